From an optimization exercise on the open Yosys and OpenROAD flow, aimed at small area, a short achievable clock period and few clock cycles per item; shortcuts taken in it are not production practice.
Function was checked by simulation only, so behaviour that the tests miss may differ from the original.
Runs are listed by start time; runs that overlapped did not see each other's results, and the first one shown may already differ from the original design.
Not every run is shown, and edits may drop behaviour that the tests do not exercise.
No driver is modelled on the clock port, so clocking that relies on it looks cheaper here than on a real chip.
No activity file was given, so power comes from the tool's default toggle rates.

==> flow/run.sh <==
#!/bin/bash
# synth_recipe.tcl (not shown) runs the flow's synth.tcl, then flattens the netlist and writes it again
# the make line also repeats each setting of config.mk as NAME=value (left out here)
make -C /OpenROAD-flow-scripts/flow DESIGN_CONFIG=/design/flow/config.mk WORK_HOME=/design/flow/orfs CLKGATE_MAP_FILE= SYNTH_SCRIPT=/design/flow/synth_recipe.tcl finish
==> flow/config.mk <==
export PLATFORM = sky130hd
export DESIGN_NAME = Xsr
export DESIGN_NICKNAME = Xsr
export VERILOG_FILES = /design/flow/design.v
export SDC_FILE = /design/flow/constraint.sdc
export NUM_CORES = 4
export LEC_CHECK = 0
export CAP_MARGIN = 20
export CORE_MARGIN = 2
export CORE_UTILIZATION = 40
export SLEW_MARGIN = 20
==> flow/constraint.sdc <==
create_clock -name core_clock -period 50.0 [get_ports {clk}]
set_input_delay 10.0000 -clock core_clock [delete_from_list [all_inputs] [get_ports {clk}]]
set_output_delay 10.0000 -clock core_clock [all_outputs]
set_load 0.01 [all_outputs]
==> flow/design.v <==
module Splitmix (
  input  wire [63 : 0] seed,
  output wire [63 : 0] next_state,
  output wire [63 : 0] value
);
parameter val1 = 64'h9e3779b97f4a7c15; 
parameter val2 = 64'hbf58476d1ce4e5b9;
parameter val3 = 64'h94d049bb133111eb; 
wire [63 : 0] a;
wire [63 : 0] b;
wire [63 : 0] c;
assign a   = seed + val1;
assign b   = (a ^ (a >> 30)) * val2;
assign c   = (b ^ (b >> 27)) * val3;
assign value = (c ^ (c >> 31));
assign next_state = a;
endmodule
module Xsr (
  input  wire        clk,
  input  wire        rst,
  input  wire [63:0] seed,
  input  wire        gen,
  output wire        ready,
  output wire        valid,
  output wire [63:0] out
);
reg [63:0] s0, s1, s2, s3, o;
reg        busy, valid_reg;
reg [5:0]  cnt;
reg [1:0]  wi;    
reg [1:0] wsel, gsh;
reg       ld_z, ld_w, nz, neg;
always @* begin
  wsel = 2'd0; gsh = 2'd0; ld_z = 1'b0; ld_w = 1'b0; nz = 1'b0; neg = 1'b0;
  case (cnt)
      6'd0: begin wsel = 2'd0; ld_z = 1'b1; end
      6'd1: begin gsh = 2'd3; nz = 1'b1; neg = 1'b1; end
      6'd2: begin gsh = 2'd2; nz = 1'b0; neg = 1'b0; end
      6'd3: begin gsh = 2'd1; nz = 1'b1; neg = 1'b1; end
      6'd4: begin gsh = 2'd0; nz = 1'b1; neg = 1'b1; end
      6'd5: begin gsh = 2'd0; nz = 1'b1; neg = 1'b1; end
      6'd6: begin gsh = 2'd1; nz = 1'b0; neg = 1'b0; end
      6'd7: begin gsh = 2'd0; nz = 1'b1; neg = 1'b0; end
      6'd8: begin gsh = 2'd1; nz = 1'b1; neg = 1'b0; end
      6'd9: begin gsh = 2'd2; nz = 1'b1; neg = 1'b1; end
      6'd10: begin gsh = 2'd1; nz = 1'b1; neg = 1'b1; end
      6'd11: begin gsh = 2'd0; nz = 1'b1; neg = 1'b1; end
      6'd12: begin gsh = 2'd0; nz = 1'b1; neg = 1'b0; end
      6'd13: begin gsh = 2'd1; nz = 1'b1; neg = 1'b0; end
      6'd14: begin gsh = 2'd1; nz = 1'b1; neg = 1'b1; end
      6'd15: begin gsh = 2'd0; nz = 1'b1; neg = 1'b0; end
      6'd16: begin gsh = 2'd1; nz = 1'b1; neg = 1'b1; end
      6'd17: begin gsh = 2'd1; nz = 1'b1; neg = 1'b0; end
      6'd18: begin gsh = 2'd0; nz = 1'b1; neg = 1'b0; end
      6'd19: begin gsh = 2'd1; nz = 1'b1; neg = 1'b1; end
      6'd20: begin gsh = 2'd0; nz = 1'b1; neg = 1'b0; end
      6'd21: begin gsh = 2'd0; nz = 1'b1; neg = 1'b1; end
      6'd22: begin gsh = 2'd1; nz = 1'b1; neg = 1'b1; end
      6'd23: begin gsh = 2'd1; nz = 1'b1; neg = 1'b1; end
      6'd24: begin gsh = 2'd1; nz = 1'b1; neg = 1'b0; end
      6'd25: begin wsel = 2'd1; ld_z = 1'b1; end
      6'd26: begin gsh = 2'd3; nz = 1'b1; neg = 1'b1; end
      6'd27: begin gsh = 2'd1; nz = 1'b1; neg = 1'b0; end
      6'd28: begin gsh = 2'd0; nz = 1'b1; neg = 1'b0; end
      6'd29: begin gsh = 2'd0; nz = 1'b1; neg = 1'b0; end
      6'd30: begin gsh = 2'd0; nz = 1'b1; neg = 1'b1; end
      6'd31: begin gsh = 2'd0; nz = 1'b1; neg = 1'b0; end
      6'd32: begin gsh = 2'd2; nz = 1'b0; neg = 1'b0; end
      6'd33: begin gsh = 2'd0; nz = 1'b1; neg = 1'b0; end
      6'd34: begin gsh = 2'd1; nz = 1'b1; neg = 1'b0; end
      6'd35: begin gsh = 2'd0; nz = 1'b1; neg = 1'b0; end
      6'd36: begin gsh = 2'd1; nz = 1'b1; neg = 1'b1; end
      6'd37: begin gsh = 2'd2; nz = 1'b1; neg = 1'b1; end
      6'd38: begin gsh = 2'd0; nz = 1'b1; neg = 1'b1; end
      6'd39: begin gsh = 2'd2; nz = 1'b1; neg = 1'b0; end
      6'd40: begin gsh = 2'd0; nz = 1'b1; neg = 1'b0; end
      6'd41: begin gsh = 2'd0; nz = 1'b1; neg = 1'b1; end
      6'd42: begin gsh = 2'd0; nz = 1'b1; neg = 1'b0; end
      6'd43: begin gsh = 2'd0; nz = 1'b1; neg = 1'b1; end
      6'd44: begin gsh = 2'd2; nz = 1'b1; neg = 1'b0; end
      6'd45: begin gsh = 2'd2; nz = 1'b1; neg = 1'b0; end
      6'd46: begin gsh = 2'd1; nz = 1'b1; neg = 1'b0; end
      6'd47: begin gsh = 2'd1; nz = 1'b0; neg = 1'b0; end
      6'd48: begin gsh = 2'd0; nz = 1'b1; neg = 1'b1; end
      6'd49: begin gsh = 2'd0; nz = 1'b1; neg = 1'b1; end
      6'd50: begin gsh = 2'd0; nz = 1'b1; neg = 1'b1; end
      6'd51: begin wsel = 2'd2; ld_w = 1'b1; end
    default: ;
  endcase
end
reg [63:0] kg;
always @* begin
  case (wi)
    2'd0: kg = 64'h9e3779b97f4a7c15;
    2'd1: kg = 64'hdaa66d2c7ddf743f;
    2'd2: kg = 64'h78dde6e5fd29f054;
    2'd3: kg = 64'h3c6ef372fe94f82a;
  endcase
end
wire [63:0] b1 = busy ? kg : {s1[61:0], 2'b0};
wire [63:0] x5 = s1 + b1;
wire [63:0] r  = {x5[56:0], x5[63:57]};
reg  [63:0] a2;
always @* begin
  if (!busy) a2 = r;
  else case (gsh)
    2'd0: a2 = {o[61:0], 1'b0, neg};
    2'd1: a2 = {o[60:0], 2'b0, neg};
    2'd2: a2 = {o[59:0], 3'b0, neg};
    default: a2 = {63'b0, neg};
  endcase
end
wire [63:0] b2 = busy ? ((s1 ^ {64{neg}}) & {64{nz}}) : {r[60:0], 3'b0};
wire [63:0] y  = a2 + b2;
reg [63:0] w;
always @* begin
  case (wsel)
    2'd0: w = x5 ^ (x5 >> 30);
    2'd1: w = o ^ (o >> 27);
    default: w = o ^ (o >> 31);
  endcase
end
wire en   = gen & ~busy;
wire last = (cnt == 6'd51);
wire ld0 = busy & ld_w & (wi == 2'd0);
wire ld2 = busy & ld_w & (wi == 2'd1);
wire ld3 = busy & ld_w & (wi == 2'd2);
wire ld1 = busy & ((ld_w & (wi == 2'd3)) | ld_z);
wire ldseed = rst | (busy & ld_w & (wi != 2'd3));
wire [63:0] t  = s1 << 17;
wire [63:0] n2 = s2 ^ s0;
wire [63:0] n3 = s3 ^ s1;
assign ready = ~busy;
assign valid = valid_reg;
assign out   = o;
always @(posedge clk) begin
  o <= y;
  if (rst) begin
    busy <= 1'b1;
    cnt <= 6'd0;
    wi <= 2'd0;
    valid_reg <= 1'b0;
  end else begin
    valid_reg <= en;
    if (busy) begin
      if (last) begin
        cnt <= 6'd0;
        wi <= wi + 2'd1;
        if (wi == 2'd3) busy <= 1'b0;
      end else begin
        cnt <= cnt + 6'd1;
      end
    end
  end
  if (ld0) s0 <= w; else if (en) s0 <= s0 ^ n3;
  if (ld2) s2 <= w; else if (en) s2 <= n2 ^ t;
  if (ld3) s3 <= w; else if (en) s3 <= {n3[18:0], n3[63:19]};
  if (ldseed) s1 <= seed; else if (ld1) s1 <= w; else if (en) s1 <= s1 ^ n2;
end
endmodule
==> results of run 1 <==
[worst max-delay path: cells and delay by family]
family	cells	cell delay [ps]
and+or+nand+nor	2	1320
buffers and inverters	2	960
AOI/OAI and AO/OA	1	280
[metrics by stage]
step | power (mW) | instance area (µm²) | setup WS, ps | hold WS (ps)
floorplan | 1.07 | 29400 | 37090 | 507
global placement | 1.52 | 31200 | 36490 | 539
detailed placement | 1.52 | 31200 | 36470 | 553
CTS | 1.82 | 32500 | 37070 | 566
global route | 1.92 | 32500 | 37330 | 624
finish | 1.86 | 32500 | 37450 | 562
[worst min path at each step]
| stage | endpoint | slack, ps | cells after the start |
|---|---|---|---|
| after floorplan | cnt[1]$_SDFFE_PP0P_ | 510 | 2 |
| after global placement | cnt[1]$_SDFFE_PP0P_ | 540 | 2 |
| after detailed placement | cnt[1]$_SDFFE_PP0P_ | 550 | 2 |
| after CTS | cnt[1]$_SDFFE_PP0P_ | 570 | 2 |
| after global routing | cnt[1]$_SDFFE_PP0P_ | 620 | 2 |
| final | cnt[1]$_SDFFE_PP0P_ | 560 | 2 |
[logic make-up after synthesis]
kind of cell | after synthesis
AO/OA/AOI/OAI | 1198
AND/OR/NAND/NOR | 908
XOR/XNOR | 535
buffers and inverters | 365
flip-flops | 337
adder cells (fa/ha/maj) | 141
multiplexers | 53
[per-layer routing]
layer  vias up  share of wire  track usage
li1      12600              -            -
met1     13400           0.40        0.448
met2      1581           0.43        0.508
met3       321           0.11       0.0769
met4         4          0.059        0.155
met5         -        0.00021            0
[power by group through the flow]
| stage | sequential [mW] | combinational [mW] | clock (mW) |
|---|---|---|---|
| 2_1_floorplan | 0.416 | 0.655 | 0 |
| 6_report | 0.538 | 1.02 | 0.301 |
| 5_1_grt | 0.530 | 1.08 | 0.313 |
| 3_5_place_dp | 0.532 | 0.988 | 0 |
| 3_3_place_gp | 0.533 | 0.988 | 0 |
| 4_1_cts | 0.527 | 0.994 | 0.304 |
[layout make-up]
cell class	instances	share of cell area
Multi-Input combinational cell	2835	0.576
Timing Repair Buffer	173	0.0501
Clock inverter	13	0.00431
Sequential cell	337	0.287
Inverter	85	0.00981
Tap cell	959	0.0369
Antenna cell	4	0.000308
Clock buffer	59	0.0358
[layout by cell type (no fill, tap or decap), types with 76 or more instances in the layout]
master           netlist  routed
a21o_1                89      89
a21oi_1              365     364
clkdlybuf4s50_1        0     132
dfxtp_1               81      76
edfxtp_1             256     256
ha_1                 140     140
inv_1                 84      83
nand2_1              330     325
nor2_1               273     271
o21ai_0              305     302
o22ai_1               82      82
xnor2_1              354     353
xor2_1               174     173
==> metrics.cfg, run 1 <==
[die]
die_x_um=275
placementRows=99
die_height_um=275
start_util=0.404
pin_count=133
die_area_um2=75700
core-area_um2=72800

[worst_setup_path]
arrival_ps=12650
cp_max_fo=64
cp_slowest_cell=nand2_4
reg2reg_depth=29
start_kind=primary input
reg2reg_setup_slack_ps=40130
cp-endpoint=s1[40]$_DFFE_PP_
critPathCaptureType=register
path_cells=clkdlybuf4s50_1 -> o21bai_4 -> buf_4 -> nor2_4 -> nand2_4
crit_path_start=rst
crit_required_ps=50110
r2r-end=o[42]$_DFF_P_
slowest_delay_ps=700
critPathKind=primary input to register
r2r_start=wi[0]$_SDFFE_PP0P_

[yosys]
netlist_area_um2=29400
ys_ff_latch=337
netlist.area_leader.share=0.262
yosysMostFrequentCell=a21oi_1
postSynthCellCount=3537
avgSynthCellArea_um2=8.31
synth_compound_gate_area_share=0.252
ys_seq_area_frac=0.317
ys_top_cells_by_count=365 x a21oi_1, 354 x xnor2_1, 330 x nand2_1, 305 x o21ai_0, 273 x nor2_1
ys_warn_count=1
synth_nets=3745
async_reset_ff_frac=0
synth.distinct_cells=87
synth_top_family_by_area=compound AO/OA/AOI/OAI gates
synth_area_leaders=edfxtp_1 26%, xnor2_1 11%, a21oi_1 6.2%
synthFlopType=edfxtp_1
synth_xor_area_frac=0.163
synthAdderAreaFrac=0.0603
synthSimpleGateAreaFrac=0.141
yosysTopAreaCell=edfxtp_1
synth_edf_count=256
synthMuxAreaShare=0.0184

[min_path]
hold_start=cnt[1]$_SDFFE_PP0P_
min_path_type=register to register

[drt]
ant_nets=0
wirelength_mm=130
drt_first_iter_violations=3584
avgViaCountPerCell=6.25
wl_per_cell_um=29.0
drt_first_pass_iters=6
drc=0
vias=27900

[clocking]
cts_root_buffer=clkbuf_16
clockBufferDepth=3
cts.reportedPaths.clkPinSlew_ps=60
cts_resized=0
ctsHoldBuffers=0
htree_num_levels=2
insertion_delay_ps=590
postCtsSetupBuffers=0
clock_sinks=337
numCtsBuffers=43
cts_tree=yes

[pwr]
pwr-share-comb=0.549
max-vdd-ir-drop_v=0.0000310
intPower_mw=0.915
powerDensity_nw_per_um2=57.2
clock_power_share=0.162
p_sw_mw=0.945
swShare=0.508
seqPwrFrac=0.289
cellLeakagePower_nw=12.1

[job]
maxCapViolations=0

[final_layout]
seq_area_um2=9320
syn2layout_area_growth_pct=10.7
multiInputGateArea_um2=18700
final_core_util=0.447
fin_nets=3683
layout-drive-gt1-share=0.0511
stdcell_count=4465
fill_cells=7300

[sta]
finalCriticalPeriod_ps=12550
rsz0062_at_grt=false
hold_viol_final=0
slew_violations=0
max_freq_mhz=79.7
finalCritPeriodShare=0.251
slew_headroom=0.112
setup_tns_ps=0
clock_skew_ps=21.6
setup_violations=0
worst_slew_pin_slew_ps=1320

[grt]
antenna_found_initial=9
grt_pass1_vias=25200
grt_overflow=0
grt_pass1_wl_mm=182
grt_max_degree=100
gr-usage-all-layers=0.334

[placed_design]
dp_cells=4389
port_buffers=132
post-dp-hpwl_mm=98.5
place_congestion=1.04

[outcome]
outcome=no timing/DRC/antenna violations

Testbench counts, summed over its fixed seeds: cycles 9,864, items 8,192.
==> run 2, diff against run 1 <==
==> flow/design.v (replaced) <==
module Splitmix (
  input  wire [63 : 0] seed,
  output wire [63 : 0] next_state,
  output wire [63 : 0] value
);
parameter val1 = 64'h9e3779b97f4a7c15; 
parameter val2 = 64'hbf58476d1ce4e5b9;
parameter val3 = 64'h94d049bb133111eb; 
wire [63 : 0] a;
wire [63 : 0] b;
wire [63 : 0] c;
assign a   = seed + val1;
assign b   = (a ^ (a >> 30)) * val2;
assign c   = (b ^ (b >> 27)) * val3;
assign value = (c ^ (c >> 31));
assign next_state = a;
endmodule
module Xsr (
  input  wire        clk,
  input  wire        rst,
  input  wire [63:0] seed,
  input  wire        gen,
  output wire        ready,
  output wire        valid,
  output wire [63:0] out
);
reg [63:0] s0, s1, s2, s3, o;
reg        busy, v;
reg [5:0]  cnt;
reg [1:0]  wi;    
wire [1:0] wsel, gsh;
wire       ldw, nz, neg, addk;
assign wsel[0] = (cnt == 6'd26);
assign wsel[1] = (cnt == 6'd52);
assign gsh[0] = (cnt == 6'd0) | (cnt == 6'd2) | (cnt == 6'd4) | (cnt == 6'd7) | (cnt == 6'd9) | (cnt == 6'd11) | (cnt == 6'd14) | (cnt == 6'd15) | (cnt == 6'd17) | (cnt == 6'd18) | (cnt == 6'd20) | (cnt == 6'd23) | (cnt == 6'd24) | (cnt == 6'd25) | (cnt == 6'd27) | (cnt == 6'd28) | (cnt == 6'd35) | (cnt == 6'd37) | (cnt == 6'd47) | (cnt == 6'd48);
assign gsh[1] = (cnt == 6'd0) | (cnt == 6'd2) | (cnt == 6'd3) | (cnt == 6'd10) | (cnt == 6'd27) | (cnt == 6'd33) | (cnt == 6'd38) | (cnt == 6'd40) | (cnt == 6'd45) | (cnt == 6'd46);
assign ldw = (cnt == 6'd1) | (cnt == 6'd26) | (cnt == 6'd52);
assign nz = (cnt == 6'd0) | (cnt == 6'd2) | (cnt == 6'd4) | (cnt == 6'd5) | (cnt == 6'd6) | (cnt == 6'd8) | (cnt == 6'd9) | (cnt == 6'd10) | (cnt == 6'd11) | (cnt == 6'd12) | (cnt == 6'd13) | (cnt == 6'd14) | (cnt == 6'd15) | (cnt == 6'd16) | (cnt == 6'd17) | (cnt == 6'd18) | (cnt == 6'd19) | (cnt == 6'd20) | (cnt == 6'd21) | (cnt == 6'd22) | (cnt == 6'd23) | (cnt == 6'd24) | (cnt == 6'd25) | (cnt == 6'd27) | (cnt == 6'd28) | (cnt == 6'd29) | (cnt == 6'd30) | (cnt == 6'd31) | (cnt == 6'd32) | (cnt == 6'd34) | (cnt == 6'd35) | (cnt == 6'd36) | (cnt == 6'd37) | (cnt == 6'd38) | (cnt == 6'd39) | (cnt == 6'd40) | (cnt == 6'd41) | (cnt == 6'd42) | (cnt == 6'd43) | (cnt == 6'd44) | (cnt == 6'd45) | (cnt == 6'd46) | (cnt == 6'd47) | (cnt == 6'd49) | (cnt == 6'd50) | (cnt == 6'd51);
assign neg = (cnt == 6'd2) | (cnt == 6'd4) | (cnt == 6'd5) | (cnt == 6'd6) | (cnt == 6'd10) | (cnt == 6'd11) | (cnt == 6'd12) | (cnt == 6'd15) | (cnt == 6'd17) | (cnt == 6'd20) | (cnt == 6'd22) | (cnt == 6'd23) | (cnt == 6'd24) | (cnt == 6'd27) | (cnt == 6'd31) | (cnt == 6'd37) | (cnt == 6'd38) | (cnt == 6'd39) | (cnt == 6'd42) | (cnt == 6'd44) | (cnt == 6'd49) | (cnt == 6'd50) | (cnt == 6'd51);
assign addk = (cnt == 6'd0);
reg [63:0] kg;
always @* begin
  case (wi)
    2'd0: kg = 64'h9e3779b97f4a7c15;
    2'd1: kg = 64'hdaa66d2c7ddf743f;
    2'd2: kg = 64'h78dde6e5fd29f054;
    2'd3: kg = 64'h3c6ef372fe94f82a;
  endcase
end
wire [63:0] n2  = s2 ^ s0;
wire [63:0] n3  = s3 ^ s1;
wire [63:0] s0n = s0 ^ ({64{v}} & n3);
wire [63:0] s1n = s1 ^ ({64{v}} & n2);
wire [63:0] s2n = s2 ^ ({64{v}} & (s0 ^ {s1[46:0], 17'b0}));
wire [63:0] s3n = v ? {n3[18:0], n3[63:19]} : s3;
wire [63:0] x5;
add_bk a1 (.a(s1n), .b({s1n[61:0], 2'b0}), .s(x5));
wire [63:0] r = {x5[56:0], x5[63:57]};
reg  [63:0] a2;
always @* begin
  if (!busy) a2 = r;
  else case (gsh)
    2'd0: a2 = {o[61:0], 1'b0, neg};
    2'd1: a2 = {o[60:0], 2'b0, neg};
    2'd2: a2 = {o[59:0], 3'b0, neg};
    default: a2 = addk ? kg : {63'b0, neg};
  endcase
end
wire [63:0] b2 = busy ? ((s1 ^ {64{neg}}) & {64{nz}}) : {r[60:0], 3'b0};
wire [63:0] y;
add_bk a2a (.a(a2), .b(b2), .s(y));
reg [63:0] w;
always @* begin
  case (wsel)
    2'd0: w = o ^ (o >> 30);
    2'd1: w = o ^ (o >> 27);
    default: w = o ^ (o >> 31);
  endcase
end
wire last   = (cnt == 6'd52);
wire ldp    = busy & ldw & (wsel == 2'd2);
wire ld0    = ldp & (wi == 2'd0);
wire ld2    = ldp & (wi == 2'd1);
wire ld3    = ldp & (wi == 2'd2);
wire ld1    = busy & ldw & ((wsel != 2'd2) | (wi == 2'd3));
wire ldseed = busy & ((cnt == 6'd63) | (ldp & (wi != 2'd3)));
assign ready = ~busy;
assign valid = v;
assign out   = o;
always @(posedge clk) begin
  o <= y;
  if (rst) begin
    busy <= 1'b1;
    cnt <= 6'd63;
    wi <= 2'd0;
    v <= 1'b0;
  end else begin
    v <= gen & ~busy;
    if (busy) begin
      if (last) begin
        cnt <= 6'd0;
        wi <= wi + 2'd1;
        if (wi == 2'd3) busy <= 1'b0;
      end else begin
        cnt <= cnt + 6'd1;
      end
    end
  end
  s0 <= ld0 ? w : s0n;
  s2 <= ld2 ? w : s2n;
  s3 <= ld3 ? w : s3n;
  s1 <= ldseed ? seed : ld1 ? w : s1n;
end
endmodule
module add_bk #(parameter N = 64) (input [N-1:0] a, input [N-1:0] b, output [N-1:0] s);
  wire [N-1:0] p0 = a ^ b;
  wire [N-1:0] g0 = a & b;
  reg  [N-1:0] G, P;
  integer i, d;
  always @* begin
    G = g0; P = p0;
    for (d = 1; d < N; d = d * 2)
      for (i = 2*d-1; i < N; i = i + 2*d) begin
        G[i] = G[i] | (P[i] & G[i-d]);
        P[i] = P[i] & P[i-d];
      end
    for (d = N/4; d >= 1; d = d / 2)
      for (i = 3*d-1; i < N; i = i + 2*d) begin
        G[i] = G[i] | (P[i] & G[i-d]);
        P[i] = P[i] & P[i-d];
      end
  end
  assign s = p0 ^ {G[N-2:0], 1'b0};
endmodule
==> run 2 against run 1 <==
Effect of this change: maximum frequency up 4.2%; clock skew hardly changed; setup slack improved by 510 ps; synthesized area is 15% lower; sequential cell count decreased by 7; count of clock-buffer cells in the layout is 6 higher; sequential share of layout area down 2.9 points; register-to-register slack got worse by 1100 ps; worst hold slack gained 3.7 ps.
==> metrics.cfg, run 2 <==
[outcome]
outcome=no timing/DRC/antenna violations  ; unchanged

[clocking]
numCtsBuffers=42  ; was 43
htree_num_levels=2  ; unchanged
clock_sinks=330  ; was 337
cts.reportedPaths.clkPinSlew_ps=60  ; about the same
cts_resized=0  ; unchanged
cts_root_buffer=clkbuf_16  ; unchanged
insertion_delay_ps=590  ; about the same
clockBufferDepth=3  ; unchanged
cts_tree=yes  ; unchanged
postCtsSetupBuffers=0  ; unchanged
ctsHoldBuffers=0  ; unchanged

[sta]
hold_ws_ps=566  ; was 562 ps
max_freq_mhz=83.1  ; was 79.7 MHz
slew_violations=0  ; unchanged
finalCriticalPeriod_ps=12040  ; was 12550 ps
slew_headroom=0.159  ; was 0.112
finalCritPeriodShare=0.241  ; was 0.251
hold_viol_final=0  ; unchanged
setup_violations=0  ; unchanged
rsz0062_at_grt=false  ; unchanged
clock_skew_ps=21.5  ; was 21.6 ps
setup_tns_ps=0  ; unchanged
worst_slew_pin_slew_ps=1250  ; was 1320 ps

[drt]
wirelength_mm=109  ; was 130 mm
drc=0  ; unchanged
vias=22500  ; was 27.9k
avgViaCountPerCell=5.80  ; was 6.25
wl_per_cell_um=28.1  ; was 29.0 µm
drt_first_pass_iters=5  ; was 6
ant_nets=0  ; unchanged
drt_first_iter_violations=2538  ; was 3584

[grt]
grt_pass1_vias=21600  ; was 25.2k
grt_overflow=0  ; unchanged
antenna_found_initial=3  ; was 9
grt_max_degree=83  ; was 100
grt_pass1_wl_mm=154  ; was 182 mm
gr-usage-all-layers=0.335  ; was 0.334

[final_layout]
layout.cells.most_common_list=359 x nor2_1, 357 x a21oi_1, 285 x xor2_1  ; was 364 x a21oi_1, 353 x xnor2_1, 325 x nand2_1
stdcell_count=3877  ; was 4465
diodes=0  ; was 4
layout_commonest_cell=nor2_1  ; was a21oi_1
final_core_util=0.457  ; was 0.447
fill_cells=6056  ; was 7300
fin_nets=3267  ; was 3683
syn2layout_area_growth_pct=13.0  ; was 10.7%
layout-drive-gt1-share=0.0533  ; was 0.0511

[yosys]
netlist.area_leader.share=0.214  ; was 0.262
postSynthCellCount=2981  ; was 3537
ys_warn_count=2  ; was 1
synth_edf_count=64  ; was 256
ys_top_cells_by_count=359 x nor2_1, 358 x a21oi_1, 285 x nand2_1, 285 x xor2_1, 266 x dfxtp_1  ; was 365 x a21oi_1, 354 x xnor2_1, 330 x nand2_1, 305 x o21ai_0, 273 x nor2_1
yosysTopAreaCell=dfxtp_1  ; was edfxtp_1
async_reset_ff_frac=0  ; unchanged
ys_ff_latch=330  ; was 337
synthFlopType=dfxtp_1  ; was edfxtp_1
ys_seq_area_frac=0.291  ; was 0.317
synth_area_leaders=dfxtp_1 21%, xor2_1 10%, xnor2_1 8.7%  ; was edfxtp_1 26%, xnor2_1 11%, a21oi_1 6.2%
yosysMostFrequentCell=nor2_1  ; was a21oi_1
netlist_area_um2=24900  ; was 29400 µm²
synth.distinct_cells=73  ; was 87
synth_nets=3242  ; was 3745
avgSynthCellArea_um2=8.35  ; was 8.31 µm²

[worst_setup_path]
critPathKind=register to primary output  ; was primary input to register
reg2reg_depth=32  ; was 29
path_cells=clkdlybuf4s50_1  ; was clkdlybuf4s50_1 -> o21bai_4 -> buf_4 -> nor2_4 -> nand2_4
cp_slowest_cell=dfxtp_1  ; was nand2_4
start_kind=register  ; was primary input
critPathCaptureType=primary output  ; was register
reg2reg_setup_slack_ps=39060  ; was 40130 ps
r2r_start=v$_SDFF_PP0_  ; was wi[0]$_SDFFE_PP0P_
slowest_delay_ps=770  ; was 700 ps
timing.critical_path.buf_inv=1  ; was 2
crit_family=flip-flops  ; was simple AND/OR/NAND/NOR gates
r2r-end=o[63]$_DFF_P_  ; was o[42]$_DFF_P_
crit_required_ps=40000  ; was 50110 ps
arrival_ps=2040  ; was 12650 ps
cp_max_fo=11  ; was 64

[placed_design]
place_congestion=0.987  ; was 1.04
dp_cells=3799  ; was 4389
post-dp-hpwl_mm=83.5  ; was 98.5 mm
port_buffers=132  ; unchanged

[min_path]
whs_endpoint=wi[1]$_SDFFE_PP0P_  ; was cnt[1]$_SDFFE_PP0P_
hold_depth=2  ; unchanged
hold_start=wi[1]$_SDFFE_PP0P_  ; was cnt[1]$_SDFFE_PP0P_
min_path_type=register to register  ; unchanged

[die]
die_x_um=253  ; was 275 µm
die_height_um=253  ; was 275 µm
start_util=0.404  ; about the same
die_area_um2=64200  ; was 75700 µm²
core-area_um2=61600  ; was 72800 µm²
pin_count=133  ; unchanged
placementRows=91  ; was 99

[job]
maxCapViolations=0  ; unchanged

run 2: changes by cell type after synthesis, moves of 55 or more:
cell,delta
clkbuf_1,-95
dfxtp_1,+185
edfxtp_1,-192
fa_1,+62
mux2i_1,+55
nor2_1,+86
o21ai_0,-181
xnor2_1,-106
xor2_1,+111
run 2: stage by stage:
stage / setup WS [ps] / area [µm²]
floorplan: 39110 / 24900
global placement: 38610 / 26800
detailed placement: 38570 / 26800
CTS: 37950 / 28100
global route: 37950 / 28100
finish: 37960 / 28100
run 2: worst max-delay path by stage:
stage,from,to,cells past startpoint
after floorplan,busy$_SDFF_PP1_,ready,3
after global placement,o[47]$_DFF_P_,out[47],1
after detailed placement,o[47]$_DFF_P_,out[47],1
after CTS,o[47]$_DFF_P_,out[47],1
after global routing,o[47]$_DFF_P_,out[47],1
final,o[47]$_DFF_P_,out[47],1
run 2: area by class of cell:
cell class                      count  area, µm²  area share
Sequential cell                   330       7250       0.258
Timing Repair Buffer              167       1580      0.0563
Clock buffer                       65       1210      0.0430
Multi-Input combinational cell   2391      16700       0.593
Inverter                           74        278     0.00987
Tap cell                          837       1050      0.0372
Clock inverter                     13       82.6     0.00294
run 2: layer usage:
| metal | track usage | vias up | wire length [µm] |
|---|---|---|---|
| met5 | 0 | - | 23 |
| met4 | 0.186 | 4 | 6810 |
| met3 | 0.0581 | 249 | 9340 |
| met2 | 0.530 | 1067 | 49000 |
| met1 | 0.433 | 11000 | 43700 |
| li1 | - | 10200 | - |
run 2: cell families (layout without fill, tap and decap cells):
kind of cell,count (synthesis),in the layout,synth area share
flip-flops,330,330,0.291
XOR/XNOR,533,533,0.188
buffers and inverters,260,319,0.0422
AND/OR/NAND/NOR,822,822,0.141
multiplexers,136,136,0.0566
AO/OA/AOI/OAI,706,706,0.165
adder cells (fa/ha/maj),194,194,0.117
run 2: tightest hold or removal path, delay by kind of cell, from the launching register on:
family | cells | cell delay, ps
AO/OA/AOI/OAI | 1 | 60
flip-flops | 1 | 370
AND/OR/NAND/NOR | 1 | 80
Testbench counts for the RTL of run 2, summed over its fixed seeds: cycles 9,904, items 8,192.
Power of run 2 is not shown: the default activity estimate is doubtful for this run.
==> run 3, diff against run 2 <==
==> flow/design.v (replaced) <==
module Splitmix (
  input  wire [63 : 0] seed,
  output wire [63 : 0] next_state,
  output wire [63 : 0] value
);
parameter val1 = 64'h9e3779b97f4a7c15; 
parameter val2 = 64'hbf58476d1ce4e5b9;
parameter val3 = 64'h94d049bb133111eb; 
wire [63 : 0] a;
wire [63 : 0] b;
wire [63 : 0] c;
assign a   = seed + val1;
assign b   = (a ^ (a >> 30)) * val2;
assign c   = (b ^ (b >> 27)) * val3;
assign value = (c ^ (c >> 31));
assign next_state = a;
endmodule
module Xsr (
  input  wire        clk,
  input  wire        rst,
  input  wire [63:0] seed,
  input  wire        gen,
  output wire        ready,
  output wire        valid,
  output wire [63:0] out
);
reg [63:0] s0, s1, s2, s3, o;
reg        busy, rdy, v;
reg [5:0]  cnt;   
reg [1:0]  wi;    
wire h_gsh0 = (cnt == 6'd0) | (cnt == 6'd1) | (cnt == 6'd2) | (cnt == 6'd4) | (cnt == 6'd7) | (cnt == 6'd9) | (cnt == 6'd11) | (cnt == 6'd14) | (cnt == 6'd15) | (cnt == 6'd17) | (cnt == 6'd18) | (cnt == 6'd20) | (cnt == 6'd23) | (cnt == 6'd24) | (cnt == 6'd25) | (cnt == 6'd26) | (cnt == 6'd27) | (cnt == 6'd28) | (cnt == 6'd35) | (cnt == 6'd37) | (cnt == 6'd47) | (cnt == 6'd48);
wire h_gsh1 = (cnt == 6'd0) | (cnt == 6'd1) | (cnt == 6'd2) | (cnt == 6'd3) | (cnt == 6'd10) | (cnt == 6'd26) | (cnt == 6'd27) | (cnt == 6'd33) | (cnt == 6'd38) | (cnt == 6'd40) | (cnt == 6'd45) | (cnt == 6'd46);
wire h_nz = (cnt == 6'd2) | (cnt == 6'd4) | (cnt == 6'd5) | (cnt == 6'd6) | (cnt == 6'd8) | (cnt == 6'd9) | (cnt == 6'd10) | (cnt == 6'd11) | (cnt == 6'd12) | (cnt == 6'd13) | (cnt == 6'd14) | (cnt == 6'd15) | (cnt == 6'd16) | (cnt == 6'd17) | (cnt == 6'd18) | (cnt == 6'd19) | (cnt == 6'd20) | (cnt == 6'd21) | (cnt == 6'd22) | (cnt == 6'd23) | (cnt == 6'd24) | (cnt == 6'd25) | (cnt == 6'd27) | (cnt == 6'd28) | (cnt == 6'd29) | (cnt == 6'd30) | (cnt == 6'd31) | (cnt == 6'd32) | (cnt == 6'd34) | (cnt == 6'd35) | (cnt == 6'd36) | (cnt == 6'd37) | (cnt == 6'd38) | (cnt == 6'd39) | (cnt == 6'd40) | (cnt == 6'd41) | (cnt == 6'd42) | (cnt == 6'd43) | (cnt == 6'd44) | (cnt == 6'd45) | (cnt == 6'd46) | (cnt == 6'd47) | (cnt == 6'd49) | (cnt == 6'd50) | (cnt == 6'd51);
wire h_neg = (cnt == 6'd2) | (cnt == 6'd4) | (cnt == 6'd5) | (cnt == 6'd6) | (cnt == 6'd10) | (cnt == 6'd11) | (cnt == 6'd12) | (cnt == 6'd15) | (cnt == 6'd17) | (cnt == 6'd20) | (cnt == 6'd22) | (cnt == 6'd23) | (cnt == 6'd24) | (cnt == 6'd27) | (cnt == 6'd31) | (cnt == 6'd37) | (cnt == 6'd38) | (cnt == 6'd39) | (cnt == 6'd42) | (cnt == 6'd44) | (cnt == 6'd49) | (cnt == 6'd50) | (cnt == 6'd51);
reg [63:0] kg;
always @* begin
  case (wi)
    2'd0: kg = 64'hdaa66d2c7ddf743f;
    2'd1: kg = 64'h9e3779b97f4a7c15;
    2'd2: kg = 64'h78dde6e5fd29f054;
    2'd3: kg = 64'h3c6ef372fe94f82a;
  endcase
end
wire c_init  = busy & (cnt == 6'd63);           
wire c_add   = busy & (cnt == 6'd0);            
wire c_xs30  = busy & (cnt == 6'd1);            
wire c_mid   = busy & (cnt == 6'd26);           
wire c_end   = busy & (cnt == 6'd52);           
wire c_x1    = busy & (cnt == 6'd53);           
wire c_x2    = busy & (cnt == 6'd54);           
wire c_zero  = c_init | c_end | c_x1 | c_x2;    
wire horner  = busy & ~c_add & ~c_zero;
wire [1:0] gsh = (c_zero | c_add) ? 2'd3 : {h_gsh1, h_gsh0};
wire nz  = horner & h_nz | c_add;
wire neg = horner & h_neg;
wire last = (c_end & wi[1]) | (c_x1 & (wi == 2'd1)) | (c_x2 & (wi == 2'd0));
wire e0 = v | c_x1;
wire e2 = v | c_x2;
wire c0 = c_init | c_x2;
wire c2 = c_init;
wire [63:0] n2  = s2 ^ s0;
wire [63:0] n3  = s3 ^ s1;
wire [63:0] s0n = (s0 & {64{~c0}}) ^ ({64{e0}} & n3);
wire [63:0] s1n = s1 ^ ({64{v}} & n2);
wire [63:0] s2n = (s2 & {64{~c2}}) ^ ({64{e2}} & (s0 ^ {s1[46:0], 17'b0}));
wire [63:0] s3n = v ? {n3[18:0], n3[63:19]} : s3;
wire [63:0] x5;
add_bk a1 (.a(s1n), .b({s1n[61:0], 2'b0}), .s(x5));
wire [63:0] r = {x5[56:0], x5[63:57]};
reg  [63:0] a2;
always @* begin
  if (!busy) a2 = r;
  else case (gsh)
    2'd0: a2 = {o[61:0], 1'b0, neg};
    2'd1: a2 = {o[60:0], 2'b0, neg};
    2'd2: a2 = {o[59:0], 3'b0, neg};
    default: a2 = c_add ? kg : {63'b0, neg};
  endcase
end
wire [63:0] b2 = busy ? ((s1 ^ {64{neg}}) & {64{nz}}) : {r[60:0], 3'b0};
wire [63:0] y;
add_bk a2a (.a(a2), .b(b2), .s(y));
wire [63:0] w = o ^ (c_xs30 ? (o >> 30) : c_mid ? (o >> 27) : (o >> 31));
wire ld3    = (c_add & (wi == 2'd0)) | (c_end & (wi == 2'd2));
wire ld1    = c_xs30 | c_mid | c_x1 | (c_end & (wi != 2'd2));
wire ldseed = c_init | c_x2 | (c_end & (wi == 2'd2)) | (c_x1 & (wi == 2'd1));
assign ready = rdy;
assign valid = v;
assign out   = o;
always @(posedge clk) begin
  o <= y;
  if (rst) begin
    busy <= 1'b1;
    rdy <= 1'b0;
    cnt <= 6'd63;
    wi <= 2'd0;
    v <= 1'b0;
  end else begin
    v <= gen & rdy;
    if (busy) begin
      if (last) begin
        cnt <= 6'd0;
        wi <= wi + 2'd1;
        if (wi == 2'd3) begin
          busy <= 1'b0;
          rdy <= 1'b1;
        end
      end else begin
        cnt <= cnt + 6'd1;
      end
    end
  end
  s0 <= s0n;
  s2 <= s2n;
  s3 <= ld3 ? w : s3n;
  s1 <= ldseed ? seed : ld1 ? w : s1n;
end
endmodule
module add_bk #(parameter N = 64) (input [N-1:0] a, input [N-1:0] b, output [N-1:0] s);
  wire [N-1:0] p0 = a ^ b;
  wire [N-1:0] g0 = a & b;
  reg  [N-1:0] G, P;
  integer i, d;
  always @* begin
    G = g0; P = p0;
    for (d = 1; d < N; d = d * 2)
      for (i = 2*d-1; i < N; i = i + 2*d) begin
        G[i] = G[i] | (P[i] & G[i-d]);
        P[i] = P[i] & P[i-d];
      end
    for (d = N/4; d >= 1; d = d / 2)
      for (i = 3*d-1; i < N; i = i + 2*d) begin
        G[i] = G[i] | (P[i] & G[i-d]);
        P[i] = P[i] & P[i-d];
      end
  end
  assign s = p0 ^ {G[N-2:0], 1'b0};
endmodule
==> flow/flow/run.sh (new file) <==
#!/bin/bash
# Standard synthesis and layout; the only change is the port buffer cell
# (buf_2 instead of the default clkdlybuf4s50_1). Each step's output goes to
# its own log here.
set -euo pipefail
bash standard.sh synth > synth.log 2>&1
bash standard.sh "BUFFER_PORTS_ARGS=-buffer_cell sky130_fd_sc_hd__buf_2" finish > layout.log 2>&1
==> flow/standard.sh (new file) <==
#!/bin/bash
# synth_recipe.tcl (not shown) runs the flow's synth.tcl, then flattens the netlist and writes it again
# the make line also repeats each setting of config.mk as NAME=value (left out here)
make -C /OpenROAD-flow-scripts/flow DESIGN_CONFIG=/design/flow/config.mk WORK_HOME=/design/flow/orfs CLKGATE_MAP_FILE= SYNTH_SCRIPT=/design/flow/synth_recipe.tcl "${@:-finish}"
removed: flow/run.sh
==> run 3 against run 2 <==
Effect of this change: count of clock-buffer cells in the layout is 2 lower; synthesized area fell by 2.1%; cell count fell by 4.3%; clock skew decreased by 5.8 ps; non-clock buffer count is 2 lower; synthesized cell count fell by 2.9%; register-to-register slack better by 1300 ps; largest cell class unchanged; worst hold slack worse by 110 ps; global-route usage decreased by 2.8 points; cell area down 4.3%; first-iteration DRC count shrank 2.0%; maximum frequency rose by 5.1%.
==> metrics.cfg, run 3 <==
[worst_setup_path]
critPathCaptureType=primary output  ; unchanged
cp_slowest_cell=dfxtp_1  ; unchanged
start_kind=register  ; unchanged
timing.critical_path.buf_inv=1  ; unchanged
critPathKind=register to primary output  ; unchanged
cp_max_fo=6  ; was 11
crit_required_ps=40000  ; about the same
path_cells=buf_2  ; was clkdlybuf4s50_1
slowest_delay_ps=650  ; was 770 ps
crit_family=flip-flops  ; unchanged
arrival_ps=1450  ; was 2040 ps

[sta]
finalCriticalPeriod_ps=11450  ; was 12040 ps
hold_viol_final=0  ; unchanged
slew_headroom=0.288  ; was 0.159
clock_skew_ps=15.6  ; was 21.5 ps
max_freq_mhz=87.3  ; was 83.1 MHz
setup_tns_ps=0  ; unchanged
setup_violations=0  ; unchanged
hold_ws_ps=451  ; was 566 ps
worst_slew_pin_slew_ps=1070  ; was 1250 ps
finalCritPeriodShare=0.229  ; was 0.241
rsz0062_at_grt=false  ; unchanged
slew_violations=0  ; unchanged

[grt]
grt_pass1_wl_mm=142  ; was 154 mm
grt_pass1_vias=20800  ; was 21.6k
antenna_found_initial=2  ; was 3
grt_max_degree=99  ; was 83
grt_overflow=0  ; unchanged
gr-usage-all-layers=0.307  ; was 0.335

[clocking]
cts.reportedPaths.clkPinSlew_ps=60  ; about the same
numCtsBuffers=41  ; was 42
htree_num_levels=2  ; unchanged
cts_tree=yes  ; unchanged
postCtsSetupBuffers=0  ; unchanged
clockBufferDepth=3  ; unchanged
ctsHoldBuffers=0  ; unchanged
cts_resized=0  ; unchanged
cts_root_buffer=clkbuf_16  ; unchanged
clock_sinks=331  ; was 330
insertion_delay_ps=580  ; was 590 ps

[yosys]
avgSynthCellArea_um2=8.41  ; was 8.35 µm²
synth_nets=3155  ; was 3242
synthFlopType=dfxtp_1  ; unchanged
ys_ff_latch=331  ; was 330
yosysMostFrequentCell=nand2_1  ; was nor2_1
ys_warn_count=2  ; unchanged
synth.distinct_cells=71  ; was 73
synth_area_leaders=dfxtp_1 22%, xnor2_1 14%, edfxtp_1 7.9%  ; was dfxtp_1 21%, xor2_1 10%, xnor2_1 8.7%
ys_seq_area_frac=0.298  ; was 0.291
netlist.area_leader.share=0.219  ; was 0.214
yosysTopAreaCell=dfxtp_1  ; unchanged
netlist_area_um2=24400  ; was 24900 µm²
async_reset_ff_frac=0  ; unchanged
synth_edf_count=64  ; unchanged
ys_top_cells_by_count=417 x nand2_1, 399 x xnor2_1, 267 x dfxtp_1, 253 x nor2_1, 196 x a21oi_1  ; was 359 x nor2_1, 358 x a21oi_1, 285 x nand2_1, 285 x xor2_1, 266 x dfxtp_1
postSynthCellCount=2895  ; was 2981

[die]
start_util=0.404  ; about the same
placementRows=90  ; was 91
core-area_um2=60200  ; was 61600 µm²
die_area_um2=62900  ; was 64200 µm²
pin_count=133  ; unchanged
die_height_um=251  ; was 253 µm
die_x_um=251  ; was 253 µm

[drt]
wl_per_cell_um=26.6  ; was 28.1 µm
drt_first_iter_violations=2486  ; was 2538
avgViaCountPerCell=5.83  ; was 5.80
drt_first_pass_iters=5  ; unchanged
wirelength_mm=98.5  ; was 109 mm
ant_nets=0  ; unchanged
drc=0  ; unchanged
vias=21600  ; was 22.5k

[final_layout]
fill_cells=5879  ; was 6056
layout_commonest_cell=nand2_1  ; was nor2_1
syn2layout_area_growth_pct=10.6  ; was 13.0%
fin_nets=3154  ; was 3267
fin_area_um2=26900  ; was 28100 µm²
final_core_util=0.447  ; was 0.457
layout-drive-gt1-share=0.0929  ; was 0.0533
diodes=0  ; unchanged
layout.cells.most_common_list=416 x nand2_1, 399 x xnor2_1, 265 x dfxtp_1  ; was 359 x nor2_1, 357 x a21oi_1, 285 x xor2_1

[job]
maxCapViolations=0  ; unchanged

[min_path]
min_path_type=register to register  ; unchanged

[placed_design]
port_buffers=132  ; unchanged
place_congestion=0.997  ; was 0.987
post-dp-hpwl_mm=77.0  ; was 83.5 mm
placed_cell_area_um2=25500  ; was 26800 µm²

[outcome]
outcome=no timing/DRC/antenna violations  ; unchanged

[run 3: cell types whose count changed after synthesis, sizes merged, moves of 23 or more]
cell | previous run | this run
nand2 | 286 | 417
clkbuf | 134 | 160
xnor2 | 248 | 399
o21ai | 129 | 188
a21o | 44 | 74
a2bb2oi | 0 | 36
nor2b | 74 | 6
mux2 | 37 | 14
nor2 | 359 | 253
xor2 | 285 | 135
a21oi | 359 | 198
[run 3: through the flow]
stage / setup slack [ps] / instances
3_3_place_gp: 39190 / 3633
4_1_cts: 38580 / 3709
6_report: 38550 / 3709
3_5_place_dp: 39190 / 3633
2_1_floorplan: 39520 / 2895
5_1_grt: 38550 / 3709
[run 3: layout make-up]
cell class / count / area (µm²) / share of cell area
inverter: 71 / 267 / 0.00990
sequential: 331 / 7270 / 0.270
clock buffer: 63 / 1270 / 0.0472
timing repair buffer: 165 / 908 / 0.0337
tap: 782 / 978 / 0.0363
clock inverter: 13 / 180 / 0.00669
multi-input combinational: 2284 / 16100 / 0.596
[run 3: final timing paths]
check                        start            end  slack (ps)  depth (start not counted)
setup / recovery     o[63]$_DFF_P_        out[63]       38550                          1
hold / removal    rdy$_SDFFE_PP0P_   v$_SDFF_PP0_         450                          2
setup reg to reg      v$_SDFF_PP0_  o[39]$_DFF_P_       40400                         27
hold reg to reg   rdy$_SDFFE_PP0P_   v$_SDFF_PP0_         450                          2
[run 3: cell families (layout without fill, tap and decap cells)]
| logic type | after synthesis | in the layout | synth area share |
|---|---|---|---|
| simple gates | 786 | 786 | 0.133 |
| mux | 102 | 102 | 0.0426 |
| buf+inv | 280 | 312 | 0.0461 |
| flops | 331 | 331 | 0.298 |
| xor+xnor | 535 | 535 | 0.193 |
| fa+ha+maj | 193 | 193 | 0.119 |
| compound gates | 668 | 668 | 0.169 |
[run 3: metal layers]
layer	vias to the layer above	wire [µm]	track usage
met4	4	4900	0.139
met5	-	25	0
li1	9790	-	-
met2	1051	40900	0.448
met3	177	9330	0.0638
met1	10600	43400	0.434
Testbench counts for the RTL of run 3, summed over its fixed seeds: cycles 9,928, items 8,192.
Power of run 3 is not shown: the default activity estimate is doubtful for this run.
==> run 4, diff against run 3 <==
--- a/flow/design.v
+++ b/flow/design.v
@@ -26,6 +26,7 @@
 );
 reg [63:0] s0, s1, s2, s3, o;
 reg        busy, rdy, v;
+reg        nv;    
 reg [5:0]  cnt;   
 reg [1:0]  wi;    
 wire h_gsh0 = (cnt == 6'd0) | (cnt == 6'd1) | (cnt == 6'd2) | (cnt == 6'd4) | (cnt == 6'd7) | (cnt == 6'd9) | (cnt == 6'd11) | (cnt == 6'd14) | (cnt == 6'd15) | (cnt == 6'd17) | (cnt == 6'd18) | (cnt == 6'd20) | (cnt == 6'd23) | (cnt == 6'd24) | (cnt == 6'd25) | (cnt == 6'd26) | (cnt == 6'd27) | (cnt == 6'd28) | (cnt == 6'd35) | (cnt == 6'd37) | (cnt == 6'd47) | (cnt == 6'd48);
@@ -54,16 +55,17 @@
 wire nz  = horner & h_nz | c_add;
 wire neg = horner & h_neg;
 wire last = (c_end & wi[1]) | (c_x1 & (wi == 2'd1)) | (c_x2 & (wi == 2'd0));
-wire e0 = v | c_x1;
-wire e2 = v | c_x2;
+wire step = ~nv;
+wire e0 = step | c_x1;
+wire e2 = step | c_x2;
 wire c0 = c_init | c_x2;
 wire c2 = c_init;
 wire [63:0] n2  = s2 ^ s0;
 wire [63:0] n3  = s3 ^ s1;
 wire [63:0] s0n = (s0 & {64{~c0}}) ^ ({64{e0}} & n3);
-wire [63:0] s1n = s1 ^ ({64{v}} & n2);
+wire [63:0] s1n = s1 ^ ({64{step}} & n2);
 wire [63:0] s2n = (s2 & {64{~c2}}) ^ ({64{e2}} & (s0 ^ {s1[46:0], 17'b0}));
-wire [63:0] s3n = v ? {n3[18:0], n3[63:19]} : s3;
+wire [63:0] s3n = step ? {n3[18:0], n3[63:19]} : s3;
 wire [63:0] x5;
 add_bk a1 (.a(s1n), .b({s1n[61:0], 2'b0}), .s(x5));
 wire [63:0] r = {x5[56:0], x5[63:57]};
@@ -95,8 +97,10 @@
     cnt <= 6'd63;
     wi <= 2'd0;
     v <= 1'b0;
+    nv <= 1'b1;
   end else begin
     v <= gen & rdy;
+    nv <= ~(gen & rdy);
     if (busy) begin
       if (last) begin
         cnt <= 6'd0;
--- a/flow/config.mk
+++ b/flow/config.mk
@@ -8,4 +8,7 @@
 export CAP_MARGIN = 20
 export CORE_MARGIN = 2
 export CORE_UTILIZATION = 40
+export CTS_BUF_LIST = sky130_fd_sc_hd__clkbuf_16
+export CTS_CLUSTER_DIAMETER = 200
+export CTS_CLUSTER_SIZE = 16
 export SLEW_MARGIN = 20
==> run 4 against run 3 <==
Effect of this change: critical path depth is the same; synthesized cell count is 2.8% lower; register-to-register slack got worse by 930 ps; wire length down 0.18%; critical path type unchanged; cell area is 3.5% lower; clock skew is 11 ps higher.
==> metrics.cfg, run 4 <==
[worst_setup_path]
cp_num_cells=1  ; unchanged
timing.critical_path.buf_inv=1  ; unchanged
slowest_delay_ps=620  ; was 650 ps
arrival_ps=1460  ; was 1450 ps
cp_slowest_cell=dfxtp_1  ; unchanged
crit_family=flip-flops  ; unchanged
reg2reg_depth=29  ; was 27
crit_required_ps=40000  ; about the same
path_cells=buf_2  ; unchanged
critPathKind=register to primary output  ; unchanged
start_kind=register  ; unchanged
cp_max_fo=9  ; was 6
critPathCaptureType=primary output  ; unchanged

[yosys]
synth_edf_count=64  ; unchanged
async_reset_ff_frac=0  ; unchanged
ys_warn_count=2  ; unchanged
ys_ff_latch=332  ; was 331
ys_top_cells_by_count=358 x nand2_1, 341 x xnor2_1, 319 x nor2_1, 268 x dfxtp_1, 195 x xor2_1  ; was 417 x nand2_1, 399 x xnor2_1, 267 x dfxtp_1, 253 x nor2_1, 196 x a21oi_1
ys_seq_area_frac=0.305  ; was 0.298
postSynthCellCount=2813  ; was 2895
yosysMostFrequentCell=nand2_1  ; unchanged
avgSynthCellArea_um2=8.50  ; was 8.41 µm²
synth_area_leaders=dfxtp_1 22%, xnor2_1 12%, edfxtp_1 8.0%  ; was dfxtp_1 22%, xnor2_1 14%, edfxtp_1 7.9%
synthFlopType=dfxtp_1  ; unchanged
yosysTopAreaCell=dfxtp_1  ; unchanged
synth.distinct_cells=72  ; was 71
netlist.area_leader.share=0.224  ; was 0.219
netlist_area_um2=23900  ; was 24400 µm²
synth_nets=3073  ; was 3155

[sta]
max_freq_mhz=87.2  ; was 87.3 MHz
hold_ws_ps=481  ; was 451 ps
rsz0062_at_grt=false  ; unchanged
hold_viol_final=0  ; unchanged
slew_headroom=0.244  ; was 0.288
finalCritPeriodShare=0.229  ; about the same
setup_violations=0  ; unchanged
slew_violations=0  ; unchanged
worst_slew_pin_slew_ps=1130  ; was 1070 ps
finalCriticalPeriod_ps=11460  ; was 11450 ps
setup_tns_ps=0  ; unchanged
clock_skew_ps=26.5  ; was 15.6 ps

[grt]
gr-usage-all-layers=0.308  ; was 0.307
grt_pass1_wl_mm=142  ; about the same
grt_pass1_vias=20600  ; was 20.8k
grt_overflow=0  ; unchanged
grt_max_degree=91  ; was 99
antenna_found_initial=3  ; was 2

[die]
start_util=0.405  ; was 0.404
pin_count=133  ; unchanged
die_height_um=249  ; was 251 µm
core-area_um2=59000  ; was 60200 µm²
die_x_um=249  ; was 251 µm
placementRows=89  ; was 90
die_area_um2=61800  ; was 62900 µm²

[drt]
wirelength_mm=98.3  ; was 98.5 mm
drc=0  ; unchanged
wl_per_cell_um=27.0  ; was 26.6 µm
ant_nets=0  ; unchanged
drt_first_iter_violations=2366  ; was 2486
avgViaCountPerCell=5.85  ; was 5.83
vias=21300  ; was 21.6k
drt_first_pass_iters=5  ; unchanged

[clocking]
clock_sinks=332  ; was 331
cts_resized=0  ; unchanged
postCtsSetupBuffers=0  ; unchanged
clockBufferDepth=3  ; unchanged
cts.reportedPaths.clkPinSlew_ps=90  ; was 60 ps
cts_tree=yes  ; unchanged
htree_num_levels=1  ; was 2
cts_root_buffer=clkbuf_16  ; unchanged
numCtsBuffers=24  ; was 41
ctsHoldBuffers=0  ; unchanged
insertion_delay_ps=590  ; was 580 ps

[final_layout]
layout_commonest_cell=nand2_1  ; unchanged
layout.cells.most_common_list=357 x nand2_1, 341 x xnor2_1, 319 x nor2_1  ; was 416 x nand2_1, 399 x xnor2_1, 265 x dfxtp_1
fill_cells=5971  ; was 5879
fin_nets=3109  ; was 3154
seq_area_um2=7290  ; was 7270 µm²
layout-drive-gt1-share=0.0852  ; was 0.0929
fin_area_um2=26000  ; was 26900 µm²
syn2layout_area_growth_pct=8.59  ; was 10.6%
multiInputGateArea_um2=15800  ; was 16100 µm²

[min_path]
min_path_type=register to register  ; unchanged
hold_depth=2  ; unchanged

[job]
maxCapViolations=0  ; unchanged

[placed_design]
placed_cell_area_um2=25300  ; was 25500 µm²
place_congestion=1.00  ; was 0.997
port_buffers=132  ; unchanged
post-dp-hpwl_mm=76.0  ; was 77.0 mm

[outcome]
outcome=no timing/DRC/antenna violations  ; unchanged

-- run 4: changes by cell type after synthesis, moves of 27 or more --
cell       previous run  this run
nand2_1             417       358
a2bb2oi_1            36         1
xor2_1              135       195
nor2_1              253       319
a21oi_1             196       169
xnor2_1             399       341
clkbuf_1            155       111
-- run 4: cells by family after synthesis --
group           share of synthesized area
mux                                0.0478
simple gates                        0.132
fa+ha+maj                           0.121
buf+inv                            0.0391
xor+xnor                            0.196
flops                               0.305
compound gates                      0.159
-- run 4: final timing paths --
kind	from	endpoint	slack, ps
worst max-delay path	o[39]$_DFF_P_	out[39]	38540
worst min-delay path	rdy$_SDFFE_PP0P_	v$_SDFF_PP0_	480
worst max register to register	nv$_SDFF_PP1_	o[63]$_DFF_P_	39470
worst min register to register	rdy$_SDFFE_PP0P_	v$_SDFF_PP0_	480
-- run 4: through the flow --
step / instances / util / setup WS (ps)
after floorplan: 2813 / - / 39520
after global placement: 3596 / 0.428 / 39210
after detailed placement: 3596 / 0.428 / 39170
after CTS: 3638 / 0.440 / 38540
after global routing: 3638 / 0.440 / 38520
final: 3640 / 0.440 / 38540
-- run 4: worst min-delay path, cell delays in order (launching register included) --
cell and delay [ps]:
dfxtp_1 340, nand2_1 60, nor2_1 40
-- run 4: metal layers --
metal	track usage	wire [µm]
met1	0.398	39600
met2	0.485	43700
met3	0.0565	8490
met4	0.170	6590
met5	0	23
-- run 4: cell type report --
| cell class | count | share of cell area |
|---|---|---|
| Sequential cell | 332 | 0.281 |
| Timing Repair Buffer | 167 | 0.0355 |
| Clock inverter | 17 | 0.00347 |
| Clock buffer | 25 | 0.0241 |
| Antenna cell | 2 | 0.000193 |
| Tap cell | 773 | 0.0372 |
| Inverter | 75 | 0.0108 |
| Multi-Input combinational cell | 2249 | 0.608 |
Testbench counts for the RTL of run 4, summed over its fixed seeds: cycles 9,928, items 8,192.
Power of run 4 is not shown: the default activity estimate is doubtful for this run.
==> run 5, diff against run 4 <==
--- a/flow/design.v
+++ b/flow/design.v
@@ -29,10 +29,10 @@
 reg        nv;    
 reg [5:0]  cnt;   
 reg [1:0]  wi;    
-wire h_gsh0 = (cnt == 6'd0) | (cnt == 6'd1) | (cnt == 6'd2) | (cnt == 6'd4) | (cnt == 6'd7) | (cnt == 6'd9) | (cnt == 6'd11) | (cnt == 6'd14) | (cnt == 6'd15) | (cnt == 6'd17) | (cnt == 6'd18) | (cnt == 6'd20) | (cnt == 6'd23) | (cnt == 6'd24) | (cnt == 6'd25) | (cnt == 6'd26) | (cnt == 6'd27) | (cnt == 6'd28) | (cnt == 6'd35) | (cnt == 6'd37) | (cnt == 6'd47) | (cnt == 6'd48);
-wire h_gsh1 = (cnt == 6'd0) | (cnt == 6'd1) | (cnt == 6'd2) | (cnt == 6'd3) | (cnt == 6'd10) | (cnt == 6'd26) | (cnt == 6'd27) | (cnt == 6'd33) | (cnt == 6'd38) | (cnt == 6'd40) | (cnt == 6'd45) | (cnt == 6'd46);
-wire h_nz = (cnt == 6'd2) | (cnt == 6'd4) | (cnt == 6'd5) | (cnt == 6'd6) | (cnt == 6'd8) | (cnt == 6'd9) | (cnt == 6'd10) | (cnt == 6'd11) | (cnt == 6'd12) | (cnt == 6'd13) | (cnt == 6'd14) | (cnt == 6'd15) | (cnt == 6'd16) | (cnt == 6'd17) | (cnt == 6'd18) | (cnt == 6'd19) | (cnt == 6'd20) | (cnt == 6'd21) | (cnt == 6'd22) | (cnt == 6'd23) | (cnt == 6'd24) | (cnt == 6'd25) | (cnt == 6'd27) | (cnt == 6'd28) | (cnt == 6'd29) | (cnt == 6'd30) | (cnt == 6'd31) | (cnt == 6'd32) | (cnt == 6'd34) | (cnt == 6'd35) | (cnt == 6'd36) | (cnt == 6'd37) | (cnt == 6'd38) | (cnt == 6'd39) | (cnt == 6'd40) | (cnt == 6'd41) | (cnt == 6'd42) | (cnt == 6'd43) | (cnt == 6'd44) | (cnt == 6'd45) | (cnt == 6'd46) | (cnt == 6'd47) | (cnt == 6'd49) | (cnt == 6'd50) | (cnt == 6'd51);
-wire h_neg = (cnt == 6'd2) | (cnt == 6'd4) | (cnt == 6'd5) | (cnt == 6'd6) | (cnt == 6'd10) | (cnt == 6'd11) | (cnt == 6'd12) | (cnt == 6'd15) | (cnt == 6'd17) | (cnt == 6'd20) | (cnt == 6'd22) | (cnt == 6'd23) | (cnt == 6'd24) | (cnt == 6'd27) | (cnt == 6'd31) | (cnt == 6'd37) | (cnt == 6'd38) | (cnt == 6'd39) | (cnt == 6'd42) | (cnt == 6'd44) | (cnt == 6'd49) | (cnt == 6'd50) | (cnt == 6'd51);
+wire h_gsh0 = (cnt == 6'd0) | (cnt == 6'd1) | (cnt == 6'd3) | (cnt == 6'd6) | (cnt == 6'd8) | (cnt == 6'd10) | (cnt == 6'd13) | (cnt == 6'd14) | (cnt == 6'd16) | (cnt == 6'd17) | (cnt == 6'd19) | (cnt == 6'd22) | (cnt == 6'd23) | (cnt == 6'd24) | (cnt == 6'd25) | (cnt == 6'd26) | (cnt == 6'd33) | (cnt == 6'd35) | (cnt == 6'd45) | (cnt == 6'd46);
+wire h_gsh1 = (cnt == 6'd0) | (cnt == 6'd1) | (cnt == 6'd2) | (cnt == 6'd9) | (cnt == 6'd25) | (cnt == 6'd31) | (cnt == 6'd36) | (cnt == 6'd38) | (cnt == 6'd43) | (cnt == 6'd44);
+wire h_nz = (cnt == 6'd1) | (cnt == 6'd3) | (cnt == 6'd4) | (cnt == 6'd5) | (cnt == 6'd7) | (cnt == 6'd8) | (cnt == 6'd9) | (cnt == 6'd10) | (cnt == 6'd11) | (cnt == 6'd12) | (cnt == 6'd13) | (cnt == 6'd14) | (cnt == 6'd15) | (cnt == 6'd16) | (cnt == 6'd17) | (cnt == 6'd18) | (cnt == 6'd19) | (cnt == 6'd20) | (cnt == 6'd21) | (cnt == 6'd22) | (cnt == 6'd23) | (cnt == 6'd24) | (cnt == 6'd25) | (cnt == 6'd26) | (cnt == 6'd27) | (cnt == 6'd28) | (cnt == 6'd29) | (cnt == 6'd30) | (cnt == 6'd32) | (cnt == 6'd33) | (cnt == 6'd34) | (cnt == 6'd35) | (cnt == 6'd36) | (cnt == 6'd37) | (cnt == 6'd38) | (cnt == 6'd39) | (cnt == 6'd40) | (cnt == 6'd41) | (cnt == 6'd42) | (cnt == 6'd43) | (cnt == 6'd44) | (cnt == 6'd45) | (cnt == 6'd47) | (cnt == 6'd48) | (cnt == 6'd49);
+wire h_neg = (cnt == 6'd1) | (cnt == 6'd3) | (cnt == 6'd4) | (cnt == 6'd5) | (cnt == 6'd9) | (cnt == 6'd10) | (cnt == 6'd11) | (cnt == 6'd14) | (cnt == 6'd16) | (cnt == 6'd19) | (cnt == 6'd21) | (cnt == 6'd22) | (cnt == 6'd23) | (cnt == 6'd25) | (cnt == 6'd29) | (cnt == 6'd35) | (cnt == 6'd36) | (cnt == 6'd37) | (cnt == 6'd40) | (cnt == 6'd42) | (cnt == 6'd47) | (cnt == 6'd48) | (cnt == 6'd49);
 reg [63:0] kg;
 always @* begin
   case (wi)
@@ -44,12 +44,11 @@
 end
 wire c_init  = busy & (cnt == 6'd63);           
 wire c_add   = busy & (cnt == 6'd0);            
-wire c_xs30  = busy & (cnt == 6'd1);            
-wire c_mid   = busy & (cnt == 6'd26);           
-wire c_end   = busy & (cnt == 6'd52);           
-wire c_x1    = busy & (cnt == 6'd53);           
-wire c_x2    = busy & (cnt == 6'd54);           
-wire c_zero  = c_init | c_end | c_x1 | c_x2;    
+wire c_mid   = busy & (cnt == 6'd24);           
+wire c_end   = busy & (cnt == 6'd49);           
+wire c_x1    = busy & (cnt == 6'd50);           
+wire c_x2    = busy & (cnt == 6'd51);           
+wire c_zero  = c_init | c_x1 | c_x2;            
 wire horner  = busy & ~c_add & ~c_zero;
 wire [1:0] gsh = (c_zero | c_add) ? 2'd3 : {h_gsh1, h_gsh0};
 wire nz  = horner & h_nz | c_add;
@@ -82,9 +81,9 @@
 wire [63:0] b2 = busy ? ((s1 ^ {64{neg}}) & {64{nz}}) : {r[60:0], 3'b0};
 wire [63:0] y;
 add_bk a2a (.a(a2), .b(b2), .s(y));
-wire [63:0] w = o ^ (c_xs30 ? (o >> 30) : c_mid ? (o >> 27) : (o >> 31));
-wire ld3    = (c_add & (wi == 2'd0)) | (c_end & (wi == 2'd2));
-wire ld1    = c_xs30 | c_mid | c_x1 | (c_end & (wi != 2'd2));
+wire [63:0] w = y ^ (c_add ? (y >> 30) : c_mid ? (y >> 27) : (y >> 31));
+wire ld3    = c_init | (c_end & (wi == 2'd2));
+wire ld1    = c_add | c_mid | c_x1 | (c_end & (wi != 2'd2));
 wire ldseed = c_init | c_x2 | (c_end & (wi == 2'd2)) | (c_x1 & (wi == 2'd1));
 assign ready = rdy;
 assign valid = v;
==> flow/flow/run.sh (replaced) <==
#!/bin/bash
# Standard synthesis and layout with two changes: port buffers use buf_2
# instead of the default clkdlybuf4s50_1, and after clock tree synthesis the
# output paths get one extra repair_timing pass (flow/tune.tcl) that sizes
# them towards the other paths' delay. Each step logs to its own file here.
set -euo pipefail
BP="BUFFER_PORTS_ARGS=-buffer_cell sky130_fd_sc_hd__buf_2"
bash standard.sh synth > synth.log 2>&1
bash standard.sh "$BP" cts > place_cts.log 2>&1
TUNE_MARGIN=38.8 openroad -no_init -exit flow/tune.tcl > tune.log 2>&1
bash standard.sh "$BP" finish > route_finish.log 2>&1
==> flow/flow/tune.tcl (new file) <==
# Extra setup repair after CTS, aimed at the register-to-output paths.
set res orfs/results/$::env(FLOW_PLATFORM)/Xsr/base
set plat $::env(FLOW_HOME)/platforms/$::env(FLOW_PLATFORM)
read_liberty $plat/lib/sky130_fd_sc_hd__tt_025C_1v80.lib
read_db $res/4_cts.odb
read_sdc $res/4_cts.sdc
source $plat/setRC.tcl
set_propagated_clock [all_clocks]
estimate_parasitics -placement
report_checks -to [all_outputs] -format end
report_worst_slack
repair_timing -setup -setup_margin $::env(TUNE_MARGIN) -skip_last_gasp -verbose
detailed_placement
check_placement -verbose
estimate_parasitics -placement
report_checks -to [all_outputs] -format end
report_worst_slack
write_db $res/4_cts.odb
==> run 5 against run 4 <==
Effect of this change: still clean; wire length fell by 0.95%; critical path depth did not move; die area rose by 1.2%; cell count rose by 4.8%; critical endpoint is now out[41].
==> metrics.cfg, run 5 <==
[outcome]
outcome=no timing/DRC/antenna violations  ; unchanged

[final_layout]
multiInputGateArea_um2=15900  ; was 15800 µm²
fill_cells=6117  ; was 5971
fin_nets=3277  ; was 3109
layout-drive-gt1-share=0.0828  ; was 0.0852
seq_area_um2=7300  ; was 7290 µm²
layout_commonest_cell=nand2_1  ; unchanged
final_core_util=0.439  ; was 0.440
syn2layout_area_growth_pct=8.88  ; was 8.59%
diodes=0  ; was 2
layout.cells.most_common_list=460 x nand2_1, 412 x xnor2_1, 359 x nor2_1  ; was 357 x nand2_1, 341 x xnor2_1, 319 x nor2_1

[worst_setup_path]
critPathCaptureType=primary output  ; unchanged
cp_slowest_cell=dfxtp_1  ; unchanged
slowest_delay_ps=440  ; was 620 ps
reg2reg_setup_slack_ps=39350  ; was 39470 ps
crit_family=flip-flops  ; unchanged
crit_required_ps=40000  ; about the same
start_kind=register  ; unchanged
timing.critical_path.buf_inv=1  ; unchanged
critPathKind=register to primary output  ; unchanged
path_cells=buf_2  ; unchanged
cp_max_fo=4  ; was 9
arrival_ps=1200  ; was 1460 ps

[yosys]
postSynthCellCount=2975  ; was 2813
ys_top_cells_by_count=461 x nand2_1, 413 x xnor2_1, 360 x nor2_1, 268 x dfxtp_1, 219 x o21ai_0  ; was 358 x nand2_1, 341 x xnor2_1, 319 x nor2_1, 268 x dfxtp_1, 195 x xor2_1
avgSynthCellArea_um2=8.14  ; was 8.50 µm²
netlist.area_leader.share=0.221  ; was 0.224
synthFlopType=dfxtp_1  ; unchanged
yosysTopAreaCell=dfxtp_1  ; unchanged
ys_warn_count=2  ; unchanged
ys_seq_area_frac=0.301  ; was 0.305
synth_edf_count=64  ; unchanged
synth_area_leaders=dfxtp_1 22%, xnor2_1 15%, edfxtp_1 7.9%  ; was dfxtp_1 22%, xnor2_1 12%, edfxtp_1 8.0%
ys_ff_latch=332  ; unchanged
async_reset_ff_frac=0  ; unchanged
yosysMostFrequentCell=nand2_1  ; unchanged
synth_nets=3234  ; was 3073
synth.distinct_cells=77  ; was 72
netlist_area_um2=24200  ; was 23900 µm²

[clocking]
cts_root_buffer=clkbuf_16  ; unchanged
ctsHoldBuffers=0  ; unchanged
insertion_delay_ps=590  ; about the same
cts.reportedPaths.clkPinSlew_ps=80  ; was 90 ps
postCtsSetupBuffers=0  ; unchanged
cts_resized=0  ; unchanged
clock_sinks=332  ; unchanged
htree_num_levels=1  ; unchanged
cts_tree=yes  ; unchanged
clockBufferDepth=3  ; unchanged
numCtsBuffers=24  ; unchanged

[sta]
hold_viol_final=0  ; unchanged
finalCriticalPeriod_ps=11200  ; was 11460 ps
setup_tns_ps=0  ; unchanged
slew_headroom=0.249  ; was 0.244
max_freq_mhz=89.3  ; was 87.2 MHz
hold_ws_ps=477  ; was 481 ps
finalCritPeriodShare=0.224  ; was 0.229
clock_skew_ps=38.0  ; was 26.5 ps
slew_violations=0  ; unchanged
rsz0062_at_grt=false  ; unchanged
setup_violations=0  ; unchanged
worst_slew_pin_slew_ps=1120  ; was 1130 ps

[die]
die_area_um2=62500  ; was 61800 µm²
placementRows=90  ; was 89
core-area_um2=60100  ; was 59000 µm²
pin_count=133  ; unchanged
die_height_um=250  ; was 249 µm
die_x_um=250  ; was 249 µm
start_util=0.403  ; was 0.405

[grt]
grt_overflow=0  ; unchanged
grt_pass1_wl_mm=141  ; was 142 mm
grt_max_degree=87  ; was 91
gr-usage-all-layers=0.303  ; was 0.308
grt_pass1_vias=20600  ; about the same
antenna_found_initial=4  ; was 3

[drt]
avgViaCountPerCell=5.79  ; was 5.85
drc=0  ; unchanged
drt_first_iter_violations=2839  ; was 2366
ant_nets=0  ; unchanged
wirelength_mm=97.4  ; was 98.3 mm
vias=22100  ; was 21.3k
drt_first_pass_iters=7  ; was 5
wl_per_cell_um=25.5  ; was 27.0 µm

[placed_design]
post-dp-hpwl_mm=74.9  ; was 76.0 mm
port_buffers=132  ; unchanged
place_congestion=1.02  ; was 1.00

[job]
maxCapViolations=0  ; unchanged

[min_path]
min_path_type=register to register  ; unchanged

[run 5: worst min-delay path: stages (launching register included)]
cell     delay, ps
dfxtp_1        330
nand2_1         60
nor2_1          50
[run 5: metal layers]
metal  up-vias  share of wire  GRT usage
li1      10000              -          -
met1     10600           0.43      0.443
met2      1230           0.41      0.436
met3       195           0.10     0.0493
met4         2          0.051      0.137
met5         -        0.00013          0
[run 5: kinds of logic after synthesis]
| logic type | after synthesis | synth area share |
|---|---|---|
| compound gates | 607 | 0.152 |
| xor+xnor | 533 | 0.193 |
| fa+ha+maj | 192 | 0.119 |
| buf+inv | 293 | 0.0466 |
| flops | 332 | 0.301 |
| mux | 64 | 0.0266 |
| simple gates | 954 | 0.162 |
[run 5: per-stage QoR]
| stage | setup slack (ps) | instances | cell area, µm² |
|---|---|---|---|
| 2_1_floorplan | 39510 | 2975 | 24200 |
| 3_3_place_gp | 39380 | 3771 | 25600 |
| 3_5_place_dp | 39350 | 3774 | 25700 |
| 4_1_cts | 38720 | 3814 | 26400 |
| 5_1_grt | 38610 | 3814 | 26400 |
| 6_report | 38800 | 3814 | 26400 |
[run 5: area by class of cell]
class | count | share of cell area
tap | 782 | 0.0371
sequential | 332 | 0.277
timing repair buffer | 178 | 0.0384
multi-input combinational | 2350 | 0.602
inverter | 132 | 0.0188
clock buffer | 26 | 0.0247
clock inverter | 14 | 0.00199
[run 5: path summary, 6_finish.rpt]
path | from | endpoint | cells after the start
setup / recovery | o[41]$_DFF_P_ | out[41] | 1
hold / removal | rdy$_SDFFE_PP0P_ | v$_SDFF_PP0_ | 2
setup reg to reg | nv$_SDFF_PP1_ | s3[32]$_DFFE_PP_ | 38
hold reg to reg | rdy$_SDFFE_PP0P_ | v$_SDFF_PP0_ | 2
Testbench counts for the RTL of run 5, summed over its fixed seeds: cycles 9,832, items 8,192.
Power of run 5 is not shown: default switching activity piles up to over one toggle a cycle in this logic, so the estimate is an artifact.
==> run 6, diff against run 5 <==
==> flow/flow/run.sh (replaced) <==
#!/bin/bash
# Standard synthesis and layout with two changes: port buffers use buf_2
# instead of the default clkdlybuf4s50_1, and after clock tree synthesis one
# extra repair_timing pass (flow/tune.tcl) resizes the few paths, mostly
# register-to-output, whose delay stands out above the rest. Each step logs
# to its own file here.
set -euo pipefail
BP="BUFFER_PORTS_ARGS=-buffer_cell sky130_fd_sc_hd__buf_2"
bash standard.sh synth > synth.log 2>&1
bash standard.sh "$BP" cts > place_cts.log 2>&1
TUNE_MARGIN=38.8 openroad -no_init -exit flow/tune.tcl > tune.log 2>&1
bash standard.sh "$BP" finish > route_finish.log 2>&1
--- a/flow/config.mk
+++ b/flow/config.mk
@@ -5,6 +5,7 @@
 export SDC_FILE = /design/flow/constraint.sdc
 export NUM_CORES = 4
 export LEC_CHECK = 0
+export ABC_AREA = 1
 export CAP_MARGIN = 20
 export CORE_MARGIN = 2
 export CORE_UTILIZATION = 40
==> run 6 against run 5 <==
Effect of this change: still clean on timing, DRC and antenna; synthesized area fell by 0.45%; count of clock-buffer cells in the layout is 1 lower; cell area shrank 0.82%; die area fell by 0.45%; setup slack gained 56 ps; wire length fell by 1.4%; maximum frequency grew 0.50%; worst hold slack worse by 12 ps; first-iteration DRC count shrank 5.7%; clock skew is 14 ps lower; synthesized cell count up 6.4%; largest cell class unchanged.
==> metrics.cfg, run 6 <==
[outcome]
outcome=no timing/DRC/antenna violations  ; unchanged

[die]
core-area_um2=60000  ; was 60100 µm²
start_util=0.402  ; was 0.403
die_height_um=250  ; about the same
placementRows=90  ; unchanged
die_x_um=250  ; about the same
die_area_um2=62300  ; was 62500 µm²
pin_count=133  ; unchanged

[yosys]
synthSimpleGateAreaFrac=0.161  ; was 0.162
ys_seq_area_frac=0.302  ; was 0.301
synth_area_leaders=dfxtp_1 22%, xor2_1 14%, nand2_1 11%  ; was dfxtp_1 22%, xnor2_1 15%, edfxtp_1 7.9%
netlist.area_leader.share=0.222  ; was 0.221
synthFlopType=dfxtp_1  ; unchanged
synth_xor_area_frac=0.165  ; was 0.193
ys_warn_count=2  ; unchanged
synth_compound_gate_area_share=0.178  ; was 0.152
ys_ff_latch=332  ; unchanged
yosysMostFrequentCell=nand2_1  ; unchanged
netlist_area_um2=24100  ; was 24200 µm²
ys_top_cells_by_count=705 x nand2_1, 387 x xor2_1, 341 x o21ai_0, 316 x inv_1, 268 x dfxtp_1  ; was 461 x nand2_1, 413 x xnor2_1, 360 x nor2_1, 268 x dfxtp_1, 219 x o21ai_0
synthAdderAreaFrac=0.119  ; about the same
synthMuxAreaShare=0  ; was 0.0266
synth_nets=3425  ; was 3234
synth.distinct_cells=47  ; was 77
async_reset_ff_frac=0  ; unchanged
synth_top_family_by_area=compound AO/OA/AOI/OAI gates  ; was XOR/XNOR gates
synth_edf_count=64  ; unchanged
postSynthCellCount=3166  ; was 2975
avgSynthCellArea_um2=7.62  ; was 8.14 µm²
yosysTopAreaCell=dfxtp_1  ; unchanged

[drt]
avgViaCountPerCell=5.64  ; was 5.79
drt_first_iter_violations=2676  ; was 2839
wl_per_cell_um=23.9  ; was 25.5 µm
drc=0  ; unchanged
drt_first_pass_iters=6  ; was 7
vias=22600  ; was 22.1k
ant_nets=0  ; unchanged
wirelength_mm=96.1  ; was 97.4 mm

[worst_setup_path]
critPathKind=register to primary output  ; unchanged
timing.critical_path.buf_inv=1  ; unchanged
reg2reg_setup_slack_ps=39470  ; was 39350 ps
cp_max_fo=4  ; unchanged
crit_family=flip-flops  ; unchanged
cp-endpoint=out[12]  ; was out[41]
crit_required_ps=40000  ; about the same
r2r_start=nv$_SDFF_PP1_  ; unchanged
cp_slowest_cell=dfxtp_1  ; unchanged
start_kind=register  ; unchanged
critPathCaptureType=primary output  ; unchanged
slowest_delay_ps=400  ; was 440 ps
reg2reg_depth=48  ; was 38
arrival_ps=1150  ; was 1200 ps
r2r-end=s1[28]$_DFF_P_  ; was s3[32]$_DFFE_PP_
cp_num_cells=1  ; unchanged
path_cells=buf_2  ; unchanged
crit_path_start=o[12]$_DFF_P_  ; was o[41]$_DFF_P_

[clocking]
cts_resized=0  ; unchanged
ctsHoldBuffers=0  ; unchanged
cts_tree=yes  ; unchanged
insertion_delay_ps=590  ; about the same
htree_num_levels=1  ; unchanged
clockBufferDepth=3  ; unchanged
clock_sinks=332  ; unchanged
cts_root_buffer=clkbuf_16  ; unchanged
postCtsSetupBuffers=0  ; unchanged
cts.reportedPaths.clkPinSlew_ps=90  ; was 80 ps
numCtsBuffers=24  ; unchanged

[grt]
antenna_found_initial=2  ; was 4
grt_pass1_wl_mm=139  ; was 141 mm
grt_pass1_vias=20700  ; was 20.6k
grt_overflow=0  ; unchanged
gr-usage-all-layers=0.300  ; was 0.303
grt_max_degree=85  ; was 87

[sta]
slew_headroom=0.268  ; was 0.249
hold_viol_final=0  ; unchanged
max_freq_mhz=89.7  ; was 89.3 MHz
finalCriticalPeriod_ps=11150  ; was 11200 ps
setup_tns_ps=0  ; unchanged
setup_violations=0  ; unchanged
clock_skew_ps=24.1  ; was 38.0 ps
finalCritPeriodShare=0.223  ; was 0.224
slew_violations=0  ; unchanged
rsz0062_at_grt=false  ; unchanged
worst_slew_pin_slew_ps=1100  ; was 1120 ps

[final_layout]
syn2layout_area_growth_pct=8.48  ; was 8.88%
fill_cells=6212  ; was 6117
stdcell_count=4013  ; was 3814
layout.cells.most_common_list=700 x nand2_1, 387 x xor2_1, 341 x o21ai_0  ; was 460 x nand2_1, 412 x xnor2_1, 359 x nor2_1
layout-drive-gt1-share=0.0721  ; was 0.0828
fin_nets=3472  ; was 3277
layout_commonest_cell=nand2_1  ; unchanged

[placed_design]
port_buffers=132  ; unchanged
post-dp-hpwl_mm=73.4  ; was 74.9 mm
dp_cells=3968  ; was 3774
place_congestion=1.04  ; was 1.02

[min_path]
min_path_type=register to register  ; unchanged

[job]
maxCapViolations=0  ; unchanged

==> run 6: changes by cell type after synthesis, sizes merged, moves of 119 or more <==
| cell | before | now |
|---|---|---|
| xnor2 | 414 | 67 |
| xor2 | 119 | 387 |
| nand2 | 461 | 716 |
| nor2 | 361 | 138 |
| inv | 132 | 333 |
| o21ai | 227 | 346 |
==> run 6: worst min path at each step <==
stage | to | start | slack (ps) | depth (start not counted)
floorplan | nv$_SDFF_PP1_ | rdy$_SDFFE_PP0P_ | 460 | 1
global placement | nv$_SDFF_PP1_ | rdy$_SDFFE_PP0P_ | 440 | 1
detailed placement | nv$_SDFF_PP1_ | rdy$_SDFFE_PP0P_ | 450 | 1
CTS | nv$_SDFF_PP1_ | rdy$_SDFFE_PP0P_ | 470 | 1
global route | rdy$_SDFFE_PP0P_ | rdy$_SDFFE_PP0P_ | 490 | 2
finish | nv$_SDFF_PP1_ | rdy$_SDFFE_PP0P_ | 460 | 1
==> run 6: final cells by class <==
type	instances	area, µm²	share of cell area
clock inverters	18	93.8	0.00359
repair buffers	154	833	0.0319
flip-flops and latches	332	7290	0.279
clock buffers	25	626	0.0239
well taps	782	978	0.0374
inverters	334	1260	0.0480
multi-input cells	2367	15100	0.576
diodes	1	2.50	0.0000957
==> run 6: cells by family (layout without fill, tap and decap cells) <==
| family | count (synthesis) | in the layout |
|---|---|---|
| adder cells (fa/ha/maj) | 192 | 192 |
| AND/OR/NAND/NOR | 967 | 967 |
| flip-flops | 332 | 332 |
| buffers and inverters | 467 | 531 |
| AO/OA/AOI/OAI | 754 | 754 |
| other | 0 | 1 |
| XOR/XNOR | 454 | 454 |
==> run 6: stage by stage <==
| step | instance area (µm²) | utilization | hold WS (ps) | setup slack (ps) |
|---|---|---|---|---|
| global route | 26200 | 0.436 | 491 | 38830 |
| CTS | 26100 | 0.435 | 468 | 38840 |
| global placement | 25400 | 0.423 | 440 | 39330 |
| finish | 26200 | 0.436 | 465 | 38850 |
| detailed placement | 25400 | 0.423 | 449 | 39340 |
| floorplan | 24100 | - | 459 | 39610 |
==> run 6: layer usage <==
metal | GRT usage | up-vias | share of wire
li1 | - | 10500 | -
met1 | 0.405 | 10800 | 0.42
met2 | 0.464 | 1139 | 0.44
met3 | 0.0526 | 225 | 0.090
met4 | 0.143 | 4 | 0.056
met5 | 0 | - | 0.00024
Power of run 6 is left out for the same reason.

static timing again, ports no longer ideal:
Ports are ideal in the flow. The routed layouts listed here were re-timed in OpenROAD. Step 1 assumes that a clkbuf_16 drives the clock port and a buf_2 every other input. Step 2 moves the port delays by t, midway between the first and last clock arrival at a register: inputs arrive t later, outputs are due t later. That takes back most of the time a late clock gives input paths. Slacks: no drivers / after step 1 / after step 2; pairs: no drivers / after step 1.
| run | t, ns | setup slack, ns | hold WS [ns] |
|---|---|---|---|
| run 1 | 0.651 | 37.452 / 37.495 / 36.844 | 0.562 / 0.562 / 0.562 |
| run 2 | 0.639 | 37.963 / 37.903 / 38.542 | 0.566 / 0.566 / 0.566 |
| run 3 | 0.632 | 38.548 / 38.489 / 39.121 | 0.451 / 0.451 / 0.451 |
| run 4 | 0.633 | 38.539 / 38.479 / 39.113 | 0.481 / 0.481 / 0.481 |
| run 5 | 0.637 | 38.799 / 38.735 / 39.351 | 0.477 / 0.477 / 0.477 |
| run 6 | 0.639 | 38.855 / 38.792 / 39.300 | 0.465 / 0.465 / 0.465 |
After both steps setup and hold are still met in every run listed. For run 1, which loses most, drivers alone change the setup slack by +0.043 ns; drivers and shift together by -0.608 ns.
